From an optimization exercise on the open Yosys and OpenROAD flow, aimed at small area; shortcuts taken in it are not production practice. At most, simulation tests tie the RTL to the original design; equivalence was not proved. Runs are listed by start time; runs that overlapped did not see each other's results, and the first one shown may already differ from the original design. The series may have gaps, and a smaller design here may also do less where the tests do not look. Only the layout flow was run in run 14; the RTL was not checked for function there. Power and IR drop assume default switching activity.

==> design/flow/run.sh <==
#!/bin/bash
# synth_recipe.tcl (not shown) runs the flow's synth.tcl, then flattens the netlist and writes it again
# the make line also repeats each setting of config.mk as NAME=value (left out here)
make -C /OpenROAD-flow-scripts/flow DESIGN_CONFIG=/design/flow/config.mk WORK_HOME=/design/flow/orfs CLKGATE_MAP_FILE= SYNTH_SCRIPT=/design/flow/synth_recipe.tcl finish
==> design/flow/config.mk <==
export PLATFORM = sky130hd
export DESIGN_NAME = spectrum_bins
export DESIGN_NICKNAME = spectrum_bins
export VERILOG_FILES = /design/flow/design.v
export SDC_FILE = /design/flow/constraint.sdc
export NUM_CORES = 4
export LEC_CHECK = 0
export CAP_MARGIN = 20
export CORE_MARGIN = 2
export CORE_UTILIZATION = 40
export SLEW_MARGIN = 20
==> design/flow/constraint.sdc <==
create_clock -name core_clock -period 12.0 [get_ports {clk}]
set_input_delay 2.4000 -clock core_clock [delete_from_list [all_inputs] [get_ports {clk}]]
set_output_delay 2.4000 -clock core_clock [all_outputs]
set_load 0.01 [all_outputs]
==> design/flow/design.v <==
`timescale 1ns / 1ps
module freq_counter(
    input clk,
    input rst,
    input we,
    input start,
    input [9:0] addr,
    input [23:0] freq_mag,
    output reg [464:0] freq_cnts
    );
    reg [30:0] freq_bins [0:14];
    reg start_pipe;
    integer i;
    always @(posedge clk) begin
        if (rst) begin
            start_pipe <= 1'b0;
            freq_cnts <= 465'd0;
            for (i = 0; i < 15; i = i + 1) begin
                freq_bins[i] <= 31'd0;
            end
        end else begin
        start_pipe <= start;
        if (start_pipe) begin
            for (i = 0; i < 15; i = i + 1) begin
                freq_cnts[31 * i +: 31] <= freq_bins[i];
                freq_bins[i] <= 31'd0;
            end
        end else if (we) begin
            for (i = 0; i < 15; i = i + 1) begin
                if (addr >= 68 * i && addr < 68 * (i + 1)) begin
                    freq_bins[i] <= freq_bins[i] + freq_mag;
                end 
            end
            if (addr >= 68 * 15) begin
                freq_bins[14] <= freq_bins[14] + freq_mag;
            end
        end
        end
    end
endmodule
module spectrum_bins(
    input         clk,
    input         rst,
    input         in_valid,         
    input         in_last,          
    input  [23:0] in_re,            
    input  [23:0] in_im,            
    output [464:0] freq_cnts        
    );
    reg  [9:0]  freq_addr;  
    wire [22:0] freq_re_abs;
    wire [22:0] freq_im_abs;
    wire [23:0] freq_mag;
    always @(posedge clk) begin
        if (rst) begin
            freq_addr <= 10'b0;
        end else begin
            if (in_valid) begin
                freq_addr <= freq_addr + 1;
            end
            if (in_last) begin
                freq_addr <= 10'b0;
            end
        end
    end
    assign freq_re_abs = (in_re[23]) ? ~(in_re[22:0]) + 1 : in_re[22:0];
    assign freq_im_abs = (in_im[23]) ? ~(in_im[22:0]) + 1 : in_im[22:0];
    assign freq_mag = (freq_re_abs > freq_im_abs) ? freq_re_abs + (freq_im_abs[22:2]) : freq_im_abs + (freq_re_abs[22:2]);
    freq_counter fft_pt2 (clk, rst, in_valid, in_last, freq_addr, freq_mag, freq_cnts);
endmodule
==> flow_metrics.env, run 1 <==
export IMPL_status="finished clean"
export IMPL_layout_drive_gt1_share_pct=4.986
export IMPL_worstReg2RegStart="fft_pt2.freq_bins[7][1]"
export IMPL_worstSetupPathType="input pin to flop"
export IMPL_placementRows=134
export IMPL_switching_share_pct=37.38
export IMPL_period_minus_slack_ps=10200
export IMPL_clkLatencyLatePin_ps=730
export IMPL_finish_net_count=7362
export IMPL_route_detailed_drc=0
export IMPL_drv_slew=0
export IMPL_worst_endpoint_arrival_ps=10830
export IMPL_cts_reportedPaths_clkPinSlew_ps=60
export IMPL_place_detailed_hpwl_mm=125.4
export IMPL_first_pass_iteration_count_of_the_detailed_router=5
export IMPL_route_detailed_vias_per_inst=5.475
export IMPL_cts_root_buf="clkbuf_16"
export IMPL_r2r_cells=12
export IMPL_io_pins=517
export IMPL_ys_dominant_reg_cell="dfxtp_1"
export IMPL_max_vdd_ir_drop_v=0.0001133
export IMPL_setup_tns_ps=0
export IMPL_maximum_number_of_pins_on_one_net_before_global_route_repair=183
export IMPL_fp_dieW_um=371.6
export IMPL_cts_path_max_buffers=3
export IMPL_switchingPower_w=0.003934
export IMPL_power_density_nw_per_um2=161.9
export IMPL_worst_slew_pin_slew_ps=1149
export IMPL_yosys_register_bits=941
export IMPL_r2r_end="fft_pt2.freq_bins[7][29]"
export IMPL_hold_start="fft_pt2.freq_bins[14][16]"
export IMPL_comb_power_share_pct=36.3
export IMPL_synth_edf_count=0
export IMPL_grt_first_pass_wirelength_mm=263.9
export IMPL_cell_internal_pwr_w=0.006590
export IMPL_floorplan_core_area_um2=133800
export IMPL_fillers=12860
export IMPL_wl_per_cell_um=20.08
export IMPL_max_freq_mhz=98.06
export IMPL_worst_setup_path_start_kind="input pin"
export IMPL_cts_buffers=109
export IMPL_mostFrequentLayoutCell="dfxtp_1"
export IMPL_post_synthesis_average_cell_area_um2=8.365
export IMPL_p_leak_nw=26.09
export IMPL_grt_overflow_total=0
export IMPL_cp_required_ps=12630
export IMPL_timing_reg2reg_setup_slack_ps=7920
export IMPL_max_slew_margin_rel_pct=23.43
export IMPL_yosys_warnings=3
export IMPL_syn_to_final_growth_pct=20.27
export IMPL_routability_cong=0.8886
export IMPL_dieHeight_um=371.6
export IMPL_synthesis_area_um2=54040
export IMPL_initial_utilization_pct=40.39
export IMPL_share_clk_of_total_power_pct=33.3
export IMPL_seq_area_frac_synth_pct=34.86
export IMPL_pwr_share_seq_pct=30.4
export IMPL_wl_mm=175.2
export IMPL_min_period_over_period_pct=84.98
export IMPL_final_setup_violation_count=0
export IMPL_synth_top_cells_by_area="dfxtp_1 35%, ha_1 9.7%, mux2i_1 9.0%"
export IMPL_diodes_inserted=0
export IMPL_portBuffers=516
export IMPL_synth_top_area_share_pct=34.86
export IMPL_cp_max_fo=14
export IMPL_post_cts_hold_buffer_count=0
export IMPL_syn_nets=6948
export IMPL_grt_antenna_before_repair=6
export IMPL_grt_setup_unrepaired="false"
export IMPL_worstHoldEndpoint="fft_pt2.freq_bins[14][16]"
export IMPL_first_global_vias=43940
export IMPL_hold_path_cell_count=2
export IMPL_netlist_instances=6460
export IMPL_fp_dieArea_um2=138100
export IMPL_clkSinkCount=941
export IMPL_max_cap_violations=0
export IMPL_htree_num_levels=3
export IMPL_final_hold_violation_count=0
export IMPL_worst_setup_path_end_kind="flop"
export IMPL_cts_repair_resize_count=0
export IMPL_worst_clock_skew_ps=32.73
export IMPL_final_cell_mix="940 x dfxtp_1, 874 x nor2_1, 674 x nand2_1"
export IMPL_track_usage_pct=24.52
export IMPL_detailroute_via_count=47780
export IMPL_worstHoldPathType="flop to flop"
export IMPL_synth_async_reset_ratio_pct=0
export IMPL_fin_total_pwr_w=0.01052
export IMPL_drtIter0Drc=3190
export IMPL_cts_tree="built"
export IMPL_synth_area_leader_cell="dfxtp_1"
export IMPL_synth_distinct_cells=84
export IMPL_antenna_violating_nets_post_route=0
export IMPL_post_cts_setup_buffers=0
[registers in the layout, indices dropped and copies added, names as in the netlist]
signal / flops
fft_pt2.freq_bins: 465
fft_pt2.freq_cnts: 465
freq_addr: 10
fft_pt2.start_pipe: 1
[metrics by stage]
stage,cells,worst slack (ps),utilization [%],hold slack (ps),instance area (um2)
floorplan,6460,2439,-,443.5,54040
global placement,8531,1300,45.78,456.7,61250
detailed placement,8531,1141,45.78,467.4,61250
CTS,8727,1916,48.58,476.4,64990
global route,8727,1191,48.58,489.0,64990
finish,8727,1803,48.58,476.5,64990
[synthesized netlist by cell type (36+ instances only)]
cell	number
dfxtp_1	941
nor2_1	877
nand2_1	674
a21oi_1	577
mux2i_1	486
ha_1	419
xnor2_1	247
o21ai_0	227
clkbuf_1	226
nand3_1	186
a21o_1	174
xor2_1	150
inv_1	135
nor3_1	106
or3_1	85
nor2b_1	68
a211oi_1	64
buf_1	59
and3_1	58
nand4_1	57
nand2b_1	55
o21a_1	51
a31oi_1	42
o31ai_1	41
o21bai_1	36
[routing by layer]
metal / vias to the layer above / global-route usage, % / routed length [um]
met1: 22460 / 33.72 / 81410
met5: - / 0 / 0
met4: 0 / 7.956 / 5289
met2: 1281 / 39.10 / 78310
li1: 23830 / - / -
met3: 209 / 3.841 / 10210
[power groups by stage]
stage | Clock, W | Sequential, W | Combinational [W]
after floorplan | 0 | 0.00324 | 0.00251
after global placement | 0 | 0.00327 | 0.00374
after global routing | 0.00370 | 0.00320 | 0.00416
after CTS | 0.00358 | 0.00320 | 0.00380
after detailed placement | 0 | 0.00327 | 0.00377
final | 0.00350 | 0.00320 | 0.00382
[cells by family after synthesis]
logic type / synth area share [%]
simple gates: 19.27
compound gates: 16.93
flops: 34.86
mux: 9.065
fa+ha+maj: 10.37
buf+inv: 3.012
xor+xnor: 6.495
[critical path, cell delays in order]
cell             delay (ps)
clkdlybuf4s50_1         500
inv_1                   100
ha_1                    200
or4b_1                  550
or4_4                   510
o41ai_1                 360
xnor2_1                 310
inv_1                   170
ha_1                    340
nand4_1                 110
or3_4                   420
o31ai_4                 240
nor2_4                  150
mux2_2                  630
inv_2                   490
fa_1                    550
nor2b_1                 140
o21a_1                  130
o21ai_0                 140
a21oi_1                 230
a21oi_1                 140
a21oi_1                 290
a21oi_1                 190
o21ai_0                 490
a2111oi_0               200
buf_4                   200
or4_1                   480
a21oi_1                 150
[area by class of cell]
cell class / count / area, um2 / share of cell area [%]
inverters: 136 / 510.5 / 0.7854
clock buffers: 145 / 3107 / 4.780
clock inverters: 51 / 639.4 / 0.9837
repair buffers: 594 / 5831 / 8.971
flip-flops and latches: 941 / 18840 / 28.99
multi-input cells: 5092 / 33850 / 52.09
well taps: 1768 / 2212 / 3.404
[how the worst max path moves through the flow]
| stage | start | to | slack [ps] | cells after the start |
|---|---|---|---|---|
| after global routing | in_im[0] | fft_pt2.freq_bins[8][26] | 1190 | 27 |
| final | in_im[0] | fft_pt2.freq_bins[5][28] | 1800 | 28 |
| after global placement | in_im[0] | fft_pt2.freq_bins[5][28] | 1300 | 29 |
| after floorplan | in_im[1] | fft_pt2.freq_bins[13][26] | 2440 | 27 |
| after detailed placement | in_im[0] | fft_pt2.freq_bins[5][28] | 1140 | 28 |
| after CTS | in_im[0] | fft_pt2.freq_bins[5][28] | 1920 | 28 |
==> run 2, diff against run 1 <==
==> design/flow/design.v (replaced) <==
module freq_counter(
    input clk,
    input rst,
    input we,
    input start_pipe,
    input start_pipe_n,         
    input [14:0] sel,           
    input [23:0] freq_mag,
    output reg [464:0] freq_cnts
    );
    reg  [30:0] freq_bins [0:14];
    reg  [30:0] cur;
    wire [30:0] sum = cur + {7'd0, freq_mag};
    integer i;
    wire        go   = we & ~start_pipe & ~rst;
    wire        keep = ~start_pipe & ~rst;
    wire [14:0] wr   = sel & {15{go}};
    wire [14:0] hold = ~(sel & {15{we}}) & {15{keep}};
    wire        load = start_pipe & ~rst;
    wire        stay = start_pipe_n & ~rst;
    always @(*) begin
        cur = 31'd0;
        for (i = 0; i < 15; i = i + 1)
            cur = cur | (freq_bins[i] & {31{sel[i]}});
    end
    always @(posedge clk) begin
        for (i = 0; i < 15; i = i + 1) begin
            freq_bins[i] <= (sum & {31{wr[i]}}) | (freq_bins[i] & {31{hold[i]}});
            freq_cnts[31 * i +: 31] <= (freq_bins[i] & {31{load}})
                                     | (freq_cnts[31 * i +: 31] & {31{stay}});
        end
    end
endmodule
module spectrum_bins(
    input         clk,
    input         rst,
    input         in_valid,         
    input         in_last,          
    input  [23:0] in_re,            
    input  [23:0] in_im,            
    output [464:0] freq_cnts        
    );
    reg  [3:0]  bin_no;
    reg  [6:0]  offset;
    reg         start_pipe;
    reg         start_pipe_n;
    wire [22:0] freq_re_abs;
    wire [22:0] freq_im_abs;
    wire [23:0] freq_mag;
    wire        bin_end = (bin_no == 4'd14) ? (offset == 7'd71) : (offset == 7'd67);
    wire [14:0] sel;
    always @(posedge clk) begin
        if (rst) begin
            bin_no <= 4'd0;
            offset <= 7'd0;
            start_pipe <= 1'b0;
            start_pipe_n <= 1'b1;
        end else begin
            start_pipe <= in_last;
            start_pipe_n <= ~in_last;
            if (in_last) begin
                bin_no <= 4'd0;
                offset <= 7'd0;
            end else if (in_valid) begin
                if (bin_end) begin
                    offset <= 7'd0;
                    bin_no <= (bin_no == 4'd14) ? 4'd0 : bin_no + 4'd1;
                end else begin
                    offset <= offset + 7'd1;
                end
            end
        end
    end
    genvar g;
    generate
        for (g = 0; g < 15; g = g + 1) begin : dec
            assign sel[g] = (bin_no == g);
        end
    endgenerate
    assign freq_re_abs = (in_re[23]) ? ~(in_re[22:0]) + 1 : in_re[22:0];
    assign freq_im_abs = (in_im[23]) ? ~(in_im[22:0]) + 1 : in_im[22:0];
    assign freq_mag = (freq_re_abs > freq_im_abs) ? freq_re_abs + (freq_im_abs[22:2]) : freq_im_abs + (freq_re_abs[22:2]);
    freq_counter fft_pt2 (clk, rst, in_valid, start_pipe, start_pipe_n, sel, freq_mag, freq_cnts);
endmodule
==> flow_metrics.env, run 2 <==
export IMPL_most_numerous_cell_in_the_yosys_netlist="dfxtp_1"
export IMPL_placed_cells=4811
export IMPL_ys_top_cells_by_count="943 x dfxtp_1, 882 x a22o_1, 276 x clkbuf_1, 147 x nand2_1, 125 x a22oi_1"
export IMPL_routability_cong=0.9635
export IMPL_route_detailed_drc=0
export IMPL_comb_power_share_pct=23.9
export IMPL_final_critical_path_setup_slack_ps=1820
export IMPL_synthesis_area_um2=36170
export IMPL_worstHoldPathType="flop to flop"
export IMPL_cp_max_fo=23
export IMPL_worst_slew_pin_slew_ps=1211
export IMPL_worst_clock_skew_ps=40.24
export IMPL_max_cap_violations=0
export IMPL_p_leak_nw=17.21
export IMPL_largest_registers="fft_pt2.freq_bins (465), fft_pt2.freq_cnts (465), offset (7)"
export IMPL_yosys_register_bits=943
export IMPL_htree_num_levels=3
export IMPL_synth_edf_count=0
export IMPL_netlist_instances=3341
export IMPL_final_cell_mix="943 x dfxtp_1, 882 x a22o_1, 515 x clkdlybuf4s50_1"
export IMPL_final_setup_violation_count=0
export IMPL_grt_overflow_total=0
export IMPL_mostFrequentLayoutCell="dfxtp_1"
export IMPL_yosys_warnings=3
export IMPL_cts_buffers=98
export IMPL_cts_reportedPaths_clkPinSlew_ps=60
export IMPL_initial_utilization_pct=40.25
export IMPL_synth_distinct_cells=76
export IMPL_fp_dieArea_um2=92850
export IMPL_clkSinkCount=943
export IMPL_fp_dieW_um=304.7
export IMPL_wl_met3_mm=19.90
export IMPL_clkLatencyLatePin_ps=680
export IMPL_seq_area_frac_synth_pct=52.19
export IMPL_placementRows=110
export IMPL_cts_path_max_buffers=3
export IMPL_setup_tns_ps=0
export IMPL_place_detailed_hpwl_mm=112.4
export IMPL_cell_internal_pwr_w=0.005495
export IMPL_first_pass_iteration_count_of_the_detailed_router=6
export IMPL_power_density_nw_per_um2=180.5
export IMPL_post_route_cell_area_um2=45920
export IMPL_grt_setup_unrepaired="false"
export IMPL_cts_root_buf="clkbuf_16"
export IMPL_placed_cell_area_um2=42600
export IMPL_synth_top_cells_by_area="dfxtp_1 52%, a22o_1 21%, clkbuf_1 2.9%"
export IMPL_min_period_over_period_pct=84.84
export IMPL_worst_setup_path_end_kind="flop"
export IMPL_max_freq_mhz=98.23
export IMPL_synth_async_reset_ratio_pct=0
export IMPL_status="finished clean"
export IMPL_maximum_number_of_pins_on_one_net_before_global_route_repair=177
export IMPL_routed_top_layer="met5"
export IMPL_period_minus_slack_ps=10180
export IMPL_first_global_vias=28730
export IMPL_portBuffers=516
export IMPL_switching_share_pct=33.71
export IMPL_io_pins=517
export IMPL_post_synthesis_average_cell_area_um2=10.83
export IMPL_share_clk_of_total_power_pct=37.3
export IMPL_grt_antenna_before_repair=8
export IMPL_cp_required_ps=12510
export IMPL_synth_top_area_share_pct=52.19
export IMPL_drv_slew=0
export IMPL_post_cts_setup_buffers=0
export IMPL_cts_repair_resize_count=0
export IMPL_worstSetupPathType="input pin to flop"
export IMPL_switchingPower_w=0.002795
export IMPL_drt_met1_wl_mm=67.26
export IMPL_layout_drive_gt1_share_pct=8.266
export IMPL_finish_net_count=3866
export IMPL_syn_to_final_growth_pct=26.96
export IMPL_dieHeight_um=304.7
export IMPL_cts_tree="built"
export IMPL_wl_per_cell_um=31.60
export IMPL_antenna_violating_nets_post_route=0
export IMPL_max_slew_margin_rel_pct=18.89
export IMPL_syn_nets=3471
export IMPL_fin_cells=4992
export IMPL_worst_endpoint_arrival_ps=10690
export IMPL_wl_mm=157.7
export IMPL_final_hold_violation_count=0
export IMPL_synth_area_leader_cell="dfxtp_1"
export IMPL_track_usage_pct=32.32
export IMPL_floorplan_core_area_um2=89870
export IMPL_detailroute_via_count=31680
export IMPL_drtIter0Drc=4702
export IMPL_pwr_share_seq_pct=38.7
export IMPL_placement_setup_worst_slack_ps=1043
export IMPL_worst_setup_path_start_kind="input pin"
export IMPL_route_detailed_vias_per_inst=6.346
export IMPL_grt_first_pass_wirelength_mm=219.7
export IMPL_ys_dominant_reg_cell="dfxtp_1"
export IMPL_max_vdd_ir_drop_v=0.0001858
export IMPL_post_cts_hold_buffer_count=0
export IMPL_routed_length_on_met2_mm=64.65
==> run 2: cell types whose count changed after synthesis, sizes merged, moves of 167 or more <==
cell,delta
nand2,-527
mux2i,-468
nor2,-823
ha,-344
a21oi,-502
nand3,-167
a22o,+877
==> run 2: layout make-up <==
class | instances | area, um2
timing repair buffer | 591 | 5756
fill | 8114 | 43950
multi-input combinational | 2051 | 16380
antenna | 5 | 12.51
clock inverter | 36 | 420.4
clock buffer | 139 | 2818
tap | 1176 | 1471
sequential | 943 | 18880
inverter | 51 | 191.4
==> run 2: final timing paths <==
| kind | slack (ps) | end | depth (start not counted) | startpoint |
|---|---|---|---|---|
| max reg2reg | 5290 | fft_pt2.freq_bins[12][15] | 18 | bin_no[0] |
| min reg2reg | 480 | fft_pt2.freq_cnts[393] | 1 | fft_pt2.freq_cnts[393] |
| max | 1820 | fft_pt2.freq_bins[12][15] | 28 | in_re[0] |
| min | 480 | fft_pt2.freq_cnts[393] | 1 | fft_pt2.freq_cnts[393] |
==> run 2: critical path, cell delays in order <==
cell and delay, ps:
clkdlybuf4s50_1 480, inv_1 130, ha_1 200, or3b_2 500, o41ai_1 480, xor2_1 570, inv_1 160, ha_1 340
nand3_1 100, nand4bb_1 280, o221a_2 340, o21ai_0 150, o2111ai_1 160, o211ai_2 160, buf_4 410, mux2_4 350
ha_1 280, a21o_1 100, a21oi_1 110, o21bai_1 160, a21oi_1 160, o31ai_1 680, o21bai_1 250, o21ai_0 420
a21o_1 180, a21oi_1 80, xor2_1 820, o21ai_0 240
==> run 2: metrics by stage <==
stage | total power [W] | utilization, % | hold slack (ps)
floorplan | 0.004395 | - | 440.5
global placement | 0.005139 | 47.40 | 461.4
detailed placement | 0.005146 | 47.40 | 462.8
CTS | 0.008198 | 51.00 | 480.8
global route | 0.008514 | 51.09 | 485.3
finish | 0.008291 | 51.10 | 477.5
==> run 2: metal layers <==
| metal | vias to the layer above | GRT usage, % |
|---|---|---|
| li1 | 13730 | - |
| met1 | 15710 | 45.86 |
| met2 | 1982 | 45.48 |
| met3 | 252 | 10.30 |
| met4 | 6 | 11.92 |
| met5 | - | 0 |
==> run 2: cells by family (layout without fill, tap and decap cells) <==
| group | after synthesis | count (layout) | synth area share (%) |
|---|---|---|---|
| fa+ha+maj | 81 | 81 | 2.844 |
| other cells | 0 | 5 | 0 |
| mux | 31 | 31 | 0.9547 |
| xor+xnor | 136 | 136 | 3.345 |
| compound gates | 1398 | 1398 | 31.27 |
| simple gates | 405 | 405 | 5.763 |
| flops | 943 | 943 | 52.19 |
| buf+inv | 347 | 817 | 3.632 |
==> run 2: power groups by stage <==
stage	logic [W]	registers, W	clock network [W]
2_1_floorplan	0.00114	0.00326	0
3_3_place_gp	0.00186	0.00328	0
3_5_place_dp	0.00187	0.00328	0
4_1_cts	0.00187	0.00321	0.00311
5_1_grt	0.00206	0.00321	0.00324
6_report	0.00198	0.00321	0.00310
==> run 3, diff against run 2 <==
==> design/flow/flow/run.sh (new file) <==
#!/bin/bash
# Standard ORFS layout (standard.sh), with the port buffers taken as
# the smallest buffer cell and clock tree synthesis without dummy loads.
set -euo pipefail
export BUFFER_PORTS_ARGS="-buffer_cell sky130_fd_sc_hd__buf_1"
export CTS_ARGS="-sink_clustering_enable -repair_clock_nets -dont_use_dummy_load"
bash standard.sh > standard_flow.log 2>&1
==> design/flow/standard.sh (new file) <==
#!/bin/bash
# synth_recipe.tcl (not shown) runs the flow's synth.tcl, then flattens the netlist and writes it again
# the make line also repeats each setting of config.mk as NAME=value (left out here)
make -C /OpenROAD-flow-scripts/flow DESIGN_CONFIG=/design/flow/config.mk WORK_HOME=/design/flow/orfs CLKGATE_MAP_FILE= SYNTH_SCRIPT=/design/flow/synth_recipe.tcl "${@:-finish}"
removed: design/flow/run.sh
==> flow_metrics.env, run 3 <==
export IMPL_status="finished clean"
export IMPL_detailroute_via_count=30970
export IMPL_r2r_cells=18
export IMPL_grt_first_pass_wirelength_mm=213.5
export IMPL_worstHoldPathType="flop to flop"
export IMPL_route_detailed_vias_per_inst=6.316
export IMPL_first_pass_iteration_count_of_the_detailed_router=7
export IMPL_ys_top_cells_by_count="943 x dfxtp_1, 882 x a22o_1, 276 x clkbuf_1, 147 x nand2_1, 125 x a22oi_1"
export IMPL_synth_distinct_cells=76
export IMPL_synthSimpleGateAreaFrac_pct=5.763
export IMPL_post_cts_hold_buffer_count=0
export IMPL_setup_tns_ps=0
export IMPL_finish_net_count=3858
export IMPL_syn_nets=3471
export IMPL_synth_async_reset_ratio_pct=0
export IMPL_max_cap_violations=0
export IMPL_pwr_share_seq_pct=42.3
export IMPL_htree_num_levels=3
export IMPL_synth_top_cells_by_area="dfxtp_1 52%, a22o_1 21%, clkbuf_1 2.9%"
export IMPL_switching_share_pct=33.74
export IMPL_placementRows=110
export IMPL_dominant_combinational_cell_family_by_area_after_synthesis="compound AO/OA/AOI/OAI gates"
export IMPL_synth_compound_area_share_pct=31.27
export IMPL_wl_mm=151.2
export IMPL_max_vdd_ir_drop_v=0.0001261
export IMPL_comb_power_share_pct=25.0
export IMPL_ys_dominant_reg_cell="dfxtp_1"
export IMPL_worstHoldEndpoint="fft_pt2.freq_cnts[138]"
export IMPL_worstSetupPathType="input pin to flop"
export IMPL_mostFrequentLayoutCell="dfxtp_1"
export IMPL_worstPathBufferInverterCount=4
export IMPL_antenna_violating_nets_post_route=0
export IMPL_yosys_register_bits=943
export IMPL_max_freq_mhz=96.51
export IMPL_switchingPower_w=0.002564
export IMPL_cts_root_buf="clkbuf_16"
export IMPL_min_period_over_period_pct=86.34
export IMPL_grt_overflow_total=0
export IMPL_synth_area_leader_cell="dfxtp_1"
export IMPL_cts_repair_resize_count=0
export IMPL_synthAdderAreaFrac_pct=2.844
export IMPL_maximum_number_of_pins_on_one_net_before_global_route_repair=202
export IMPL_cp_required_ps=12490
export IMPL_power_density_nw_per_um2=181.8
export IMPL_period_minus_slack_ps=10360
export IMPL_max_slew_margin_rel_pct=20.33
export IMPL_clkLatencyLatePin_ps=660
export IMPL_worst_endpoint_arrival_ps=10850
export IMPL_io_pins=517
export IMPL_cts_reportedPaths_clkPinSlew_ps=60
export IMPL_ff_latch_area_um2=18880
export IMPL_synth_top_area_share_pct=52.19
export IMPL_drv_slew=0
export IMPL_share_clk_of_total_power_pct=32.7
export IMPL_cp_top_family="compound AO/OA/AOI/OAI gates"
export IMPL_max_stage_delay_on_crit_path_ps=820
export IMPL_place_detailed_hpwl_mm=108.8
export IMPL_portBuffers=516
export IMPL_layout_drive_gt1_share_pct=6.817
export IMPL_critical_path_slowest_cell="xor2_1"
export IMPL_syn_to_final_growth_pct=15.57
export IMPL_cell_internal_pwr_w=0.005034
export IMPL_synth_xor_area_share_pct=3.345
export IMPL_fp_dieArea_um2=92850
export IMPL_clkSinkCount=943
export IMPL_netlist_instances=3341
export IMPL_worst_setup_path_start_kind="input pin"
export IMPL_worst_setup_path_end_kind="flop"
export IMPL_r2r_end="fft_pt2.freq_bins[14][30]"
export IMPL_fp_dieW_um=304.7
export IMPL_synthesis_area_um2=36170
export IMPL_final_hold_violation_count=0
export IMPL_hold_start="fft_pt2.freq_bins[4][14]"
export IMPL_final_setup_violation_count=0
export IMPL_fillers=8477
export IMPL_worstReg2RegStart="bin_no[1]"
export IMPL_routability_cong=1.003
export IMPL_final_cell_mix="943 x dfxtp_1, 882 x a22o_1, 515 x buf_1"
export IMPL_cts_path_max_buffers=3
export IMPL_largest_registers="fft_pt2.freq_bins (465), fft_pt2.freq_cnts (465), offset (7)"
export IMPL_seq_area_frac_synth_pct=52.19
export IMPL_timing_critical_path_mode_cell="o21ai_0"
export IMPL_floorplan_core_area_um2=89870
export IMPL_yosys_mux_area_fraction_pct=0.9548
export IMPL_yosys_warnings=3
export IMPL_most_numerous_cell_in_the_yosys_netlist="dfxtp_1"
export IMPL_post_cts_setup_buffers=0
export IMPL_post_synthesis_average_cell_area_um2=10.83
export IMPL_critical_path_depth_in_cells=28
export IMPL_synth_edf_count=0
export IMPL_first_global_vias=28370
export IMPL_dieHeight_um=304.7
export IMPL_worst_clock_skew_ps=57.58
export IMPL_grt_antenna_before_repair=3
export IMPL_worst_slew_pin_slew_ps=1189
export IMPL_p_leak_nw=15.62
export IMPL_cts_buffers=92
export IMPL_initial_utilization_pct=40.25
export IMPL_placed_cell_area_um2=39440
export IMPL_hold_path_cell_count=1
export IMPL_cts_tree="built"
export IMPL_cp_max_fo=23
export IMPL_wl_per_cell_um=30.84
export IMPL_drtIter0Drc=4312
export IMPL_track_usage_pct=31.13
export IMPL_timing_reg2reg_setup_slack_ps=4710
export IMPL_grt_setup_unrepaired="false"
export IMPL_post_route_cell_area_um2=41800
export IMPL_route_detailed_drc=0
export IMPL_multiInputGateArea_um2=16380
run 3: cell count changes in the layout (fill, tap and decap cells not counted), moves of 5 or more:
cell / before / now
clkinv_2: 19 / 0
clkbuf_16: 99 / 92
bufinv_16: 7 / 0
clkdlybuf4s50_1: 515 / 0
clkbuf_8: 19 / 0
xnor2_1: 86 / 81
clkbuf_1: 21 / 0
buf_4: 73 / 67
buf_1: 0 / 515
xnor2_2: 5 / 12
run 3: how the worst max path moves through the flow:
stage	start	to	slack, ps
finish	in_re[0]	fft_pt2.freq_bins[14][30]	1640
floorplan	in_re[16]	fft_pt2.freq_bins[8][22]	2880
global placement	in_re[0]	fft_pt2.freq_bins[12][30]	1400
global route	in_re[0]	fft_pt2.freq_bins[8][30]	1100
CTS	in_re[0]	fft_pt2.freq_bins[14][30]	1720
detailed placement	in_re[0]	fft_pt2.freq_bins[6][30]	1070
run 3: kinds of logic after synthesis:
family                   after synthesis
multiplexers                          31
AO/OA/AOI/OAI                       1398
XOR/XNOR                             136
adder cells (fa/ha/maj)               81
buffers and inverters                347
flip-flops                           943
AND/OR/NAND/NOR                      405
run 3: power by group through the flow:
stage	clock network, W	registers [W]	logic, W
6_report	0.00249	0.00321	0.00190
5_1_grt	0.00262	0.00321	0.00199
4_1_cts	0.00251	0.00321	0.00181
3_5_place_dp	0	0.00328	0.00181
3_3_place_gp	0	0.00328	0.00181
2_1_floorplan	0	0.00326	0.00114
run 3: stage by stage:
step | hold slack (ps) | total power [W] | setup slack [ps] | util [%] | cells
global placement | 461.5 | 0.005083 | 1404 | 43.82 | 4806
detailed placement | 462.8 | 0.005086 | 1070 | 43.89 | 4808
finish | 459.2 | 0.007598 | 1639 | 46.51 | 4903
global route | 484.6 | 0.007824 | 1103 | 46.51 | 4903
CTS | 449.1 | 0.007531 | 1716 | 46.45 | 4900
floorplan | 440.5 | 0.004395 | 2878 | - | 3341
run 3: worst reg2reg max path, cell delays in order, from the launching register on:
cell	delay [ps]
dfxtp_1	1080
inv_1	210
nand2_1	220
nor2_2	110
buf_4	320
a222oi_1	870
and3_1	270
nand4_1	230
ha_1	450
a21oi_1	270
o21bai_1	150
a2111oi_0	790
nor3_1	130
o2111ai_1	370
a31oi_1	170
o21a_1	250
o21ai_0	260
xor2_1	820
o21ai_0	180
run 3: area by class of cell:
cell class / instances / area share (%)
diodes: 1 / 0.005986
repair buffers: 589 / 6.160
flip-flops and latches: 943 / 45.16
clock buffers: 92 / 5.508
well taps: 1176 / 3.520
multi-input cells: 2051 / 39.19
inverters: 51 / 0.4580
run 3: per-layer routing:
metal  track usage [%]  vias up  share of wire [%]
met5                 0        -             0.0086
met4             10.65        2                3.7
met3             11.70      236                 14
met2             43.81     1901                 41
met1             43.36    15190                 42
li1                  -    13640                  -
==> run 4, diff against run 3 <==
--- a/design/flow/design.v
+++ b/design/flow/design.v
@@ -5,13 +5,32 @@
     input start_pipe,
     input start_pipe_n,         
     input [14:0] sel,           
-    input [23:0] freq_mag,
+    input [22:0] maxp,
+    input [20:0] minq,          
+    input cmax,
+    input cmin,
     output reg [464:0] freq_cnts
     );
     reg  [30:0] freq_bins [0:14];
     reg  [30:0] cur;
-    wire [30:0] sum = cur + {7'd0, freq_mag};
     integer i;
+    wire [23:0] x = {1'b0, maxp};
+    wire [23:0] y = {3'd0, minq};
+    wire [23:0] s = cur[23:0] ^ x ^ y;
+    wire [23:0] c = {(cur[22:0] & x[22:0]) | (cur[22:0] & y[22:0]) | (x[22:0] & y[22:0]), cmin};
+    wire [24:0] w = {s, 1'b1} + {c, cmax};
+    wire        k24 = (s[23] & c[23]) | ((s[23] ^ c[23]) & (w[24] ^ s[23] ^ c[23]));
+    wire [30:0] sum;
+    wire [6:0]  pre;
+    genvar g;
+    assign sum[23:0] = w[24:1];
+    assign pre[0] = 1'b1;
+    generate
+        for (g = 1; g < 7; g = g + 1) begin : inc
+            assign pre[g] = pre[g-1] & cur[23+g];
+        end
+    endgenerate
+    assign sum[30:24] = cur[30:24] ^ ({7{k24}} & pre);
     wire        go   = we & ~start_pipe & ~rst;
     wire        keep = ~start_pipe & ~rst;
     wire [14:0] wr   = sel & {15{go}};
@@ -44,9 +63,6 @@
     reg  [6:0]  offset;
     reg         start_pipe;
     reg         start_pipe_n;
-    wire [22:0] freq_re_abs;
-    wire [22:0] freq_im_abs;
-    wire [23:0] freq_mag;
     wire        bin_end = (bin_no == 4'd14) ? (offset == 7'd71) : (offset == 7'd67);
     wire [14:0] sel;
     always @(posedge clk) begin
@@ -77,8 +93,16 @@
             assign sel[g] = (bin_no == g);
         end
     endgenerate
-    assign freq_re_abs = (in_re[23]) ? ~(in_re[22:0]) + 1 : in_re[22:0];
-    assign freq_im_abs = (in_im[23]) ? ~(in_im[22:0]) + 1 : in_im[22:0];
-    assign freq_mag = (freq_re_abs > freq_im_abs) ? freq_re_abs + (freq_im_abs[22:2]) : freq_im_abs + (freq_re_abs[22:2]);
-    freq_counter fft_pt2 (clk, rst, in_valid, start_pipe, start_pipe_n, sel, freq_mag, freq_cnts);
+    wire        sa = in_re[23] & |in_re[22:0];
+    wire        sb = in_im[23] & |in_im[22:0];
+    wire [22:0] ap = in_re[22:0] ^ {23{sa}};
+    wire [22:0] bp = in_im[22:0] ^ {23{sb}};
+    wire        a_big = sb ? (ap > bp) : (ap >= bp);
+    wire [22:0] maxp = a_big ? ap : bp;
+    wire [22:0] minp = a_big ? bp : ap;
+    wire        smax = a_big ? sa : sb;
+    wire        smin = a_big ? sb : sa;
+    wire        cmin = smin & minp[1] & minp[0];
+    freq_counter fft_pt2 (clk, rst, in_valid, start_pipe, start_pipe_n, sel,
+                          maxp, minp[22:2], smax, cmin, freq_cnts);
 endmodule
==> design/flow/flow/run.sh (replaced) <==
#!/bin/bash
# Standard ORFS layout (standard.sh), with the port buffers taken as
# the smallest buffer cell, and clock tree synthesis with clkbuf_8, sink clusters
# of at most 14 and no dummy loads.
set -euo pipefail
export BUFFER_PORTS_ARGS="-buffer_cell sky130_fd_sc_hd__buf_1"
export CTS_ARGS="-sink_clustering_enable -repair_clock_nets -dont_use_dummy_load -buf_list sky130_fd_sc_hd__clkbuf_8 -sink_clustering_size 14 -sink_clustering_max_diameter 60"
bash standard.sh > standard_flow.log 2>&1
--- a/design/flow/config.mk
+++ b/design/flow/config.mk
@@ -7,5 +7,5 @@
 export LEC_CHECK = 0
 export CAP_MARGIN = 20
 export CORE_MARGIN = 2
-export CORE_UTILIZATION = 40
+export CORE_UTILIZATION = 50
 export SLEW_MARGIN = 20
==> flow_metrics.env, run 4 <==
export IMPL_cts_root_buf="clkbuf_8"
export IMPL_worst_setup_path_start_kind="input pin"
export IMPL_cp_max_fo=40
export IMPL_fp_dieW_um=268.9
export IMPL_drv_slew=0
export IMPL_setup_tns_ps=0
export IMPL_pwr_share_seq_pct=43.6
export IMPL_syn_nets=3287
export IMPL_mostFrequentLayoutCell="dfxtp_1"
export IMPL_timing_reg2reg_setup_slack_ps=4840
export IMPL_max_slew_margin_rel_pct=20.71
export IMPL_post_cts_hold_buffer_count=0
export IMPL_antenna_violating_nets_post_route=0
export IMPL_most_numerous_cell_in_the_yosys_netlist="dfxtp_1"
export IMPL_synthesis_area_um2=35090
export IMPL_hold_start="fft_pt2.freq_bins[12][8]"
export IMPL_cell_internal_pwr_w=0.004392
export IMPL_floorplan_core_area_um2=69790
export IMPL_max_vdd_ir_drop_v=0.0001800
export IMPL_switchingPower_w=0.002917
export IMPL_worst_slew_pin_slew_ps=1184
export IMPL_syn_to_final_growth_pct=10.82
export IMPL_synth_top_cells_by_area="dfxtp_1 54%, a22o_1 23%, a22oi_1 2.8%"
export IMPL_max_freq_mhz=99.12
export IMPL_final_setup_violation_count=0
export IMPL_place_detailed_hpwl_mm=94.22
export IMPL_track_usage_pct=36.46
export IMPL_cts_repair_resize_count=0
export IMPL_fillers=6149
export IMPL_post_synthesis_average_cell_area_um2=11.09
export IMPL_r2r_cells=20
export IMPL_htree_num_levels=3
export IMPL_route_detailed_drc=0
export IMPL_final_cell_mix="943 x dfxtp_1, 916 x a22o_1, 515 x buf_1"
export IMPL_grt_setup_unrepaired="false"
export IMPL_grt_overflow_total=0
export IMPL_synth_async_reset_ratio_pct=0
export IMPL_portBuffers=516
export IMPL_worstSetupPathType="input pin to flop"
export IMPL_drtIter0Drc=3751
export IMPL_placed_cell_area_um2=37760
export IMPL_seq_area_frac_synth_pct=53.80
export IMPL_wl_mm=136.8
export IMPL_cts_reportedPaths_clkPinSlew_ps=100
export IMPL_ys_dominant_reg_cell="dfxtp_1"
export IMPL_grt_first_pass_wirelength_mm=194.9
export IMPL_worstHoldPathType="flop to flop"
export IMPL_final_hold_violation_count=0
export IMPL_initial_utilization_pct=50.28
export IMPL_clkLatencyLatePin_ps=720
export IMPL_switching_share_pct=39.91
export IMPL_worst_clock_skew_ps=56.63
export IMPL_worst_setup_path_end_kind="flop"
export IMPL_cts_tree="built"
export IMPL_routability_cong=0.9454
export IMPL_p_leak_nw=14.81
export IMPL_cts_buffers=80
export IMPL_status="finished clean"
export IMPL_finish_net_count=3637
export IMPL_layout_drive_gt1_share_pct=6.238
export IMPL_worstHoldEndpoint="fft_pt2.freq_cnts[380]"
export IMPL_cp_required_ps=12620
export IMPL_route_detailed_vias_per_inst=6.671
export IMPL_placementRows=97
export IMPL_post_cts_setup_buffers=0
export IMPL_netlist_instances=3163
export IMPL_synth_distinct_cells=75
export IMPL_share_clk_of_total_power_pct=22.3
export IMPL_io_pins=517
export IMPL_comb_power_share_pct=34.1
export IMPL_largest_registers="fft_pt2.freq_bins (465), fft_pt2.freq_cnts (465), offset (7)"
export IMPL_first_global_vias=27960
export IMPL_r2r_end="fft_pt2.freq_bins[5][30]"
export IMPL_max_cap_violations=0
export IMPL_yosys_warnings=3
export IMPL_worst_endpoint_arrival_ps=10710
export IMPL_synth_area_leader_cell="dfxtp_1"
export IMPL_synth_top_area_share_pct=53.80
export IMPL_dieHeight_um=268.9
export IMPL_wl_per_cell_um=30.72
export IMPL_cts_path_max_buffers=3
export IMPL_ys_top_cells_by_count="943 x dfxtp_1, 916 x a22o_1, 240 x clkbuf_1, 132 x a22oi_1, 99 x nand2_1"
export IMPL_grt_antenna_before_repair=2
export IMPL_power_density_nw_per_um2=187.9
export IMPL_maximum_number_of_pins_on_one_net_before_global_route_repair=107
export IMPL_detailroute_via_count=29710
export IMPL_fp_dieArea_um2=72320
export IMPL_first_pass_iteration_count_of_the_detailed_router=6
export IMPL_post_route_cell_area_um2=38890
export IMPL_period_minus_slack_ps=10090
export IMPL_worstReg2RegStart="bin_no[3]"
export IMPL_hold_path_cell_count=1
export IMPL_min_period_over_period_pct=84.07
export IMPL_clkSinkCount=943
export IMPL_synth_edf_count=0
export IMPL_yosys_register_bits=943
## run 4: cell types whose count changed in the layout (fill, tap and decap cells not counted), moves of 19 or more
cell	previous run	this run
a22o_1	882	916
and3_1	34	12
clkbuf_16	92	0
clkbuf_8	0	80
fa_1	3	22
ha_1	75	50
inv_1	50	75
nand2_1	147	99
nand3_1	19	51
o21ai_0	118	62
xnor2_1	81	26
## run 4: through the flow
stage | cells | worst slack [ps] | hold slack, ps | utilization [%] | total power, W
5_1_grt | 4453 | 1455 | 499.3 | 55.73 | 0.007560
3_5_place_dp | 4371 | 1424 | 461.8 | 54.10 | 0.005651
3_3_place_gp | 4371 | 1631 | 459.2 | 54.09 | 0.005623
4_1_cts | 4451 | 2124 | 474.7 | 55.68 | 0.007222
6_report | 4453 | 1911 | 457.5 | 55.73 | 0.007309
2_1_floorplan | 3163 | 2546 | 438.2 | - | 0.004700
## run 4: metal layers
metal	track usage [%]	vias up	wire length [um]
met3	7.571	293	13260
met1	48.81	14840	55530
met5	0	-	0
li1	-	12750	-
met4	18.24	0	6749
met2	55.94	1822	61250
## run 4: worst max path at each step
stage	startpoint	endpoint	slack, ps
5_1_grt	in_im[17]	fft_pt2.freq_bins[1][30]	1450
3_5_place_dp	in_im[17]	fft_pt2.freq_bins[2][30]	1420
3_3_place_gp	in_im[16]	fft_pt2.freq_bins[7][30]	1630
4_1_cts	in_im[17]	fft_pt2.freq_bins[5][30]	2120
6_report	in_im[17]	fft_pt2.freq_bins[5][30]	1910
2_1_floorplan	in_im[16]	fft_pt2.freq_bins[0][30]	2550
## run 4: kinds of logic (layout without fill, tap and decap cells)
family                     after synthesis  after routing  share of synthesized area, %
and+or+nand+nor                        358            358                         5.199
other                                    0              2                             0
DFF                                    943            943                         53.80
muxes                                   41             41                         1.234
buffers and inverters                  384            732                         4.368
xor gates and xnor gates                74             74                         2.029
AOI/OAI and AO/OA                     1290           1290                         30.30
adders and majority gates               73             73                         3.070
## run 4: final cells by class
| class | count | area, um2 | area share, % |
|---|---|---|---|
| well taps | 940 | 1176 | 3.024 |
| flip-flops and latches | 943 | 18880 | 48.54 |
| inverters | 75 | 281.5 | 0.7239 |
| repair buffers | 577 | 2400 | 6.171 |
| clock buffers | 80 | 1101 | 2.831 |
| diodes | 2 | 5.005 | 0.01287 |
| multi-input cells | 1836 | 15050 | 38.69 |
## run 4: critical path, stage by stage
cell and delay [ps]:
buf_1 110, nor4_1 420, nand4_1 200, o21ai_2 640, buf_4 320, xor2_1 270
ha_1 220, nand4_1 240, nor4_1 490, nand2_1 210, o21ai_4 850, buf_4 460
mux2i_1 160, fa_1 570, inv_1 50, ha_1 370, and2_1 190, and3_1 190
o21ai_1 110, a211o_1 300, a21o_1 250, a221oi_2 430, o21ai_4 150, or4_4 480
xor2_4 420, a22o_1 190
## run 4: power by group through the flow
stage          Sequential, W  Combinational [W]  Clock [W]
3_5_place_dp         0.00326            0.00239          0
5_1_grt              0.00319            0.00261    0.00176
6_report             0.00319            0.00249    0.00163
2_1_floorplan        0.00325            0.00145          0
3_3_place_gp         0.00326            0.00236          0
4_1_cts              0.00319            0.00239    0.00164
==> run 5, diff against run 4 <==
==> design/flow/flow/run.sh (replaced) <==
#!/bin/bash
# Standard ORFS layout (standard.sh), with the port buffers taken as
# the smallest buffer cell, and clock tree synthesis with clkbuf_16, sink clusters
# of at most 30 and no dummy loads.
set -euo pipefail
export BUFFER_PORTS_ARGS="-buffer_cell sky130_fd_sc_hd__buf_1"
export CTS_ARGS="-sink_clustering_enable -repair_clock_nets -dont_use_dummy_load -buf_list sky130_fd_sc_hd__clkbuf_16 -sink_clustering_size 30 -sink_clustering_max_diameter 80"
bash standard.sh > standard_flow.log 2>&1
==> flow_metrics.env, run 5 <==
export IMPL_max_freq_mhz=98.83
export IMPL_worst_endpoint_arrival_ps=10670
export IMPL_final_core_util_pct=55.58
export IMPL_critical_path_slowest_cell="o21ai_4"
export IMPL_wl_per_cell_um=30.78
export IMPL_place_detailed_hpwl_mm=94.22
export IMPL_final_critical_path_setup_slack_ps=1881
export IMPL_clkSinkCount=943
export IMPL_r2r_end="fft_pt2.freq_bins[2][30]"
export IMPL_worst_slew_pin_slew_ps=1164
export IMPL_synth_top_area_share_pct=53.80
export IMPL_p_leak_nw=14.72
export IMPL_detailroute_via_count=29600
export IMPL_post_cts_setup_buffers=0
export IMPL_synth_edf_count=0
export IMPL_worstSetupStartpoint="in_im[17]"
export IMPL_layout_drive_gt1_share_pct=5.157
export IMPL_max_slew_margin_rel_pct=22.01
export IMPL_ys_dominant_reg_cell="dfxtp_1"
export IMPL_netlist_instances=3163
export IMPL_fin_total_pwr_w=0.007254
export IMPL_final_hold_violation_count=0
export IMPL_first_pass_iteration_count_of_the_detailed_router=6
export IMPL_final_cell_mix="943 x dfxtp_1, 916 x a22o_1, 515 x buf_1"
export IMPL_min_period_over_period_pct=84.32
export IMPL_final_setup_violation_count=0
export IMPL_grt_setup_unrepaired="false"
export IMPL_clkLatencyLatePin_ps=650
export IMPL_max_vdd_ir_drop_v=0.0001864
export IMPL_initial_utilization_pct=50.28
export IMPL_fp_dieArea_um2=72320
export IMPL_cp_required_ps=12550
export IMPL_cts_buffers=40
export IMPL_post_synthesis_average_cell_area_um2=11.09
export IMPL_r2r_cells=20
export IMPL_synth_area_leader_cell="dfxtp_1"
export IMPL_maximum_number_of_pins_on_one_net_before_global_route_repair=107
export IMPL_grt_first_pass_wirelength_mm=193.2
export IMPL_status="finished clean"
export IMPL_max_stage_delay_on_crit_path_ps=860
export IMPL_post_cts_hold_buffer_count=0
export IMPL_wl_met3_mm=13.34
export IMPL_synth_top_cells_by_area="dfxtp_1 54%, a22o_1 23%, a22oi_1 2.8%"
export IMPL_period_minus_slack_ps=10120
export IMPL_cts_tree="built"
export IMPL_antenna_violating_nets_post_route=0
export IMPL_fp_dieW_um=268.9
export IMPL_io_pins=517
export IMPL_ys_top_cells_by_count="943 x dfxtp_1, 916 x a22o_1, 240 x clkbuf_1, 132 x a22oi_1, 99 x nand2_1"
export IMPL_track_usage_pct=36.07
export IMPL_hold_path_cell_count=1
export IMPL_route_detailed_drc=0
export IMPL_routed_length_on_met2_mm=60.73
export IMPL_cts_root_buf="clkbuf_16"
export IMPL_cp_max_fo=40
export IMPL_synth_distinct_cells=75
export IMPL_diodes_inserted=0
export IMPL_cts_repair_resize_count=0
export IMPL_worst_setup_path_start_kind="input pin"
export IMPL_wl_mm=135.8
export IMPL_worstHoldPathType="flop to flop"
export IMPL_syn_nets=3287
export IMPL_worst_setup_path_end_kind="flop"
export IMPL_finish_net_count=3597
export IMPL_yosys_register_bits=943
export IMPL_drv_slew=0
export IMPL_worst_setup_path_endpoint="fft_pt2.freq_bins[2][30]"
export IMPL_cts_path_max_buffers=3
export IMPL_yosys_warnings=3
export IMPL_timing_reg2reg_setup_slack_ps=4970
export IMPL_worstSetupPathType="input pin to flop"
export IMPL_first_global_vias=27510
export IMPL_power_density_nw_per_um2=187.0
export IMPL_synth_async_reset_ratio_pct=0
export IMPL_synthesis_area_um2=35090
export IMPL_syn_to_final_growth_pct=10.52
export IMPL_grt_antenna_before_repair=0
export IMPL_setup_tns_ps=0
export IMPL_portBuffers=516
export IMPL_worst_clock_skew_ps=106.2
export IMPL_floorplan_core_area_um2=69790
export IMPL_mostFrequentLayoutCell="dfxtp_1"
export IMPL_drt_met1_wl_mm=54.80
export IMPL_seq_area_frac_synth_pct=53.80
export IMPL_max_cap_violations=0
export IMPL_most_numerous_cell_in_the_yosys_netlist="dfxtp_1"
export IMPL_route_detailed_vias_per_inst=6.711
export IMPL_placementRows=97
export IMPL_cts_reportedPaths_clkPinSlew_ps=80
export IMPL_placement_setup_worst_slack_ps=1424
export IMPL_worstReg2RegStart="bin_no[3]"
export IMPL_drtIter0Drc=3797
export IMPL_grt_overflow_total=0
export IMPL_routability_cong=0.9454
export IMPL_largest_registers="fft_pt2.freq_bins (465), fft_pt2.freq_cnts (465), offset (7)"
export IMPL_htree_num_levels=2
export IMPL_dieHeight_um=268.9
export IMPL_routed_top_layer="met4"
[run 5: cell counts after synthesis]
No cell type changed its count.
[run 5: power by group]
part	switching (W)	internal [W]	total [W]
clock network	0.000979	0.000603	0.00158
registers	0.0000305	0.00316	0.00319
logic	0.00185	0.000636	0.00248
[run 5: worst max-delay path: cells and delay by family]
family                     cells  cell delay [ps]
buffers and inverters          4              940
muxes                          1              160
AOI/OAI and AO/OA              8             2900
adders and majority gates      3             1170
and+or+nand+nor                8             2380
xor gates and xnor gates       2              690
[run 5: layout make-up]
class / instances / area, um2
clock buffers: 40 / 1001
fillers: 6135 / 31000
multi-input cells: 1836 / 15050
flip-flops and latches: 943 / 18880
inverters: 75 / 281.5
well taps: 940 / 1176
repair buffers: 577 / 2400
[run 5: worst min path at each step]
stage                                         from                 endpoint
final                       fft_pt2.freq_cnts[236]   fft_pt2.freq_cnts[236]
after global routing      fft_pt2.freq_bins[5][23]   fft_pt2.freq_cnts[178]
after CTS                 fft_pt2.freq_bins[5][23]   fft_pt2.freq_cnts[178]
after detailed placement    fft_pt2.freq_cnts[284]   fft_pt2.freq_cnts[284]
after global placement       fft_pt2.freq_cnts[61]    fft_pt2.freq_cnts[61]
after floorplan            fft_pt2.freq_bins[1][8]  fft_pt2.freq_bins[1][8]
[run 5: metal layers]
layer / vias to the layer above / global-route usage (%)
met5: - / 0
met4: 0 / 16.55
met3: 309 / 6.685
met2: 1900 / 56.14
met1: 14710 / 48.71
li1: 12690 / -
[run 5: through the flow]
stage / hold slack, ps / cell area [um2] / instances
3_5_place_dp: 461.8 / 37760 / 4371
5_1_grt: 502.0 / 38780 / 4411
4_1_cts: 478.6 / 38760 / 4411
3_3_place_gp: 459.2 / 37750 / 4371
2_1_floorplan: 438.2 / 35090 / 3163
6_report: 483.8 / 38780 / 4411
[run 5: cell families (layout without fill, tap and decap cells)]
logic type	Yosys count	in the layout	synth area share (%)
and+or+nand+nor	358	358	5.199
DFF	943	943	53.80
muxes	41	41	1.234
adders and majority gates	73	73	3.070
buffers and inverters	384	692	4.368
xor gates and xnor gates	74	74	2.029
AOI/OAI and AO/OA	1290	1290	30.30
==> run 6, diff against run 5 <==
--- a/design/flow/design.v
+++ b/design/flow/design.v
@@ -18,12 +18,82 @@
     wire [23:0] y = {3'd0, minq};
     wire [23:0] s = cur[23:0] ^ x ^ y;
     wire [23:0] c = {(cur[22:0] & x[22:0]) | (cur[22:0] & y[22:0]) | (x[22:0] & y[22:0]), cmin};
-    wire [24:0] w = {s, 1'b1} + {c, cmax};
-    wire        k24 = (s[23] & c[23]) | ((s[23] ^ c[23]) & (w[24] ^ s[23] ^ c[23]));
+    wire [23:0] gg = s & c;
+    wire [23:0] pp = s ^ c;
+    wire [23:0] G0 = {gg[23:1], gg[0] | (pp[0] & cmax)}, P0 = pp;
+    wire [23:0] G1, P1, G2, P2, G3, P3, G4, P4, G5, P5;
+    genvar t;
+    generate
+        for (t = 0; t < 24; t = t + 1) begin : up1
+            if (t % 2 == 1) begin : n
+                assign G1[t] = G0[t] | (P0[t] & G0[t-1]);
+                assign P1[t] = P0[t] & P0[t-1];
+            end else begin : k
+                assign G1[t] = G0[t];
+                assign P1[t] = P0[t];
+            end
+        end
+        for (t = 0; t < 24; t = t + 1) begin : up2
+            if (t % 4 == 3) begin : n
+                assign G2[t] = G1[t] | (P1[t] & G1[t-2]);
+                assign P2[t] = P1[t] & P1[t-2];
+            end else begin : k
+                assign G2[t] = G1[t];
+                assign P2[t] = P1[t];
+            end
+        end
+        for (t = 0; t < 24; t = t + 1) begin : up3
+            if (t % 8 == 7) begin : n
+                assign G3[t] = G2[t] | (P2[t] & G2[t-4]);
+                assign P3[t] = P2[t] & P2[t-4];
+            end else begin : k
+                assign G3[t] = G2[t];
+                assign P3[t] = P2[t];
+            end
+        end
+        for (t = 0; t < 24; t = t + 1) begin : up4
+            if (t == 15) begin : n
+                assign G4[t] = G3[t] | (P3[t] & G3[t-8]);
+                assign P4[t] = P3[t] & P3[t-8];
+            end else if (t == 23) begin : m
+                assign G4[t] = G3[t] | (P3[t] & G3[t-8]);
+                assign P4[t] = P3[t] & P3[t-8];
+            end else begin : k
+                assign G4[t] = G3[t];
+                assign P4[t] = P3[t];
+            end
+        end
+    endgenerate
+    wire [23:0] GP, PP;
+    generate
+        for (t = 0; t < 24; t = t + 1) begin : dn
+            if (t == 0 || t == 1 || t == 3 || t == 7 || t == 15) begin : root
+                assign GP[t] = (t == 0) ? G0[0] : (t == 1) ? G1[1] : (t == 3) ? G2[3] : (t == 7) ? G3[7] : G4[15];
+                assign PP[t] = (t == 0) ? P0[0] : (t == 1) ? P1[1] : (t == 3) ? P2[3] : (t == 7) ? P3[7] : P4[15];
+            end else if (t == 23) begin : top
+                assign GP[t] = G4[23] | (P4[23] & GP[15]);
+                assign PP[t] = P4[23] & PP[15];
+            end else if (t % 8 == 7) begin : s8
+                assign GP[t] = G3[t] | (P3[t] & GP[t-8]);
+                assign PP[t] = P3[t] & PP[t-8];
+            end else if (t % 4 == 3) begin : s4
+                assign GP[t] = G2[t] | (P2[t] & GP[t-4]);
+                assign PP[t] = P2[t] & PP[t-4];
+            end else if (t % 2 == 1) begin : s2
+                assign GP[t] = G1[t] | (P1[t] & GP[t-2]);
+                assign PP[t] = P1[t] & PP[t-2];
+            end else begin : s1
+                assign GP[t] = G0[t] | (P0[t] & GP[t-1]);
+                assign PP[t] = P0[t] & PP[t-1];
+            end
+        end
+    endgenerate
+    wire [24:0] kk = {GP, cmax};
+    wire        k24 = kk[24];
     wire [30:0] sum;
     wire [6:0]  pre;
     genvar g;
-    assign sum[23:0] = w[24:1];
+    assign sum[23:0] = pp ^ kk[23:0];
     assign pre[0] = 1'b1;
     generate
         for (g = 1; g < 7; g = g + 1) begin : inc
@@ -93,15 +163,22 @@
             assign sel[g] = (bin_no == g);
         end
     endgenerate
-    wire        sa = in_re[23] & |in_re[22:0];
-    wire        sb = in_im[23] & |in_im[22:0];
-    wire [22:0] ap = in_re[22:0] ^ {23{sa}};
-    wire [22:0] bp = in_im[22:0] ^ {23{sb}};
-    wire        a_big = sb ? (ap > bp) : (ap >= bp);
-    wire [22:0] maxp = a_big ? ap : bp;
-    wire [22:0] minp = a_big ? bp : ap;
-    wire        smax = a_big ? sa : sb;
-    wire        smin = a_big ? sb : sa;
+    wire        na = in_re[23];
+    wire        nb = in_im[23];
+    wire        za = na & ~|in_re[22:0];
+    wire        zb = nb & ~|in_im[22:0];
+    wire [22:0] ap = in_re[22:0] ^ {23{na}};
+    wire [22:0] bp = in_im[22:0] ^ {23{nb}};
+    wire        a_ge = nb ? (ap > bp) : (ap >= bp);
+    wire        a_big = ~za & (zb | a_ge);
+    wire        ta = a_big;
+    wire        tb = ~a_big & ~zb;
+    wire        ua = a_big & ~zb;
+    wire        ub = ~a_big & ~za;
+    wire [22:0] maxp = ({23{ta}} & ap) | ({23{tb}} & bp);
+    wire [22:0] minp = ({23{ua}} & bp) | ({23{ub}} & ap);
+    wire        smax = (ta & na) | (tb & nb);
+    wire        smin = (ua & nb) | (ub & na);
     wire        cmin = smin & minp[1] & minp[0];
     freq_counter fft_pt2 (clk, rst, in_valid, start_pipe, start_pipe_n, sel,
                           maxp, minp[22:2], smax, cmin, freq_cnts);
==> design/flow/flow/run.sh (replaced) <==
#!/bin/bash
# Standard ORFS layout (standard.sh), with the port buffers taken as
# the smallest buffer cell, and clock tree synthesis with clkbuf_8, sink clusters
# of at most 14 and no dummy loads.
set -euo pipefail
export BUFFER_PORTS_ARGS="-buffer_cell sky130_fd_sc_hd__buf_1"
export CTS_ARGS="-sink_clustering_enable -repair_clock_nets -dont_use_dummy_load -buf_list sky130_fd_sc_hd__clkbuf_8 -sink_clustering_size 14 -sink_clustering_max_diameter 60"
bash standard.sh > standard_flow.log 2>&1
==> flow_metrics.env, run 6 <==
export IMPL_status="finished clean"
export IMPL_drtIter0Drc=4007
export IMPL_synth_top_cells_by_area="dfxtp_1 54%, a22o_1 18%, nand2_1 3.0%"
export IMPL_cts_buffers=78
export IMPL_timing_reg2reg_setup_slack_ps=4460
export IMPL_fp_dieW_um=268.4
export IMPL_dieHeight_um=268.4
export IMPL_worstPathBufferInverterCount=7
export IMPL_syn_nets=3379
export IMPL_min_period_over_period_pct=78.27
export IMPL_wl_met3_mm=14.55
export IMPL_cts_reportedPaths_clkPinSlew_ps=100
export IMPL_power_density_nw_per_um2=172.2
export IMPL_placementRows=96
export IMPL_max_vdd_ir_drop_v=0.0002464
export IMPL_critical_path_slowest_cell="a21oi_1"
export IMPL_cts_root_buf="clkbuf_8"
export IMPL_layout_drive_gt1_share_pct=5.971
export IMPL_cts_path_max_buffers=3
export IMPL_cp_required_ps=12610
export IMPL_post_synthesis_average_cell_area_um2=10.77
export IMPL_ys_top_cells_by_count="943 x dfxtp_1, 701 x a22o_1, 281 x nand2_1, 265 x clkbuf_1, 201 x o21ai_0"
export IMPL_route_detailed_vias_per_inst=6.677
export IMPL_finish_net_count=3719
export IMPL_htree_num_levels=3
export IMPL_largest_registers="fft_pt2.freq_bins (465), fft_pt2.freq_cnts (465), offset (7)"
export IMPL_worstSetupPathType="input pin to flop"
export IMPL_grt_setup_unrepaired="false"
export IMPL_syn_to_final_growth_pct=10.56
export IMPL_synth_edf_count=0
export IMPL_max_freq_mhz=106.5
export IMPL_mostFrequentLayoutCell="dfxtp_1"
export IMPL_synth_area_leader_cell="dfxtp_1"
export IMPL_cp_top_family="compound AO/OA/AOI/OAI gates"
export IMPL_worst_setup_path_start_kind="input pin"
export IMPL_first_global_vias=28580
export IMPL_max_slew_margin_rel_pct=14.80
export IMPL_floorplan_core_area_um2=68950
export IMPL_track_usage_pct=38.37
export IMPL_final_setup_violation_count=0
export IMPL_worst_setup_path_end_kind="flop"
export IMPL_drv_slew=0
export IMPL_clkSinkCount=943
export IMPL_final_hold_violation_count=0
export IMPL_synth_async_reset_ratio_pct=0
export IMPL_post_cts_setup_buffers=0
export IMPL_cts_tree="built"
export IMPL_drt_met1_wl_mm=56.31
export IMPL_worst_slew_pin_slew_ps=1275
export IMPL_fp_dieArea_um2=72050
export IMPL_initial_utilization_pct=50.71
export IMPL_grt_first_pass_wirelength_mm=202.2
export IMPL_routability_cong=0.9357
export IMPL_wl_per_cell_um=31.65
export IMPL_grt_antenna_before_repair=3
export IMPL_cp_max_fo=32
export IMPL_io_pins=517
export IMPL_worst_clock_skew_ps=74.78
export IMPL_routed_top_layer="met5"
export IMPL_hold_start="fft_pt2.freq_bins[11][17]"
export IMPL_worstReg2RegStart="bin_no[0]"
export IMPL_first_pass_iteration_count_of_the_detailed_router=9
export IMPL_worstHoldPathType="flop to flop"
export IMPL_p_leak_nw=14.16
export IMPL_final_core_util_pct=56.06
export IMPL_period_minus_slack_ps=9393
export IMPL_synthesis_area_um2=34960
export IMPL_setup_tns_ps=0
export IMPL_yosys_warnings=3
export IMPL_netlist_instances=3246
export IMPL_synth_distinct_cells=74
export IMPL_ys_dominant_reg_cell="dfxtp_1"
export IMPL_worst_endpoint_arrival_ps=10000
export IMPL_max_stage_delay_on_crit_path_ps=620
export IMPL_maximum_number_of_pins_on_one_net_before_global_route_repair=219
export IMPL_worstSetupStartpoint="in_re[23]"
export IMPL_grt_overflow_total=0
export IMPL_max_cap_violations=0
export IMPL_detailroute_via_count=30180
export IMPL_post_cts_hold_buffer_count=0
export IMPL_cts_repair_resize_count=0
export IMPL_most_numerous_cell_in_the_yosys_netlist="dfxtp_1"
export IMPL_yosys_register_bits=943
export IMPL_wl_mm=143.1
export IMPL_clkLatencyLatePin_ps=730
export IMPL_synth_top_area_share_pct=54.00
export IMPL_final_cell_mix="943 x dfxtp_1, 701 x a22o_1, 514 x buf_1"
export IMPL_portBuffers=516
export IMPL_route_detailed_drc=0
export IMPL_routed_length_on_met2_mm=65.38
export IMPL_place_detailed_hpwl_mm=99.83
export IMPL_seq_area_frac_synth_pct=54.00
export IMPL_antenna_violating_nets_post_route=0
-- run 6: metal layers --
metal | track usage [%] | vias up
met5 | 0 | -
met2 | 60.65 | 1948
met4 | 17.25 | 2
li1 | - | 12870
met3 | 7.753 | 370
met1 | 50.88 | 14990
-- run 6: cells by family (layout without fill, tap and decap cells) --
group	Yosys count	in the layout	synth area share, %
buf+inv	355	693	4.073
xor+xnor	67	67	1.678
flops	943	943	54.00
fa+ha+maj	82	82	3.658
other cells	0	5	0
mux	38	38	1.120
compound gates	1267	1267	28.55
simple gates	494	494	6.922
-- run 6: metrics by stage --
stage | area, um2 | instances | hold WS, ps | power, W | setup WS, ps
after floorplan | 34960 | 3246 | 440.2 | 0.004343 | 3240
after global placement | 37470 | 4436 | 459.1 | 0.005005 | 2160
after detailed placement | 37520 | 4436 | 461.9 | 0.005065 | 1995
after CTS | 38590 | 4514 | 453.1 | 0.006596 | 2659
after global routing | 38640 | 4516 | 486.6 | 0.006860 | 2134
final | 38650 | 4520 | 456.7 | 0.006655 | 2607
-- run 6: worst paths after layout --
kind              depth (start not counted)                  endpoint
setup / recovery                         26  fft_pt2.freq_bins[9][25]
hold reg to reg                           1    fft_pt2.freq_cnts[358]
setup reg to reg                         21  fft_pt2.freq_bins[9][25]
hold / removal                            1    fft_pt2.freq_cnts[358]
-- run 6: layout make-up --
type                       count  area, um2
sequential                   943      18880
fill                        6150      30290
antenna                        5      12.51
multi-input combinational   1948      14920
tap                          931       1165
timing repair buffer         581       2472
inverter                      34      127.6
clock buffer                  78       1074
-- run 6: worst register-to-register path: stages, from the launching register on --
cell and delay (ps):
dfxtp_1 320, buf_4 510, nor2b_1 640, and2_1 750, buf_4 500, a22oi_1 140, nand4_1 250, fa_1 460
inv_1 70, fa_1 170, inv_1 60, fa_1 480, a211oi_1 290, o21bai_1 180, o211ai_1 270, a31oi_1 370
a21oi_1 620, inv_2 200, ha_1 260, xor2_1 440, buf_4 310, a22o_1 150
-- run 6: power by group --
group	total (W)	internal, W	switching (W)
logic	0.00187	0.000463	0.00141
registers	0.00318	0.00316	0.0000286
clock network	0.00160	0.000583	0.00102
total	0.00666	0.00420	0.00245
==> run 7, diff against run 6 <==
==> design/flow/flow/run.sh (replaced) <==
#!/bin/bash
# Standard ORFS layout (standard.sh), with the port buffers taken as
# the smallest buffer cell, and clock tree synthesis with clkbuf_8, sink clusters
# of at most 17 and no dummy loads.
set -euo pipefail
export BUFFER_PORTS_ARGS="-buffer_cell sky130_fd_sc_hd__buf_1"
export CTS_ARGS="-sink_clustering_enable -repair_clock_nets -dont_use_dummy_load -buf_list sky130_fd_sc_hd__clkbuf_8 -sink_clustering_size 17 -sink_clustering_max_diameter 70"
bash standard.sh > standard_flow.log 2>&1
==> flow_metrics.env, run 7 <==
export IMPL_post_synthesis_average_cell_area_um2=10.77
export IMPL_worst_endpoint_arrival_ps=10000
export IMPL_timing_reg2reg_setup_slack_ps=4530
export IMPL_most_numerous_cell_in_the_yosys_netlist="dfxtp_1"
export IMPL_cts_root_buf="clkbuf_8"
export IMPL_synthesis_area_um2=34960
export IMPL_max_cap_violations=0
export IMPL_max_vdd_ir_drop_v=0.0002451
export IMPL_status="finished clean"
export IMPL_syn_to_final_growth_pct=9.788
export IMPL_routability_cong=0.9357
export IMPL_hold_worst_slack_ps=432.7
export IMPL_cts_reportedPaths_clkPinSlew_ps=110
export IMPL_post_cts_hold_buffer_count=0
export IMPL_wl_mm=142.8
export IMPL_seq_area_frac_synth_pct=54.00
export IMPL_wl_per_cell_um=31.73
export IMPL_first_pass_iteration_count_of_the_detailed_router=6
export IMPL_cts_path_max_buffers=3
export IMPL_finish_net_count=3701
export IMPL_fin_total_pwr_w=0.006495
export IMPL_worst_clock_skew_ps=134.5
export IMPL_route_detailed_vias_per_inst=6.675
export IMPL_fp_dieArea_um2=72050
export IMPL_largest_registers="fft_pt2.freq_bins (465), fft_pt2.freq_cnts (465), offset (7)"
export IMPL_placed_cells=4436
export IMPL_yosys_register_bits=943
export IMPL_final_cell_mix="943 x dfxtp_1, 701 x a22o_1, 514 x buf_1"
export IMPL_max_freq_mhz=106.6
export IMPL_post_route_cell_area_um2=38380
export IMPL_grt_overflow_total=0
export IMPL_route_detailed_drc=0
export IMPL_fp_dieW_um=268.4
export IMPL_place_detailed_hpwl_mm=99.83
export IMPL_worst_setup_path_start_kind="input pin"
export IMPL_final_setup_violation_count=0
export IMPL_worstHoldPathType="flop to flop"
export IMPL_htree_num_levels=2
export IMPL_setup_tns_ps=0
export IMPL_placed_cell_area_um2=37520
export IMPL_track_usage_pct=38.18
export IMPL_drtIter0Drc=3866
export IMPL_drv_slew=0
export IMPL_cts_tree="built"
export IMPL_mostFrequentLayoutCell="dfxtp_1"
export IMPL_grt_first_pass_wirelength_mm=201.3
export IMPL_synth_area_leader_cell="dfxtp_1"
export IMPL_synth_distinct_cells=74
export IMPL_synth_async_reset_ratio_pct=0
export IMPL_dieHeight_um=268.4
export IMPL_first_global_vias=28300
export IMPL_grt_antenna_before_repair=5
export IMPL_worstSetupPathType="input pin to flop"
export IMPL_io_pins=517
export IMPL_maximum_number_of_pins_on_one_net_before_global_route_repair=219
export IMPL_post_cts_setup_buffers=0
export IMPL_worst_slew_pin_slew_ps=1290
export IMPL_clkLatencyLatePin_ps=810
export IMPL_final_hold_violation_count=0
export IMPL_initial_utilization_pct=50.71
export IMPL_netlist_instances=3246
export IMPL_yosys_warnings=3
export IMPL_fin_cells=4499
export IMPL_period_minus_slack_ps=9379
export IMPL_max_slew_margin_rel_pct=14.01
export IMPL_detailroute_via_count=30030
export IMPL_syn_nets=3379
export IMPL_grt_setup_unrepaired="false"
export IMPL_cp_max_fo=32
export IMPL_cts_repair_resize_count=0
export IMPL_clkSinkCount=943
export IMPL_synth_top_area_share_pct=54.00
export IMPL_floorplan_core_area_um2=68950
export IMPL_p_leak_nw=14.03
export IMPL_placementRows=96
export IMPL_min_period_over_period_pct=78.16
export IMPL_ys_dominant_reg_cell="dfxtp_1"
export IMPL_cts_buffers=61
export IMPL_layout_drive_gt1_share_pct=5.496
export IMPL_synth_edf_count=0
export IMPL_cp_required_ps=12620
export IMPL_power_density_nw_per_um2=169.2
export IMPL_synth_top_cells_by_area="dfxtp_1 54%, a22o_1 18%, nand2_1 3.0%"
export IMPL_ys_top_cells_by_count="943 x dfxtp_1, 701 x a22o_1, 281 x nand2_1, 265 x clkbuf_1, 201 x o21ai_0"
export IMPL_worst_setup_path_end_kind="flop"
export IMPL_antenna_violating_nets_post_route=0
export IMPL_portBuffers=516
## run 7: cell count changes in the layout (fill, tap and decap cells not counted), sizes merged
| cell | change |
|---|---|
| diode | -3 |
| buf | -1 |
| clkbuf | -17 |
## run 7: area by class of cell
class | count | area, um2
Inverter | 34 | 127.6
Sequential cell | 943 | 18880
Timing Repair Buffer | 580 | 2445
Fill cell | 6166 | 30560
Clock buffer | 61 | 839.6
Antenna cell | 2 | 5.005
Tap cell | 931 | 1165
Multi-Input combinational cell | 1948 | 14920
## run 7: worst paths after layout
path,from,endpoint,depth (start not counted)
worst max register to register,bin_no[0],fft_pt2.freq_bins[11][25],21
worst max-delay path,in_re[23],fft_pt2.freq_bins[11][25],26
worst min-delay path,fft_pt2.freq_bins[11][13],fft_pt2.freq_cnts[354],1
worst min register to register,fft_pt2.freq_bins[11][13],fft_pt2.freq_cnts[354],1
## run 7: layer usage
layer / share of wire, % / GRT usage [%]
met5: 0.020 / 0
met4: 5.1 / 17.37
met3: 10 / 7.909
met2: 45 / 60.22
met1: 39 / 50.52
## run 7: where the power goes
group	total [W]	internal [W]	switching, W
sequential	0.00319	0.00316	0.0000286
clock	0.00144	0.000454	0.000983
combinational	0.00187	0.000463	0.00141
## run 7: per-stage QoR
| step | util (%) | setup slack (ps) |
|---|---|---|
| 2_1_floorplan | - | 3240 |
| 3_3_place_gp | 54.35 | 2160 |
| 3_5_place_dp | 54.42 | 1995 |
| 4_1_cts | 55.63 | 2684 |
| 5_1_grt | 55.67 | 2173 |
| 6_report | 55.67 | 2621 |
## run 7: kinds of logic (layout without fill, tap and decap cells)
logic type | after synthesis | in the layout | synth area share [%]
other | 0 | 2 | 0
multiplexers | 38 | 38 | 1.120
flip-flops | 943 | 943 | 54.00
AND/OR/NAND/NOR | 494 | 494 | 6.922
buffers and inverters | 355 | 675 | 4.073
XOR/XNOR | 67 | 67 | 1.678
adder cells (fa/ha/maj) | 82 | 82 | 3.658
AO/OA/AOI/OAI | 1267 | 1267 | 28.55
## run 7: critical path: stages
cell and delay [ps]:
clkbuf_2 480, xnor2_1 470, inv_1 100, ha_1 300
and3_1 200, nand3_1 100, nor3_1 390, nand3_1 220
o211ai_1 260, buf_4 420, mux2i_1 310, fa_1 450
inv_1 70, fa_1 170, inv_1 60, fa_1 480
a211oi_1 290, o21bai_1 180, o211ai_1 270, a31oi_1 380
a21oi_1 620, inv_2 190, ha_1 240, xor2_1 440
buf_4 310, a22o_1 140
==> run 8, diff against run 7 <==
==> design/flow/flow/run.sh (replaced) <==
#!/bin/bash
# Standard ORFS layout (standard.sh), with the port buffers taken as
# the smallest buffer cell, and clock tree synthesis with clkbuf_8, sink clusters
# of at most 14 and no dummy loads.
set -euo pipefail
export BUFFER_PORTS_ARGS="-buffer_cell sky130_fd_sc_hd__buf_1"
export CTS_ARGS="-sink_clustering_enable -repair_clock_nets -dont_use_dummy_load -buf_list sky130_fd_sc_hd__clkbuf_8 -sink_clustering_size 14 -sink_clustering_max_diameter 60"
bash standard.sh > standard_flow.log 2>&1
--- a/design/flow/config.mk
+++ b/design/flow/config.mk
@@ -7,5 +7,5 @@
 export LEC_CHECK = 0
 export CAP_MARGIN = 20
 export CORE_MARGIN = 2
-export CORE_UTILIZATION = 50
+export CORE_UTILIZATION = 60
 export SLEW_MARGIN = 20
==> flow_metrics.env, run 8 <==
export IMPL_status="finished clean"
export IMPL_max_slew_margin_rel_pct=15.07
export IMPL_drv_slew=0
export IMPL_p_leak_nw=14.13
export IMPL_fin_total_pwr_w=0.006616
export IMPL_post_synthesis_average_cell_area_um2=10.77
export IMPL_cell_internal_pwr_w=0.004204
export IMPL_worstReg2RegStart="bin_no[0]"
export IMPL_antenna_violating_nets_post_route=0
export IMPL_worst_endpoint_arrival_ps=9840
export IMPL_critical_path_cell_chain="clkbuf_2 > nor4b_1 > nand4_1 > or2_1 > and3_1 > and4_1 > o21ai_1 > buf_4 > o22ai_1 > fa_1 > inv_1 > fa_1 > inv_1 > fa_1 > a211oi_1 > o21bai_1 > o211ai_1 > a31oi_1 > a21o_1 > a21oi_1 > fa_1 > xor2_1 > o21ai_0"
export IMPL_fp_dieW_um=245.4
export IMPL_multiInputGateArea_um2=14960
export IMPL_ys_top_cells_by_count="943 x dfxtp_1, 701 x a22o_1, 281 x nand2_1, 265 x clkbuf_1, 201 x o21ai_0"
export IMPL_cts_path_max_buffers=3
export IMPL_layout_drive_gt1_share_pct=5.669
export IMPL_setup_tns_ps=0
export IMPL_post_cts_setup_buffers=0
export IMPL_yosys_warnings=3
export IMPL_synthesis_area_um2=34960
export IMPL_grt_overflow_total=0
export IMPL_fp_dieArea_um2=60220
export IMPL_switchingPower_w=0.002413
export IMPL_routability_cong=0.9786
export IMPL_track_usage_pct=43.58
export IMPL_hold_start="fft_pt2.freq_bins[6][5]"
export IMPL_synth_async_reset_ratio_pct=0
export IMPL_place_detailed_hpwl_mm=94.07
export IMPL_synth_area_leader_cell="dfxtp_1"
export IMPL_cp_required_ps=12520
export IMPL_route_detailed_vias_per_inst=7.060
export IMPL_final_hold_violation_count=0
export IMPL_fillers=4547
export IMPL_switching_share_pct=36.47
export IMPL_worst_slew_pin_slew_ps=1271
export IMPL_synth_distinct_cells=74
export IMPL_wl_mm=136.3
export IMPL_comb_power_share_pct=28.0
export IMPL_portBuffers=516
export IMPL_pwr_share_seq_pct=48.2
export IMPL_worst_clock_skew_ps=72.91
export IMPL_grt_first_pass_wirelength_mm=194.2
export IMPL_cts_buffers=78
export IMPL_cts_root_buf="clkbuf_8"
export IMPL_dieHeight_um=245.4
export IMPL_timing_critical_path_mode_cell="fa_1"
export IMPL_hold_path_cell_count=1
export IMPL_cts_reportedPaths_clkPinSlew_ps=90
export IMPL_worstHoldPathType="flop to flop"
export IMPL_finish_net_count=3716
export IMPL_worstSetupPathType="input pin to flop"
export IMPL_most_numerous_cell_in_the_yosys_netlist="dfxtp_1"
export IMPL_r2r_cells=17
export IMPL_worst_setup_path_end_kind="flop"
export IMPL_io_pins=517
export IMPL_first_pass_iteration_count_of_the_detailed_router=8
export IMPL_clkLatencyLatePin_ps=700
export IMPL_yosys_register_bits=943
export IMPL_power_density_nw_per_um2=172.1
export IMPL_clkSinkCount=943
export IMPL_detailroute_via_count=30710
export IMPL_grt_antenna_before_repair=3
export IMPL_htree_num_levels=3
export IMPL_mostFrequentLayoutCell="dfxtp_1"
export IMPL_grt_setup_unrepaired="false"
export IMPL_synth_edf_count=0
export IMPL_post_cts_hold_buffer_count=0
export IMPL_syn_nets=3379
export IMPL_final_cell_mix="943 x dfxtp_1, 701 x a22o_1, 513 x buf_1"
export IMPL_synth_top_cells_by_area="dfxtp_1 54%, a22o_1 18%, nand2_1 3.0%"
export IMPL_cts_repair_resize_count=0
export IMPL_share_clk_of_total_power_pct=23.9
export IMPL_max_freq_mhz=107.3
export IMPL_final_critical_path_setup_slack_ps=2680
export IMPL_max_cap_violations=0
export IMPL_max_vdd_ir_drop_v=0.0001604
export IMPL_seq_area_frac_synth_pct=54.00
export IMPL_syn_to_final_growth_pct=9.988
export IMPL_critical_path_slowest_cell="a31oi_1"
export IMPL_drtIter0Drc=4358
export IMPL_synth_top_area_share_pct=54.00
export IMPL_period_minus_slack_ps=9320
export IMPL_final_setup_violation_count=0
export IMPL_placementRows=88
export IMPL_cts_tree="built"
export IMPL_ys_dominant_reg_cell="dfxtp_1"
export IMPL_min_period_over_period_pct=77.67
export IMPL_wl_per_cell_um=31.34
export IMPL_initial_utilization_pct=60.60
export IMPL_floorplan_core_area_um2=57700
export IMPL_cp_max_fo=26
export IMPL_ff_latch_area_um2=18880
export IMPL_worst_setup_path_start_kind="input pin"
export IMPL_placement_setup_worst_slack_ps=2074
export IMPL_maximum_number_of_pins_on_one_net_before_global_route_repair=115
export IMPL_first_global_vias=29010
export IMPL_hold_worst_slack_ps=477.1
export IMPL_max_stage_delay_on_crit_path_ps=670
export IMPL_route_detailed_drc=0
export IMPL_netlist_instances=3246
export IMPL_largest_registers="fft_pt2.freq_bins (465), fft_pt2.freq_cnts (465), offset (7)"
export IMPL_worstSetupStartpoint="in_im[23]"
run 8: stage by stage:
stage                     cell area, um2  utilization [%]  instances
final                              38450            66.65       4350
after global routing               38450            66.64       4347
after CTS                          38430            66.60       4346
after detailed placement           37350            64.74       4268
after global placement             37290            64.63       4266
after floorplan                    34960                -       3246
run 8: cells by family after synthesis:
group                    after synthesis  synth area share [%]
AO/OA/AOI/OAI                       1267                 28.55
XOR/XNOR                              67                 1.678
adder cells (fa/ha/maj)               82                 3.658
buffers and inverters                355                 4.073
flip-flops                           943                 54.00
multiplexers                          38                 1.120
AND/OR/NAND/NOR                      494                 6.922
run 8: area by class of cell:
class | count | share of cell area, %
timing repair buffer | 578 | 6.371
inverter | 34 | 0.3319
multi-input combinational | 1948 | 38.90
antenna | 4 | 0.02603
sequential | 943 | 49.09
clock buffer | 78 | 2.792
tap | 765 | 2.489
run 8: worst max-delay path: cells and delay by family:
family | cells | cell delay, ps
xor+xnor | 1 | 670
compound gates | 9 | 2090
simple gates | 5 | 1990
buf+inv | 4 | 1010
fa+ha+maj | 4 | 1630
run 8: power by group through the flow:
stage                     clock (W)  combinational [W]  sequential [W]
after floorplan                   0            0.00110         0.00325
after global placement            0            0.00170         0.00326
after detailed placement          0            0.00175         0.00326
after CTS                   0.00157            0.00175         0.00318
after global routing        0.00168            0.00192         0.00319
final                       0.00158            0.00185         0.00319
run 8: worst paths after layout:
path	endpoint	slack (ps)
worst min register to register	fft_pt2.freq_cnts[191]	480
worst min-delay path	fft_pt2.freq_cnts[191]	480
worst max register to register	fft_pt2.freq_bins[5][15]	5100
worst max-delay path	fft_pt2.freq_bins[7][23]	2680
run 8: per-layer routing:
metal | GRT usage (%) | vias up | wire length, um
li1 | - | 12860 | -
met5 | 0 | - | 12
met3 | 12.43 | 572 | 18290
met2 | 66.04 | 2400 | 59880
met1 | 55.43 | 14880 | 49250
met4 | 25.85 | 2 | 8899
==> run 9, diff against run 8 <==
--- a/design/flow/design.v
+++ b/design/flow/design.v
@@ -21,7 +21,7 @@
     wire [23:0] gg = s & c;
     wire [23:0] pp = s ^ c;
     wire [23:0] G0 = {gg[23:1], gg[0] | (pp[0] & cmax)}, P0 = pp;
-    wire [23:0] G1, P1, G2, P2, G3, P3, G4, P4, G5, P5;
+    wire [23:0] G1, P1, G2, P2, G3, P3, G4, P4;
     genvar t;
     generate
         for (t = 0; t < 24; t = t + 1) begin : up1
@@ -52,10 +52,7 @@
             end
         end
         for (t = 0; t < 24; t = t + 1) begin : up4
-            if (t == 15) begin : n
-                assign G4[t] = G3[t] | (P3[t] & G3[t-8]);
-                assign P4[t] = P3[t] & P3[t-8];
-            end else if (t == 23) begin : m
+            if (t == 15 || t == 23) begin : n
                 assign G4[t] = G3[t] | (P3[t] & G3[t-8]);
                 assign P4[t] = P3[t] & P3[t-8];
             end else begin : k
@@ -64,27 +61,21 @@
             end
         end
     endgenerate
-    wire [23:0] GP, PP;
+    wire [23:0] GP;
     generate
         for (t = 0; t < 24; t = t + 1) begin : dn
             if (t == 0 || t == 1 || t == 3 || t == 7 || t == 15) begin : root
                 assign GP[t] = (t == 0) ? G0[0] : (t == 1) ? G1[1] : (t == 3) ? G2[3] : (t == 7) ? G3[7] : G4[15];
-                assign PP[t] = (t == 0) ? P0[0] : (t == 1) ? P1[1] : (t == 3) ? P2[3] : (t == 7) ? P3[7] : P4[15];
             end else if (t == 23) begin : top
                 assign GP[t] = G4[23] | (P4[23] & GP[15]);
-                assign PP[t] = P4[23] & PP[15];
             end else if (t % 8 == 7) begin : s8
                 assign GP[t] = G3[t] | (P3[t] & GP[t-8]);
-                assign PP[t] = P3[t] & PP[t-8];
             end else if (t % 4 == 3) begin : s4
                 assign GP[t] = G2[t] | (P2[t] & GP[t-4]);
-                assign PP[t] = P2[t] & PP[t-4];
             end else if (t % 2 == 1) begin : s2
                 assign GP[t] = G1[t] | (P1[t] & GP[t-2]);
-                assign PP[t] = P1[t] & PP[t-2];
             end else begin : s1
                 assign GP[t] = G0[t] | (P0[t] & GP[t-1]);
-                assign PP[t] = P0[t] & PP[t-1];
             end
         end
     endgenerate
==> design/flow/flow/run.sh (replaced) <==
#!/bin/bash
# Standard ORFS layout (standard.sh), with the port buffers taken as
# the smallest buffer cell, and clock tree synthesis with clkbuf_8, sink clusters
# of at most 16 and no dummy loads.
set -euo pipefail
export BUFFER_PORTS_ARGS="-buffer_cell sky130_fd_sc_hd__buf_1"
export CTS_ARGS="-sink_clustering_enable -repair_clock_nets -dont_use_dummy_load -buf_list sky130_fd_sc_hd__clkbuf_8 -sink_clustering_size 16 -sink_clustering_max_diameter 60"
bash standard.sh > standard_flow.log 2>&1
--- a/design/flow/config.mk
+++ b/design/flow/config.mk
@@ -7,5 +7,5 @@
 export LEC_CHECK = 0
 export CAP_MARGIN = 20
 export CORE_MARGIN = 2
-export CORE_UTILIZATION = 60
+export CORE_UTILIZATION = 50
 export SLEW_MARGIN = 20
==> flow_metrics.env, run 9 <==
export IMPL_status="finished clean"
export IMPL_synth_area_leader_cell="dfxtp_1"
export IMPL_final_hold_violation_count=0
export IMPL_max_cap_violations=0
export IMPL_critical_path_depth_in_cells=25
export IMPL_final_core_util_pct=55.88
export IMPL_placed_cell_area_um2=37520
export IMPL_fin_total_pwr_w=0.006600
export IMPL_p_leak_nw=14.10
export IMPL_first_pass_iteration_count_of_the_detailed_router=6
export IMPL_portBuffers=516
export IMPL_fp_dieArea_um2=72050
export IMPL_worstHoldPathType="flop to flop"
export IMPL_drtIter0Drc=3957
export IMPL_synthSimpleGateAreaFrac_pct=6.921
export IMPL_finish_net_count=3711
export IMPL_r2r_end="fft_pt2.freq_bins[10][28]"
export IMPL_synth_xor_area_share_pct=1.678
export IMPL_placementRows=96
export IMPL_cp_top_family="compound AO/OA/AOI/OAI gates"
export IMPL_min_period_over_period_pct=78.61
export IMPL_r2r_cells=19
export IMPL_clkSinkCount=943
export IMPL_synth_edf_count=0
export IMPL_synthAdderAreaFrac_pct=3.658
export IMPL_max_stage_delay_on_crit_path_ps=810
export IMPL_most_numerous_cell_in_the_yosys_netlist="dfxtp_1"
export IMPL_grt_first_pass_wirelength_mm=201.6
export IMPL_hold_start="fft_pt2.freq_bins[0][8]"
export IMPL_seq_area_frac_synth_pct=54.00
export IMPL_worst_setup_path_end_kind="flop"
export IMPL_route_detailed_drc=0
export IMPL_max_slew_margin_rel_pct=14.49
export IMPL_wl_per_cell_um=31.69
export IMPL_cts_reportedPaths_clkPinSlew_ps=100
export IMPL_synth_top_area_share_pct=54.00
export IMPL_post_cts_setup_buffers=0
export IMPL_route_detailed_vias_per_inst=6.680
export IMPL_power_density_nw_per_um2=171.3
export IMPL_synth_async_reset_ratio_pct=0
export IMPL_track_usage_pct=38.25
export IMPL_grt_setup_unrepaired="false"
export IMPL_routability_cong=0.9357
export IMPL_place_detailed_hpwl_mm=99.83
export IMPL_final_setup_violation_count=0
export IMPL_io_pins=517
export IMPL_synth_compound_area_share_pct=28.55
export IMPL_first_global_vias=28540
export IMPL_floorplan_core_area_um2=68950
export IMPL_cts_tree="built"
export IMPL_wl_mm=143.0
export IMPL_maximum_number_of_pins_on_one_net_before_global_route_repair=219
export IMPL_cp_required_ps=12480
export IMPL_htree_num_levels=3
export IMPL_synth_distinct_cells=74
export IMPL_hold_worst_slack_ps=463.9
export IMPL_cts_root_buf="clkbuf_8"
export IMPL_initial_utilization_pct=50.71
export IMPL_ys_dominant_reg_cell="dfxtp_1"
export IMPL_syn_nets=3379
export IMPL_dominant_combinational_cell_family_by_area_after_synthesis="compound AO/OA/AOI/OAI gates"
export IMPL_mostFrequentLayoutCell="dfxtp_1"
export IMPL_timing_reg2reg_setup_slack_ps=4510
export IMPL_ys_top_cells_by_count="943 x dfxtp_1, 701 x a22o_1, 281 x nand2_1, 265 x clkbuf_1, 201 x o21ai_0"
export IMPL_worstSetupStartpoint="in_re[23]"
export IMPL_netlist_instances=3246
export IMPL_synthesis_area_um2=34960
export IMPL_hold_path_cell_count=1
export IMPL_worstPathBufferInverterCount=5
export IMPL_grt_antenna_before_repair=6
export IMPL_post_route_cell_area_um2=38530
export IMPL_fp_dieW_um=268.4
export IMPL_worst_clock_skew_ps=92.71
export IMPL_clkLatencyLatePin_ps=720
export IMPL_post_synthesis_average_cell_area_um2=10.77
export IMPL_layout_drive_gt1_share_pct=5.733
export IMPL_worstSetupPathType="input pin to flop"
export IMPL_cts_repair_resize_count=0
export IMPL_dieHeight_um=268.4
export IMPL_largest_registers="fft_pt2.freq_bins (465), fft_pt2.freq_cnts (465), offset (7)"
export IMPL_drv_slew=0
export IMPL_detailroute_via_count=30140
export IMPL_max_freq_mhz=106.0
export IMPL_grt_overflow_total=0
export IMPL_yosys_register_bits=943
export IMPL_cts_buffers=71
export IMPL_period_minus_slack_ps=9433
export IMPL_final_cell_mix="943 x dfxtp_1, 701 x a22o_1, 514 x buf_1"
export IMPL_worst_slew_pin_slew_ps=1283
export IMPL_cts_path_max_buffers=3
export IMPL_critical_path_slowest_cell="xor2_1"
export IMPL_yosys_mux_area_fraction_pct=1.120
export IMPL_setup_tns_ps=0
export IMPL_worst_setup_path_endpoint="fft_pt2.freq_bins[8][23]"
export IMPL_post_cts_hold_buffer_count=0
export IMPL_antenna_violating_nets_post_route=0
export IMPL_syn_to_final_growth_pct=10.20
export IMPL_yosys_warnings=3
export IMPL_worstReg2RegStart="bin_no[0]"
export IMPL_worst_endpoint_arrival_ps=9910
export IMPL_timing_critical_path_mode_cell="fa_1"
export IMPL_max_vdd_ir_drop_v=0.0002485
export IMPL_synth_top_cells_by_area="dfxtp_1 54%, a22o_1 18%, nand2_1 3.0%"
export IMPL_cp_max_fo=32
export IMPL_worst_setup_path_start_kind="input pin"
==> run 9: cells by family after synthesis <==
kind of cell / after synthesis
AO/OA/AOI/OAI: 1267
XOR/XNOR: 67
adder cells (fa/ha/maj): 82
buffers and inverters: 355
flip-flops: 943
multiplexers: 38
AND/OR/NAND/NOR: 494
==> run 9: stage by stage <==
stage	setup slack (ps)	cells
final	2567	4512
after global routing	2078	4509
after CTS	2677	4507
after detailed placement	1995	4436
after global placement	2160	4436
after floorplan	3240	3246
==> run 9: per-layer routing <==
layer	track usage, %	vias up	wire [um]	part of all wire [%]
met5	0	-	13	0.0091
met4	17.97	2	7371	5.2
met3	8.329	391	15230	11
met2	60.18	1958	64680	45
met1	50.28	14920	55700	39
li1	-	12860	-	-
==> run 9: report_power, final <==
group	total [W]	internal [W]	switching [W]	leakage, nW
clock	0.00154	0.000534	0.00100	0.511
sequential	0.00319	0.00316	0.0000288	7.60
combinational	0.00188	0.000463	0.00142	5.99
total	0.00660	0.00415	0.00245	14.1
==> run 9: cell type report <==
type / instances / area, um2
Fill cell: 6157 / 30420
Sequential cell: 943 / 18880
Multi-Input combinational cell: 1948 / 14920
Timing Repair Buffer: 580 / 2445
Tap cell: 931 / 1165
Clock buffer: 71 / 977.2
Inverter: 34 / 127.6
Antenna cell: 5 / 12.51
==> run 9: worst min-delay path by stage <==
stage | to | slack, ps
after detailed placement | fft_pt2.freq_cnts[66] | 460
after CTS | fft_pt2.freq_cnts[8] | 460
after global placement | fft_pt2.freq_bins[9][13] | 460
after floorplan | fft_pt2.freq_bins[0][28] | 440
final | fft_pt2.freq_cnts[8] | 460
after global routing | fft_pt2.freq_cnts[8] | 480
==> run 10, diff against run 9 <==
==> design/flow/flow/run.sh (replaced) <==
#!/bin/bash
# Standard ORFS layout (standard.sh), with the port buffers taken as
# the smallest buffer cell, and clock tree synthesis with clkbuf_16, sink clusters
# of at most 24 and no dummy loads.
set -euo pipefail
export BUFFER_PORTS_ARGS="-buffer_cell sky130_fd_sc_hd__buf_1"
export CTS_ARGS="-sink_clustering_enable -repair_clock_nets -dont_use_dummy_load -buf_list sky130_fd_sc_hd__clkbuf_16 -sink_clustering_size 24 -sink_clustering_max_diameter 60"
bash standard.sh > standard_flow.log 2>&1
==> flow_metrics.env, run 10 <==
export IMPL_io_pins=517
export IMPL_synthesis_area_um2=34960
export IMPL_worst_setup_path_endpoint="fft_pt2.freq_bins[8][25]"
export IMPL_max_stage_delay_on_crit_path_ps=610
export IMPL_max_vdd_ir_drop_v=0.0002456
export IMPL_place_detailed_hpwl_mm=99.83
export IMPL_grt_overflow_total=0
export IMPL_initial_utilization_pct=50.71
export IMPL_final_setup_violation_count=0
export IMPL_synth_xor_area_share_pct=1.678
export IMPL_synthSimpleGateAreaFrac_pct=6.921
export IMPL_cp_top_family="compound AO/OA/AOI/OAI gates"
export IMPL_maximum_number_of_pins_on_one_net_before_global_route_repair=219
export IMPL_mostFrequentLayoutCell="dfxtp_1"
export IMPL_placed_cell_area_um2=37520
export IMPL_min_period_over_period_pct=78.70
export IMPL_placementRows=96
export IMPL_htree_num_levels=2
export IMPL_cts_reportedPaths_clkPinSlew_ps=80
export IMPL_worst_setup_path_end_kind="flop"
export IMPL_routability_cong=0.9357
export IMPL_yosys_mux_area_fraction_pct=1.120
export IMPL_layout_drive_gt1_share_pct=5.310
export IMPL_synth_top_area_share_pct=54.00
export IMPL_r2r_cells=21
export IMPL_cts_root_buf="clkbuf_16"
export IMPL_worst_slew_pin_slew_ps=1268
export IMPL_first_global_vias=28330
export IMPL_syn_nets=3379
export IMPL_wl_per_cell_um=31.72
export IMPL_syn_to_final_growth_pct=11.22
export IMPL_route_detailed_vias_per_inst=6.703
export IMPL_drtIter0Drc=3988
export IMPL_synth_area_leader_cell="dfxtp_1"
export IMPL_worstReg2RegStart="bin_no[0]"
export IMPL_antenna_violating_nets_post_route=0
export IMPL_post_route_cell_area_um2=38880
export IMPL_placed_cells=4436
export IMPL_portBuffers=516
export IMPL_clkSinkCount=943
export IMPL_cp_max_fo=32
export IMPL_critical_path_slowest_cell="a21oi_1"
export IMPL_worstHoldPathType="flop to flop"
export IMPL_yosys_register_bits=943
export IMPL_p_leak_nw=14.25
export IMPL_largest_registers="fft_pt2.freq_bins (465), fft_pt2.freq_cnts (465), offset (7)"
export IMPL_most_numerous_cell_in_the_yosys_netlist="dfxtp_1"
export IMPL_synth_edf_count=0
export IMPL_fin_cells=4493
export IMPL_worst_endpoint_arrival_ps=9980
export IMPL_seq_area_frac_synth_pct=54.00
export IMPL_final_cell_mix="943 x dfxtp_1, 701 x a22o_1, 514 x buf_1"
export IMPL_synth_top_cells_by_area="dfxtp_1 54%, a22o_1 18%, nand2_1 3.0%"
export IMPL_route_detailed_drc=0
export IMPL_yosys_warnings=3
export IMPL_detailroute_via_count=30120
export IMPL_worst_setup_path_start_kind="input pin"
export IMPL_placement_setup_worst_slack_ps=1995
export IMPL_max_slew_margin_rel_pct=15.25
export IMPL_worstSetupStartpoint="in_re[23]"
export IMPL_cts_buffers=53
export IMPL_synthAdderAreaFrac_pct=3.658
export IMPL_clkLatencyLatePin_ps=670
export IMPL_worstPathBufferInverterCount=7
export IMPL_cts_tree="built"
export IMPL_max_cap_violations=0
export IMPL_wl_mm=142.5
export IMPL_finish_net_count=3694
export IMPL_max_freq_mhz=105.9
export IMPL_critical_path_depth_in_cells=26
export IMPL_cts_path_max_buffers=3
export IMPL_ys_dominant_reg_cell="dfxtp_1"
export IMPL_grt_setup_unrepaired="false"
export IMPL_grt_first_pass_wirelength_mm=200.7
export IMPL_worstSetupPathType="input pin to flop"
export IMPL_cp_required_ps=12530
export IMPL_setup_tns_ps=0
export IMPL_grt_antenna_before_repair=5
export IMPL_post_synthesis_average_cell_area_um2=10.77
export IMPL_status="finished clean"
export IMPL_first_pass_iteration_count_of_the_detailed_router=8
export IMPL_final_hold_violation_count=0
export IMPL_fp_dieArea_um2=72050
export IMPL_drv_slew=0
export IMPL_synth_async_reset_ratio_pct=0
export IMPL_r2r_end="fft_pt2.freq_bins[8][25]"
export IMPL_final_critical_path_setup_slack_ps=2556
export IMPL_final_core_util_pct=56.40
export IMPL_post_cts_hold_buffer_count=0
export IMPL_synth_distinct_cells=74
export IMPL_ys_top_cells_by_count="943 x dfxtp_1, 701 x a22o_1, 281 x nand2_1, 265 x clkbuf_1, 201 x o21ai_0"
export IMPL_period_minus_slack_ps=9444
export IMPL_floorplan_core_area_um2=68950
export IMPL_post_cts_setup_buffers=0
export IMPL_dominant_combinational_cell_family_by_area_after_synthesis="compound AO/OA/AOI/OAI gates"
export IMPL_netlist_instances=3246
export IMPL_cts_repair_resize_count=0
export IMPL_synth_compound_area_share_pct=28.55
export IMPL_fp_dieW_um=268.4
export IMPL_dieHeight_um=268.4
export IMPL_worst_clock_skew_ps=95.59
export IMPL_track_usage_pct=38.05
export IMPL_timing_reg2reg_setup_slack_ps=4560
export IMPL_power_density_nw_per_um2=176.1
run 10: cell counts after synthesis:
Identical to the previous run, type by type.
run 10: cell families after synthesis:
logic type | count (synthesis)
flip-flops | 943
AND/OR/NAND/NOR | 494
multiplexers | 38
buffers and inverters | 355
AO/OA/AOI/OAI | 1267
adder cells (fa/ha/maj) | 82
XOR/XNOR | 67
run 10: worst min path at each step:
stage / startpoint / endpoint / slack, ps / depth (start not counted)
global route: fft_pt2.freq_bins[9][14] / fft_pt2.freq_cnts[293] / 480 / 1
detailed placement: fft_pt2.freq_cnts[66] / fft_pt2.freq_cnts[66] / 460 / 1
finish: fft_pt2.freq_bins[13][22] / fft_pt2.freq_cnts[425] / 470 / 1
global placement: fft_pt2.freq_bins[9][13] / fft_pt2.freq_bins[9][13] / 460 / 2
CTS: fft_pt2.freq_bins[13][22] / fft_pt2.freq_cnts[425] / 450 / 1
floorplan: fft_pt2.freq_bins[0][28] / fft_pt2.freq_bins[0][28] / 440 / 2
run 10: final cells by class:
type | instances | area [um2]
fill | 6111 | 30060
sequential | 943 | 18880
multi-input combinational | 1948 | 14920
timing repair buffer | 581 | 2456
clock buffer | 53 | 1326
tap | 931 | 1165
inverter | 34 | 127.6
antenna | 3 | 7.507
run 10: metrics by stage:
step                power [W]  hold WS [ps]
floorplan            0.004343         440.2
global placement     0.005005         459.1
detailed placement   0.005065         461.9
CTS                  0.006792         452.6
global route         0.007047         478.9
finish               0.006848         469.7
run 10: layer usage:
layer  GRT usage, %  part of all wire [%]  wire length [um]
met3          8.046                    10             14180
met1          50.22                    40             56480
met2          59.71                    45             64350
met4          18.09                   5.2              7450
met5              0                 0.029                41
run 10: worst register-to-register path, delay by kind of cell (launching register included):
| kind | cells | cell delay, ps |
|---|---|---|
| buffers and inverters | 6 | 1630 |
| adder cells (fa/ha/maj) | 4 | 1340 |
| AO/OA/AOI/OAI | 7 | 2030 |
| AND/OR/NAND/NOR | 3 | 1630 |
| flip-flops | 1 | 310 |
| XOR/XNOR | 1 | 450 |
run 10: power by group:
group	total (W)	switching (W)	leakage (nW)	internal, W
clock	0.00180	0.00101	0.653	0.000783
combinational	0.00187	0.00141	6.00	0.000463
sequential	0.00318	0.0000284	7.60	0.00316
total	0.00685	0.00245	14.2	0.00440
==> run 11, diff against run 10 <==
==> design/flow/flow/run.sh (replaced) <==
#!/bin/bash
# Standard ORFS layout (standard.sh), with the port buffers taken as
# the smallest buffer cell, and clock tree synthesis with clkbuf_4 and clkbuf_8, sink clusters
# of at most 14 and no dummy loads.
set -euo pipefail
export BUFFER_PORTS_ARGS="-buffer_cell sky130_fd_sc_hd__buf_1"
export CTS_ARGS="-sink_clustering_enable -repair_clock_nets -dont_use_dummy_load -buf_list \"sky130_fd_sc_hd__clkbuf_4 sky130_fd_sc_hd__clkbuf_8\" -sink_clustering_size 14 -sink_clustering_max_diameter 60"
bash standard.sh > standard_flow.log 2>&1
==> flow_metrics.env, run 11 <==
export IMPL_initial_utilization_pct=50.71
export IMPL_seq_area_frac_synth_pct=54.00
export IMPL_routed_top_layer="met5"
export IMPL_portBuffers=516
export IMPL_timing_reg2reg_setup_slack_ps=4460
export IMPL_switching_share_pct=36.87
export IMPL_switchingPower_w=0.002453
export IMPL_synth_area_leader_cell="dfxtp_1"
export IMPL_clkSinkCount=943
export IMPL_drv_slew=0
export IMPL_min_period_over_period_pct=78.27
export IMPL_max_cap_violations=0
export IMPL_first_global_vias=28580
export IMPL_final_hold_violation_count=0
export IMPL_cts_root_buf="clkbuf_8"
export IMPL_clkLatencyLatePin_ps=730
export IMPL_final_core_util_pct=56.06
export IMPL_worst_clock_skew_ps=74.78
export IMPL_status="finished clean"
export IMPL_hold_path_cell_count=1
export IMPL_wl_mm=143.1
export IMPL_netlist_instances=3246
export IMPL_max_freq_mhz=106.5
export IMPL_worst_setup_path_end_kind="flop"
export IMPL_post_cts_setup_buffers=0
export IMPL_share_clk_of_total_power_pct=24.0
export IMPL_synth_top_area_share_pct=54.00
export IMPL_mostFrequentLayoutCell="dfxtp_1"
export IMPL_setup_tns_ps=0
export IMPL_ys_top_cells_by_count="943 x dfxtp_1, 701 x a22o_1, 281 x nand2_1, 265 x clkbuf_1, 201 x o21ai_0"
export IMPL_cts_reportedPaths_clkPinSlew_ps=100
export IMPL_grt_antenna_before_repair=3
export IMPL_period_minus_slack_ps=9393
export IMPL_synth_distinct_cells=74
export IMPL_route_detailed_vias_per_inst=6.677
export IMPL_worstReg2RegStart="bin_no[0]"
export IMPL_fin_total_pwr_w=0.006655
export IMPL_worstHoldEndpoint="fft_pt2.freq_cnts[358]"
export IMPL_floorplan_core_area_um2=68950
export IMPL_worstSetupPathType="input pin to flop"
export IMPL_post_cts_hold_buffer_count=0
export IMPL_fillers=6150
export IMPL_yosys_register_bits=943
export IMPL_power_density_nw_per_um2=172.2
export IMPL_cp_required_ps=12610
export IMPL_worst_slew_pin_slew_ps=1275
export IMPL_r2r_cells=21
export IMPL_cts_path_max_buffers=3
export IMPL_placement_setup_worst_slack_ps=1995
export IMPL_comb_power_share_pct=28.1
export IMPL_fp_dieArea_um2=72050
export IMPL_drt_met1_wl_mm=56.31
export IMPL_grt_overflow_total=0
export IMPL_synth_async_reset_ratio_pct=0
export IMPL_track_usage_pct=38.37
export IMPL_final_setup_violation_count=0
export IMPL_io_pins=517
export IMPL_cts_buffers=78
export IMPL_routability_cong=0.9357
export IMPL_syn_to_final_growth_pct=10.56
export IMPL_maximum_number_of_pins_on_one_net_before_global_route_repair=219
export IMPL_cell_internal_pwr_w=0.004202
export IMPL_p_leak_nw=14.16
export IMPL_first_pass_iteration_count_of_the_detailed_router=9
export IMPL_ys_dominant_reg_cell="dfxtp_1"
export IMPL_fp_dieW_um=268.4
export IMPL_grt_first_pass_wirelength_mm=202.2
export IMPL_dieHeight_um=268.4
export IMPL_drtIter0Drc=4007
export IMPL_layout_drive_gt1_share_pct=5.971
export IMPL_most_numerous_cell_in_the_yosys_netlist="dfxtp_1"
export IMPL_max_slew_margin_rel_pct=14.80
export IMPL_final_cell_mix="943 x dfxtp_1, 701 x a22o_1, 514 x buf_1"
export IMPL_synthesis_area_um2=34960
export IMPL_worst_endpoint_arrival_ps=10000
export IMPL_place_detailed_hpwl_mm=99.83
export IMPL_synth_top_cells_by_area="dfxtp_1 54%, a22o_1 18%, nand2_1 3.0%"
export IMPL_finish_net_count=3719
export IMPL_worst_setup_path_start_kind="input pin"
export IMPL_hold_start="fft_pt2.freq_bins[11][17]"
export IMPL_route_detailed_drc=0
export IMPL_cp_max_fo=32
export IMPL_largest_registers="fft_pt2.freq_bins (465), fft_pt2.freq_cnts (465), offset (7)"
export IMPL_r2r_end="fft_pt2.freq_bins[9][25]"
export IMPL_htree_num_levels=3
export IMPL_yosys_warnings=3
export IMPL_cts_repair_resize_count=0
export IMPL_cts_tree="built"
export IMPL_synth_edf_count=0
export IMPL_pwr_share_seq_pct=47.8
export IMPL_antenna_violating_nets_post_route=0
export IMPL_wl_per_cell_um=31.65
export IMPL_syn_nets=3379
export IMPL_routed_length_on_met2_mm=65.38
export IMPL_detailroute_via_count=30180
export IMPL_final_critical_path_setup_slack_ps=2607
export IMPL_max_vdd_ir_drop_v=0.0002464
export IMPL_wl_met3_mm=14.55
export IMPL_worstHoldPathType="flop to flop"
export IMPL_post_synthesis_average_cell_area_um2=10.77
export IMPL_grt_setup_unrepaired="false"
export IMPL_placementRows=96
run 11: cell counts after synthesis:
Identical to the previous run, type by type.
run 11: worst max-delay path by stage:
stage               startpoint                        to  slack (ps)
finish               in_re[23]  fft_pt2.freq_bins[9][25]        2610
global route         in_re[23]  fft_pt2.freq_bins[1][23]        2130
CTS                  in_re[23]  fft_pt2.freq_bins[7][29]        2660
detailed placement   in_re[23]  fft_pt2.freq_bins[7][29]        1990
global placement     in_re[23]  fft_pt2.freq_bins[1][26]        2160
floorplan            in_re[23]  fft_pt2.freq_bins[1][15]        3240
run 11: cell families after synthesis:
logic type / after synthesis / share of synthesized area, %
AOI/OAI and AO/OA: 1267 / 28.55
DFF: 943 / 54.00
and+or+nand+nor: 494 / 6.922
buffers and inverters: 355 / 4.073
adders and majority gates: 82 / 3.658
xor gates and xnor gates: 67 / 1.678
muxes: 38 / 1.120
run 11: critical path, cell delays in order:
cell,delay (ps)
clkbuf_2,470
xnor2_1,480
inv_1,80
ha_1,290
and3_1,210
nand3_1,100
nor3_1,390
nand3_1,220
o211ai_1,260
buf_4,420
mux2i_1,310
fa_1,450
inv_1,70
fa_1,170
inv_1,60
fa_1,480
a211oi_1,290
o21bai_1,180
o211ai_1,270
a31oi_1,370
a21oi_1,620
inv_2,200
ha_1,260
xor2_1,440
buf_4,310
a22o_1,150
run 11: power by group through the flow:
stage	Sequential [W]	Clock [W]	Combinational (W)
after global placement	0.00326	0	0.00175
after global routing	0.00319	0.00172	0.00196
after floorplan	0.00325	0	0.00110
after CTS	0.00318	0.00160	0.00181
final	0.00318	0.00160	0.00187
after detailed placement	0.00326	0	0.00181
run 11: metrics by stage:
| stage | cells | hold slack (ps) | area (um2) |
|---|---|---|---|
| after floorplan | 3246 | 440.2 | 34960 |
| after detailed placement | 4436 | 461.9 | 37520 |
| final | 4520 | 456.7 | 38650 |
| after global placement | 4436 | 459.1 | 37470 |
| after global routing | 4516 | 486.6 | 38640 |
| after CTS | 4514 | 453.1 | 38590 |
run 11: cell type report:
cell class	count	area, um2	share of cell area (%)
multi-input cells	1948	14920	38.61
clock buffers	78	1074	2.777
flip-flops and latches	943	18880	48.84
well taps	931	1165	3.014
inverters	34	127.6	0.3302
repair buffers	581	2472	6.396
diodes	5	12.51	0.03237
run 11: metal layers:
layer  global-route usage, %  vias up
met5                       0        -
met4                   17.25        2
met3                   7.753      370
met2                   60.65     1948
met1                   50.88    14990
li1                        -    12870
==> run 12, diff against run 11 <==
==> design/flow/flow/run.sh (replaced) <==
#!/bin/bash
# Standard ORFS layout (standard.sh), with the port buffers taken as
# the smallest buffer cell, and clock tree synthesis with clkbuf_8, sink clusters
# of at most 16 and no dummy loads.
set -euo pipefail
export BUFFER_PORTS_ARGS="-buffer_cell sky130_fd_sc_hd__buf_1"
export CTS_ARGS="-sink_clustering_enable -repair_clock_nets -dont_use_dummy_load -buf_list sky130_fd_sc_hd__clkbuf_8 -sink_clustering_size 16 -sink_clustering_max_diameter 45"
bash standard.sh > standard_flow.log 2>&1
==> flow_metrics.env, run 12 <==
export IMPL_dieHeight_um=268.4
export IMPL_ys_top_cells_by_count="943 x dfxtp_1, 701 x a22o_1, 281 x nand2_1, 265 x clkbuf_1, 201 x o21ai_0"
export IMPL_io_pins=517
export IMPL_final_hold_violation_count=0
export IMPL_cts_tree="built"
export IMPL_synth_async_reset_ratio_pct=0
export IMPL_yosys_mux_area_fraction_pct=1.120
export IMPL_max_slew_margin_rel_pct=14.87
export IMPL_synthSimpleGateAreaFrac_pct=6.921
export IMPL_drtIter0Drc=3883
export IMPL_r2r_cells=21
export IMPL_synth_top_area_share_pct=54.00
export IMPL_worstHoldEndpoint="fft_pt2.freq_cnts[337]"
export IMPL_track_usage_pct=38.36
export IMPL_final_cell_mix="943 x dfxtp_1, 701 x a22o_1, 514 x buf_1"
export IMPL_p_leak_nw=14.36
export IMPL_max_vdd_ir_drop_v=0.0002606
export IMPL_syn_to_final_growth_pct=11.65
export IMPL_route_detailed_drc=0
export IMPL_post_cts_setup_buffers=0
export IMPL_yosys_register_bits=943
export IMPL_initial_utilization_pct=50.71
export IMPL_cts_root_buf="clkbuf_8"
export IMPL_antenna_violating_nets_post_route=0
export IMPL_grt_first_pass_wirelength_mm=202.1
export IMPL_netlist_instances=3246
export IMPL_most_numerous_cell_in_the_yosys_netlist="dfxtp_1"
export IMPL_synthAdderAreaFrac_pct=3.658
export IMPL_first_pass_iteration_count_of_the_detailed_router=8
export IMPL_hold_path_cell_count=1
export IMPL_setup_tns_ps=0
export IMPL_timing_reg2reg_setup_slack_ps=4520
export IMPL_fin_total_pwr_w=0.006909
export IMPL_clkSinkCount=943
export IMPL_max_cap_violations=0
export IMPL_fin_cells=4547
export IMPL_worst_endpoint_arrival_ps=9910
export IMPL_fp_dieW_um=268.4
export IMPL_cts_buffers=108
export IMPL_cts_path_max_buffers=3
export IMPL_detailroute_via_count=30220
export IMPL_mostFrequentLayoutCell="dfxtp_1"
export IMPL_worst_clock_skew_ps=143.8
export IMPL_worstSetupPathType="input pin to flop"
export IMPL_fillers=6108
export IMPL_hold_start="fft_pt2.freq_bins[10][27]"
export IMPL_post_route_cell_area_um2=39030
export IMPL_r2r_end="fft_pt2.freq_bins[7][25]"
export IMPL_place_detailed_hpwl_mm=99.83
export IMPL_post_synthesis_average_cell_area_um2=10.77
export IMPL_final_setup_violation_count=0
export IMPL_min_period_over_period_pct=78.22
export IMPL_placed_cell_area_um2=37520
export IMPL_syn_nets=3379
export IMPL_period_minus_slack_ps=9386
export IMPL_first_global_vias=28770
export IMPL_htree_num_levels=3
export IMPL_synth_edf_count=0
export IMPL_post_cts_hold_buffer_count=0
export IMPL_cp_required_ps=12530
export IMPL_route_detailed_vias_per_inst=6.645
export IMPL_cp_max_fo=32
export IMPL_wl_per_cell_um=31.54
export IMPL_synth_distinct_cells=74
export IMPL_ys_dominant_reg_cell="dfxtp_1"
export IMPL_placementRows=96
export IMPL_worst_slew_pin_slew_ps=1277
export IMPL_fp_dieArea_um2=72050
export IMPL_maximum_number_of_pins_on_one_net_before_global_route_repair=219
export IMPL_routability_cong=0.9357
export IMPL_clkLatencyLatePin_ps=770
export IMPL_synth_top_cells_by_area="dfxtp_1 54%, a22o_1 18%, nand2_1 3.0%"
export IMPL_drv_slew=0
export IMPL_placed_cells=4436
export IMPL_seq_area_frac_synth_pct=54.00
export IMPL_worst_setup_path_start_kind="input pin"
export IMPL_worst_setup_path_end_kind="flop"
export IMPL_yosys_warnings=3
export IMPL_portBuffers=516
export IMPL_wl_mm=143.4
export IMPL_largest_registers="fft_pt2.freq_bins (465), fft_pt2.freq_cnts (465), offset (7)"
export IMPL_layout_drive_gt1_share_pct=6.726
export IMPL_floorplan_core_area_um2=68950
export IMPL_synth_area_leader_cell="dfxtp_1"
export IMPL_status="finished clean"
export IMPL_final_core_util_pct=56.61
export IMPL_grt_setup_unrepaired="false"
export IMPL_worstReg2RegStart="bin_no[0]"
export IMPL_cts_repair_resize_count=0
export IMPL_max_freq_mhz=106.5
export IMPL_synth_xor_area_share_pct=1.678
export IMPL_worstHoldPathType="flop to flop"
export IMPL_synth_compound_area_share_pct=28.55
export IMPL_grt_antenna_before_repair=5
export IMPL_cts_reportedPaths_clkPinSlew_ps=80
export IMPL_grt_overflow_total=0
export IMPL_power_density_nw_per_um2=177.0
export IMPL_dominant_combinational_cell_family_by_area_after_synthesis="compound AO/OA/AOI/OAI gates"
export IMPL_finish_net_count=3748
export IMPL_synthesis_area_um2=34960
-- run 12: cell types whose count changed in the layout (fill, tap and decap cells not counted) --
cell / delta
clkbuf_8: +30
diode_2: -2
buf_16: -1
-- run 12: where the power goes --
group	switching, W	total (W)	internal [W]
sequential	0.0000285	0.00319	0.00316
clock	0.00106	0.00185	0.000793
combinational	0.00141	0.00187	0.000463
-- run 12: final cells by class --
class / instances / area [um2] / share of cell area [%]
antenna: 3 / 7.507 / 0.01923
clock buffer: 108 / 1486 / 3.808
inverter: 34 / 127.6 / 0.3270
multi-input combinational: 1948 / 14920 / 38.23
sequential: 943 / 18880 / 48.37
tap: 931 / 1165 / 2.984
timing repair buffer: 580 / 2445 / 6.264
-- run 12: worst max-delay path by stage --
stage | from | end | slack [ps] | depth (start not counted)
after global placement | in_re[23] | fft_pt2.freq_bins[1][26] | 2160 | 22
after floorplan | in_re[23] | fft_pt2.freq_bins[1][15] | 3240 | 29
after detailed placement | in_re[23] | fft_pt2.freq_bins[7][29] | 1990 | 24
final | in_re[23] | fft_pt2.freq_bins[12][23] | 2610 | 25
after global routing | in_re[23] | fft_pt2.freq_bins[12][23] | 2150 | 25
after CTS | in_re[23] | fft_pt2.freq_bins[9][29] | 2730 | 24
-- run 12: metrics by stage --
| stage | hold slack (ps) | setup slack (ps) |
|---|---|---|
| finish | 445.4 | 2614 |
| global route | 480.8 | 2153 |
| global placement | 459.1 | 2160 |
| floorplan | 440.2 | 3240 |
| detailed placement | 461.9 | 1995 |
| CTS | 439.9 | 2731 |
-- run 12: layer usage --
metal	vias to the layer above	track usage, %	share of wire (%)
met5	-	0	0.017
met4	4	19.04	5.3
met3	392	8.767	11
met2	1936	60.18	45
met1	14960	49.89	39
li1	12930	-	-
-- run 12: cells by family (layout without fill, tap and decap cells) --
| kind of cell | count (synthesis) | in the layout |
|---|---|---|
| buffers and inverters | 355 | 722 |
| muxes | 38 | 38 |
| and+or+nand+nor | 494 | 494 |
| xor gates and xnor gates | 67 | 67 |
| DFF | 943 | 943 |
| adders and majority gates | 82 | 82 |
| other | 0 | 3 |
| AOI/OAI and AO/OA | 1267 | 1267 |
-- run 12: critical path: stages --
cell      delay, ps
clkbuf_2        470
xnor2_1         510
inv_1            80
ha_1            280
and3_1          190
nand3_1         100
nor3_1          390
nand3_1         230
o211ai_1        270
buf_4           420
o22ai_1         170
fa_1            550
inv_1            50
fa_1            360
inv_1            90
fa_1            250
a211oi_1        100
o21bai_1        320
o211ai_1        190
a31oi_1         720
a21o_1          220
a21oi_1          80
fa_1            440
xor2_1          800
o21ai_0         220
==> run 13, diff against run 12 <==
==> design/flow/flow/run.sh (replaced) <==
#!/bin/bash
# Standard ORFS layout (standard.sh), with the port buffers taken as
# the smallest buffer cell, and clock tree synthesis with clkbuf_8, sink clusters
# of at most 17 and no dummy loads.
set -euo pipefail
export BUFFER_PORTS_ARGS="-buffer_cell sky130_fd_sc_hd__buf_1"
export CTS_ARGS="-sink_clustering_enable -repair_clock_nets -dont_use_dummy_load -buf_list sky130_fd_sc_hd__clkbuf_8 -sink_clustering_size 17 -sink_clustering_max_diameter 70"
bash standard.sh > standard_flow.log 2>&1
==> flow_metrics.env, run 13 <==
export IMPL_critical_path_slowest_cell="a21oi_1"
export IMPL_max_cap_violations=0
export IMPL_maximum_number_of_pins_on_one_net_before_global_route_repair=219
export IMPL_cts_path_max_buffers=3
export IMPL_htree_num_levels=2
export IMPL_ys_dominant_reg_cell="dfxtp_1"
export IMPL_min_period_over_period_pct=78.16
export IMPL_netlist_instances=3246
export IMPL_use_met3_pct=7.909
export IMPL_fp_dieW_um=268.4
export IMPL_critical_path_depth_in_cells=26
export IMPL_p_leak_nw=14.03
export IMPL_portBuffers=516
export IMPL_worst_endpoint_arrival_ps=10000
export IMPL_worstSetupPathType="input pin to flop"
export IMPL_synth_area_leader_cell="dfxtp_1"
export IMPL_syn_to_final_growth_pct=9.788
export IMPL_synth_async_reset_ratio_pct=0
export IMPL_wl_mm=142.8
export IMPL_status="finished clean"
export IMPL_cts_buffers=61
export IMPL_post_cts_hold_buffer_count=0
export IMPL_cp_top_family="compound AO/OA/AOI/OAI gates"
export IMPL_first_pass_iteration_count_of_the_detailed_router=6
export IMPL_max_stage_delay_on_crit_path_ps=620
export IMPL_synthesis_area_um2=34960
export IMPL_dieHeight_um=268.4
export IMPL_fin_cells=4499
export IMPL_finish_net_count=3701
export IMPL_mostFrequentLayoutCell="dfxtp_1"
export IMPL_final_setup_violation_count=0
export IMPL_ys_top_cells_by_count="943 x dfxtp_1, 701 x a22o_1, 281 x nand2_1, 265 x clkbuf_1, 201 x o21ai_0"
export IMPL_globalRouteMet1Util_pct=50.52
export IMPL_max_freq_mhz=106.6
export IMPL_placementRows=96
export IMPL_syn_nets=3379
export IMPL_routability_cong=0.9357
export IMPL_worst_clock_skew_ps=134.5
export IMPL_grt_setup_unrepaired="false"
export IMPL_post_cts_setup_buffers=0
export IMPL_most_numerous_cell_in_the_yosys_netlist="dfxtp_1"
export IMPL_r2r_end="fft_pt2.freq_bins[11][25]"
export IMPL_post_synthesis_average_cell_area_um2=10.77
export IMPL_worst_setup_path_start_kind="input pin"
export IMPL_cp_required_ps=12620
export IMPL_power_density_nw_per_um2=169.2
export IMPL_synth_edf_count=0
export IMPL_timing_reg2reg_setup_slack_ps=4530
export IMPL_final_hold_violation_count=0
export IMPL_route_detailed_vias_per_inst=6.675
export IMPL_drv_slew=0
export IMPL_synth_distinct_cells=74
export IMPL_placed_cells=4436
export IMPL_place_detailed_hpwl_mm=99.83
export IMPL_layout_drive_gt1_share_pct=5.496
export IMPL_yosys_warnings=3
export IMPL_worst_setup_path_end_kind="flop"
export IMPL_grt_first_pass_wirelength_mm=201.3
export IMPL_track_usage_pct=38.18
export IMPL_cts_tree="built"
export IMPL_cts_repair_resize_count=0
export IMPL_max_slew_margin_rel_pct=14.01
export IMPL_final_cell_mix="943 x dfxtp_1, 701 x a22o_1, 514 x buf_1"
export IMPL_largest_registers="fft_pt2.freq_bins (465), fft_pt2.freq_cnts (465), offset (7)"
export IMPL_synth_top_cells_by_area="dfxtp_1 54%, a22o_1 18%, nand2_1 3.0%"
export IMPL_io_pins=517
export IMPL_clkLatencyLatePin_ps=810
export IMPL_floorplan_core_area_um2=68950
export IMPL_cts_root_buf="clkbuf_8"
export IMPL_detailroute_via_count=30030
export IMPL_hold_start="fft_pt2.freq_bins[11][13]"
export IMPL_worstPathBufferInverterCount=7
export IMPL_grt_antenna_before_repair=5
export IMPL_hold_worst_slack_ps=432.7
export IMPL_max_vdd_ir_drop_v=0.0002451
export IMPL_synth_top_area_share_pct=54.00
export IMPL_busiest_layer="met2"
export IMPL_setup_tns_ps=0
export IMPL_fillers=6166
export IMPL_hold_path_cell_count=1
export IMPL_first_global_vias=28300
export IMPL_worstReg2RegStart="bin_no[0]"
export IMPL_r2r_cells=21
export IMPL_cp_max_fo=32
export IMPL_route_detailed_drc=0
export IMPL_yosys_register_bits=943
export IMPL_fp_dieArea_um2=72050
export IMPL_grt_overflow_total=0
export IMPL_worstHoldPathType="flop to flop"
export IMPL_drtIter0Drc=3866
export IMPL_final_core_util_pct=55.67
export IMPL_seq_area_frac_synth_pct=54.00
export IMPL_cts_reportedPaths_clkPinSlew_ps=110
export IMPL_worst_slew_pin_slew_ps=1290
export IMPL_initial_utilization_pct=50.71
export IMPL_period_minus_slack_ps=9379
export IMPL_grtUsageMet2_pct=60.22
export IMPL_wl_per_cell_um=31.73
export IMPL_clkSinkCount=943
export IMPL_worstHoldEndpoint="fft_pt2.freq_cnts[354]"
export IMPL_antenna_violating_nets_post_route=0
run 13: cell counts after synthesis:
Identical to the previous run, type by type.
run 13: worst max path at each step:
| stage | startpoint | to | slack, ps |
|---|---|---|---|
| floorplan | in_re[23] | fft_pt2.freq_bins[1][15] | 3240 |
| global placement | in_re[23] | fft_pt2.freq_bins[1][26] | 2160 |
| detailed placement | in_re[23] | fft_pt2.freq_bins[7][29] | 1990 |
| CTS | in_re[23] | fft_pt2.freq_bins[12][29] | 2680 |
| global route | in_re[23] | fft_pt2.freq_bins[11][23] | 2170 |
| finish | in_re[23] | fft_pt2.freq_bins[11][25] | 2620 |
run 13: cell families after synthesis:
logic type	Yosys count	synth area share (%)
flops	943	54.00
fa+ha+maj	82	3.658
compound gates	1267	28.55
simple gates	494	6.922
buf+inv	355	4.073
xor+xnor	67	1.678
mux	38	1.120
run 13: through the flow:
| step | instance area (um2) | power (W) | setup slack, ps |
|---|---|---|---|
| 6_report | 38380 | 0.006495 | 2621 |
| 5_1_grt | 38380 | 0.006694 | 2173 |
| 3_3_place_gp | 37470 | 0.005005 | 2160 |
| 4_1_cts | 38360 | 0.006434 | 2684 |
| 3_5_place_dp | 37520 | 0.005065 | 1995 |
| 2_1_floorplan | 34960 | 0.004343 | 3240 |
run 13: layer usage:
metal | vias to the layer above | part of all wire [%]
met5 | - | 0.020
met4 | 4 | 5.1
met3 | 380 | 10
met2 | 1908 | 45
met1 | 14910 | 39
li1 | 12830 | -
run 13: layout make-up:
| cell class | instances | area (um2) | share of cell area [%] |
|---|---|---|---|
| Tap cell | 931 | 1165 | 3.035 |
| Inverter | 34 | 127.6 | 0.3325 |
| Clock buffer | 61 | 839.6 | 2.187 |
| Multi-Input combinational cell | 1948 | 14920 | 38.88 |
| Sequential cell | 943 | 18880 | 49.18 |
| Timing Repair Buffer | 580 | 2445 | 6.370 |
| Antenna cell | 2 | 5.005 | 0.01304 |
run 13: where the power goes:
group	switching (W)	internal (W)
Clock	0.000983	0.000454
Sequential	0.0000286	0.00316
Combinational	0.00141	0.000463
==> run 14, diff against run 13 <==
--- a/design/flow/design.v
+++ b/design/flow/design.v
@@ -18,80 +18,45 @@
     wire [23:0] y = {3'd0, minq};
     wire [23:0] s = cur[23:0] ^ x ^ y;
     wire [23:0] c = {(cur[22:0] & x[22:0]) | (cur[22:0] & y[22:0]) | (x[22:0] & y[22:0]), cmin};
-    wire [23:0] gg = s & c;
-    wire [23:0] pp = s ^ c;
-    wire [23:0] G0 = {gg[23:1], gg[0] | (pp[0] & cmax)}, P0 = pp;
-    wire [23:0] G1, P1, G2, P2, G3, P3, G4, P4;
-    genvar t;
+    wire [30:0] sum;
+    wire [6:0]  ka;                  
+    wire [23:0] u;                   
+    wire [23:0] ucy;                 
+    wire [30:0] pre;                 
+    wire [4:0]  kb;                  
+    genvar g;
+    assign ka[0] = cmax;
     generate
-        for (t = 0; t < 24; t = t + 1) begin : up1
-            if (t % 2 == 1) begin : n
-                assign G1[t] = G0[t] | (P0[t] & G0[t-1]);
-                assign P1[t] = P0[t] & P0[t-1];
-            end else begin : k
-                assign G1[t] = G0[t];
-                assign P1[t] = P0[t];
+        for (g = 0; g < 6; g = g + 1) begin : b0
+            assign sum[g]  = s[g] ^ c[g] ^ ka[g];
+            assign ka[g+1] = (s[g] & c[g]) | (s[g] & ka[g]) | (c[g] & ka[g]);
+        end
+        for (g = 6; g < 24; g = g + 1) begin : b123
+            if (g % 6 == 0) begin : first
+                assign u[g]   = s[g] ^ c[g];
+                assign ucy[g] = s[g] & c[g];
+                assign pre[g] = 1'b1;
+            end else begin : rest
+                assign u[g]   = s[g] ^ c[g] ^ ucy[g-1];
+                assign ucy[g] = (s[g] & c[g]) | (s[g] & ucy[g-1]) | (c[g] & ucy[g-1]);
+                assign pre[g] = pre[g-1] & u[g-1];
             end
+            assign sum[g] = u[g] ^ (kb[g / 6] & pre[g]);
         end
-        for (t = 0; t < 24; t = t + 1) begin : up2
-            if (t % 4 == 3) begin : n
-                assign G2[t] = G1[t] | (P1[t] & G1[t-2]);
-                assign P2[t] = P1[t] & P1[t-2];
-            end else begin : k
-                assign G2[t] = G1[t];
-                assign P2[t] = P1[t];
+        for (g = 24; g < 31; g = g + 1) begin : b4
+            if (g == 24) begin : first
+                assign pre[g] = 1'b1;
+            end else begin : rest
+                assign pre[g] = pre[g-1] & cur[g-1];
             end
-        end
-        for (t = 0; t < 24; t = t + 1) begin : up3
-            if (t % 8 == 7) begin : n
-                assign G3[t] = G2[t] | (P2[t] & G2[t-4]);
-                assign P3[t] = P2[t] & P2[t-4];
-            end else begin : k
-                assign G3[t] = G2[t];
-                assign P3[t] = P2[t];
-            end
-        end
-        for (t = 0; t < 24; t = t + 1) begin : up4
-            if (t == 15 || t == 23) begin : n
-                assign G4[t] = G3[t] | (P3[t] & G3[t-8]);
-                assign P4[t] = P3[t] & P3[t-8];
-            end else begin : k
-                assign G4[t] = G3[t];
-                assign P4[t] = P3[t];
-            end
+            assign sum[g] = cur[g] ^ (kb[4] & pre[g]);
         end
     endgenerate
-    wire [23:0] GP;
-    generate
-        for (t = 0; t < 24; t = t + 1) begin : dn
-            if (t == 0 || t == 1 || t == 3 || t == 7 || t == 15) begin : root
-                assign GP[t] = (t == 0) ? G0[0] : (t == 1) ? G1[1] : (t == 3) ? G2[3] : (t == 7) ? G3[7] : G4[15];
-            end else if (t == 23) begin : top
-                assign GP[t] = G4[23] | (P4[23] & GP[15]);
-            end else if (t % 8 == 7) begin : s8
-                assign GP[t] = G3[t] | (P3[t] & GP[t-8]);
-            end else if (t % 4 == 3) begin : s4
-                assign GP[t] = G2[t] | (P2[t] & GP[t-4]);
-            end else if (t % 2 == 1) begin : s2
-                assign GP[t] = G1[t] | (P1[t] & GP[t-2]);
-            end else begin : s1
-                assign GP[t] = G0[t] | (P0[t] & GP[t-1]);
-            end
-        end
-    endgenerate
-    wire [24:0] kk = {GP, cmax};
-    wire        k24 = kk[24];
-    wire [30:0] sum;
-    wire [6:0]  pre;
-    genvar g;
-    assign sum[23:0] = pp ^ kk[23:0];
-    assign pre[0] = 1'b1;
-    generate
-        for (g = 1; g < 7; g = g + 1) begin : inc
-            assign pre[g] = pre[g-1] & cur[23+g];
-        end
-    endgenerate
-    assign sum[30:24] = cur[30:24] ^ ({7{k24}} & pre);
+    assign kb[0] = cmax;
+    assign kb[1] = ka[6];
+    assign kb[2] = ucy[11] | (kb[1] & pre[11] & u[11]);
+    assign kb[3] = ucy[17] | (kb[2] & pre[17] & u[17]);
+    assign kb[4] = ucy[23] | (kb[3] & pre[23] & u[23]);
     wire        go   = we & ~start_pipe & ~rst;
     wire        keep = ~start_pipe & ~rst;
     wire [14:0] wr   = sel & {15{go}};
==> flow_metrics.env, run 14 <==
export IMPL_status="finished clean"
export IMPL_power_density_nw_per_um2=175.6
export IMPL_p_leak_nw=14.10
export IMPL_yosys_register_bits=943
export IMPL_cp_max_fo=15
export IMPL_route_detailed_vias_per_inst=6.548
export IMPL_grt_antenna_before_repair=2
export IMPL_initial_utilization_pct=50.62
export IMPL_netlist_instances=3268
export IMPL_most_numerous_cell_in_the_yosys_netlist="dfxtp_1"
export IMPL_final_cell_mix="941 x dfxtp_1, 677 x a22o_1, 514 x buf_1"
export IMPL_ys_top_cells_by_count="943 x dfxtp_1, 677 x a22o_1, 304 x nand2_1, 267 x o21ai_0, 251 x clkbuf_1"
export IMPL_floorplan_core_area_um2=68710
export IMPL_layout_drive_gt1_share_pct=5.923
export IMPL_wl_mm=145.0
export IMPL_grt_first_pass_wirelength_mm=203.6
export IMPL_antenna_violating_nets_post_route=0
export IMPL_worst_slew_pin_slew_ps=1247
export IMPL_post_cts_hold_buffer_count=0
export IMPL_seq_area_frac_synth_pct=54.28
export IMPL_maximum_number_of_pins_on_one_net_before_global_route_repair=205
export IMPL_timing_reg2reg_setup_slack_ps=2270
export IMPL_syn_nets=3396
export IMPL_route_detailed_drc=0
export IMPL_cts_path_max_buffers=3
export IMPL_ys_dominant_reg_cell="dfxtp_1"
export IMPL_fp_dieArea_um2=71690
export IMPL_max_freq_mhz=88.24
export IMPL_place_detailed_hpwl_mm=103.8
export IMPL_period_minus_slack_ps=11330
export IMPL_drv_slew=0
export IMPL_critical_path_slowest_cell="xor2_2"
export IMPL_worstReg2RegStart="bin_no[3]"
export IMPL_first_global_vias=28680
export IMPL_cts_buffers=67
export IMPL_grt_setup_unrepaired="false"
export IMPL_synth_async_reset_ratio_pct=0
export IMPL_synth_top_cells_by_area="dfxtp_1 54%, a22o_1 17%, o21ai_0 3.8%"
export IMPL_fin_total_pwr_w=0.006732
export IMPL_max_vdd_ir_drop_v=0.0002161
export IMPL_routability_cong=0.9613
export IMPL_placementRows=96
export IMPL_r2r_end="fft_pt2.freq_bins[6][29]"
export IMPL_setup_tns_ps=0
export IMPL_worst_setup_path_start_kind="input pin"
export IMPL_detailroute_via_count=29880
export IMPL_synth_distinct_cells=81
export IMPL_max_slew_margin_rel_pct=16.83
export IMPL_worst_clock_skew_ps=97.34
export IMPL_hold_path_cell_count=1
export IMPL_hold_start="fft_pt2.freq_bins[13][17]"
export IMPL_clkSinkCount=943
export IMPL_cts_repair_resize_count=0
export IMPL_max_cap_violations=0
export IMPL_final_hold_violation_count=0
export IMPL_finish_net_count=3760
export IMPL_synth_edf_count=0
export IMPL_fp_dieW_um=267.7
export IMPL_cts_tree="built"
export IMPL_min_period_over_period_pct=94.44
export IMPL_cp_required_ps=12650
export IMPL_io_pins=517
export IMPL_worstSetupPathType="input pin to flop"
export IMPL_worstHoldPathType="flop to flop"
export IMPL_syn_to_final_growth_pct=10.22
export IMPL_track_usage_pct=39.08
export IMPL_portBuffers=516
export IMPL_r2r_cells=33
export IMPL_dieHeight_um=267.7
export IMPL_worstHoldEndpoint="fft_pt2.freq_cnts[420]"
export IMPL_final_setup_violation_count=0
export IMPL_first_pass_iteration_count_of_the_detailed_router=6
export IMPL_clkLatencyLatePin_ps=730
export IMPL_post_synthesis_average_cell_area_um2=10.64
export IMPL_synth_area_leader_cell="dfxtp_1"
export IMPL_cts_reportedPaths_clkPinSlew_ps=100
export IMPL_max_stage_delay_on_crit_path_ps=580
export IMPL_cts_root_buf="clkbuf_8"
export IMPL_worst_setup_path_end_kind="flop"
export IMPL_worst_endpoint_arrival_ps=11980
export IMPL_synthesis_area_um2=34780
export IMPL_synth_top_area_share_pct=54.28
export IMPL_wl_per_cell_um=31.78
export IMPL_post_cts_setup_buffers=0
export IMPL_grt_overflow_total=0
export IMPL_drtIter0Drc=3774
export IMPL_hold_worst_slack_ps=436.3
export IMPL_mostFrequentLayoutCell="dfxtp_1"
export IMPL_timing_critical_path_mode_cell="fa_1"
export IMPL_yosys_warnings=3
export IMPL_htree_num_levels=3
export IMPL_largest_registers="fft_pt2.freq_bins (465), fft_pt2.freq_cnts (465), offset (7)"
run 14: cell types whose count changed after synthesis, moves of 22 or more:
cell,previous run,this run
o21ai_0,201,267
nor2_1,18,45
mux2i_1,29,7
xnor2_1,59,37
xor2_1,8,36
o22ai_1,23,0
inv_1,32,68
o31ai_1,37,5
nand2_1,281,304
nand3_1,17,60
a22o_1,701,677
run 14: final cells by class:
class | instances | area, um2
well taps | 931 | 1165
diodes | 2 | 5.005
fillers | 6193 | 30370
flip-flops and latches | 943 | 18880
multi-input cells | 1954 | 14530
inverters | 69 | 259.0
repair buffers | 597 | 2580
clock buffers | 67 | 922.1
run 14: cells by family (layout without fill, tap and decap cells):
kind of cell	count (synthesis)	in the layout	synth area share, %
xor gates and xnor gates	75	75	1.932
other	0	2	0
and+or+nand+nor	542	542	7.317
muxes	19	19	0.6655
AOI/OAI and AO/OA	1241	1241	27.77
adders and majority gates	77	77	3.669
DFF	943	943	54.28
buffers and inverters	371	733	4.371
run 14: how the worst max path moves through the flow:
stage,startpoint,depth (start not counted),endpoint
6_report,in_re[23],38,fft_pt2.freq_bins[6][29]
5_1_grt,in_re[23],38,fft_pt2.freq_bins[2][29]
4_1_cts,in_im[23],40,fft_pt2.freq_bins[6][29]
3_5_place_dp,in_im[23],40,fft_pt2.freq_bins[5][29]
3_3_place_gp,in_re[23],38,fft_pt2.freq_bins[11][29]
2_1_floorplan,in_re[23],41,fft_pt2.freq_bins[0][30]
run 14: per-stage QoR:
step                      std cells  utilization [%]  area (um2)  setup slack [ps]
after global placement         4493            54.43       37390             129.9
after CTS                      4560            55.77       38320             761.4
final                          4563            55.80       38340             666.9
after global routing           4562            55.79       38330             131.9
after detailed placement       4493            54.43       37390             23.79
after floorplan                3268                -       34780             961.2
run 14: metal layers:
layer	wire, um	vias to the layer above	global-route usage (%)
li1	-	12820	-
met4	10370	0	24.38
met1	51580	14830	45.57
met2	69990	1816	66.17
met5	0	-	0
met3	13050	408	7.725
run 14: power by group:
part           leakage [nW]  internal (W)  switching, W  total [W]
registers              7.60       0.00316     0.0000289    0.00319
logic                  6.02      0.000500       0.00154    0.00204
clock network         0.482      0.000505       0.00100    0.00151
total                  14.1       0.00416       0.00257    0.00673
run 14: critical path: cells and delay by family:
kind / cells / cell delay [ps]
AO/OA/AOI/OAI: 6 / 1180
AND/OR/NAND/NOR: 15 / 2870
adder cells (fa/ha/maj): 11 / 3710
buffers and inverters: 4 / 900
XOR/XNOR: 2 / 950

[separate check: timing with driven ports]
The results above use ideal ports. As a check the final layouts listed here were re-extracted and re-timed, cells and wires unchanged.
Step 1, drivers: a clkbuf_16 drives clk and a buf_2 each remaining input, both assumed.
Step 2 also shifts input and output timing later by t, the mid clock arrival at the registers, as if the neighbouring blocks saw the same clock.
Three values: ideal, step 1, step 2; two values: the first two.
run	t, ns	setup WS [ns]	hold WS [ns]	latest minus earliest clock arrival (ns)
run 1	0.788	1.803 / 1.856 / 1.069	0.477 / 0.477 / 0.477	0.036 / 0.037
run 2	0.726	1.820 / 1.869 / 1.144	0.478 / 0.478 / 0.478	0.041 / 0.041
run 3	0.698	1.639 / 1.683 / 0.985	0.459 / 0.459 / 0.459	0.058 / 0.058
run 4	0.756	1.911 / 1.957 / 1.200	0.457 / 0.457 / 0.457	0.056 / 0.057
run 5	0.662	1.881 / 1.931 / 1.269	0.484 / 0.484 / 0.484	0.107 / 0.106
run 6	0.756	2.607 / 2.653 / 1.897	0.457 / 0.457 / 0.457	0.074 / 0.074
run 7	0.801	2.621 / 2.663 / 1.861	0.433 / 0.433 / 0.433	0.134 / 0.135
run 8	0.734	2.680 / 2.719 / 1.985	0.477 / 0.477 / 0.477	0.087 / 0.086
run 9	0.734	2.567 / 2.609 / 1.875	0.464 / 0.464 / 0.464	0.093 / 0.093
run 10	0.687	2.556 / 2.602 / 1.915	0.470 / 0.470 / 0.470	0.096 / 0.096
run 11	0.756	2.607 / 2.653 / 1.897	0.457 / 0.457 / 0.457	0.074 / 0.074
run 12	0.767	2.614 / 2.658 / 1.891	0.445 / 0.445 / 0.445	0.150 / 0.150
run 13	0.801	2.621 / 2.663 / 1.861	0.433 / 0.433 / 0.433	0.134 / 0.135
run 14	0.746	0.667 / 0.705 / -0.040	0.436 / 0.436 / 0.436	0.097 / 0.097
With both steps, setup timing fails in run 14, where it was met with ideal ports.
